Context: an optimization exercise on an open-source flow, tuned for a short achievable clock period and few clock cycles. The choices shown serve that exercise and are no tape-out recipe.
Function was checked by simulation only, so behaviour that the tests miss may differ from the original.
Order is by start time. A run may have started before the one above it ended, and the first run may already hold edits.
The series may have gaps, and a smaller design here may also do less where the tests do not look.
Power is estimated from default activity; no workload was simulated.

==> design.v <==
module stage_IF (
  input           clk, rst, br_take, hazard,
  input [31:0]    instr_from_mem, pc_res,
  output logic [13:0] instr_addr,
  output logic [31:0] pc_fromIF, pc4_fromIF, instr
);
logic         br_take_reg, hazard_reg;
logic [31:0]  pc, pc4, instr_reg;
assign instr_addr = pc[15:2];
assign pc4 = pc + 4;
always_comb begin
  if(br_take_reg)
    instr = 32'd0;
  else if(hazard_reg)
    instr = instr_reg;
  else
    instr = instr_from_mem;
end
always_ff @(posedge clk) begin
  if (rst)
      pc <= 32'd0;
  else 
    if (br_take)
      pc <= pc_res;
    else if (hazard)
      pc <= pc;
    else
      pc <= pc4;
end
always_ff @(posedge clk) begin
  if (rst || br_take) begin
    pc_fromIF <= 0;
    pc4_fromIF <= 0;
  end
  else if (hazard) begin
    pc_fromIF <= pc_fromIF;
    pc4_fromIF <= pc4_fromIF;    
  end
  else begin
    pc_fromIF <= pc;
    pc4_fromIF <= pc4;
  end
end
always_ff @(posedge clk) begin
  if (rst) begin
    instr_reg <= 32'b0;
    br_take_reg <= 1'b0;
    hazard_reg <= 1'b1;
  end
  else begin
    instr_reg <= instr;
    br_take_reg <= br_take;
    hazard_reg <= hazard;
  end
end
endmodule
module stage_ID (
  input   clk, rst, hazard,
  input   [4:0]   wb_idx,
  input   [31:0]  instr, pc_fromIF, pc4_fromIF, wb_data,  
  output logic        op1_ctrl, op2_ctrl, rd_src_fromID, mem_wr_fromID, mem_rd_fromID,
  output logic [1:0]  br_op,
  output logic [2:0]  funct3_fromID,
  output logic [3:0]  alu_op,
  output logic [4:0]  rs1_idx_fromIF, rs2_idx_fromIF,
  output logic [4:0]  rd_idx_fromID,
  output logic [31:0] imm, rs1_fromID, rs2_fromID, pc_fromID, pc4_fromID
);
logic [31:0]  regfile [31:0];
logic         mem_rd_fromID_comb, mem_wr_fromID_comb;
logic [1:0]   br_op_comb;
logic [3:0]   alu_op_comb;
logic [4:0]   rd_idx_fromIF;
logic [31:0]  imm_comb;
always_comb begin
  case(instr[6:2])
    5'b01100: 
      alu_op_comb = {instr[30], instr[14:12]};
    5'b00100: 
      alu_op_comb = (instr[14:12] == 3'b101) ? {instr[30], instr[14:12]} : {1'b0, instr[14:12]};
    5'b00000, 5'b11001, 5'b01000, 5'b11000, 5'b00101, 5'b01101, 5'b11011:
      alu_op_comb = 4'b0000;
    default:
      alu_op_comb = 4'b1111;
  endcase
end
always_comb begin
  case(instr[6:2])
    5'b00100, 5'b00000, 5'b11001: 
      imm_comb = {{21{instr[31]}}, instr[30:20]};
    5'b01000:
      imm_comb = {{21{instr[31]}}, instr[30:25], instr[11:7]};
    5'b11000:
      imm_comb = {{20{instr[31]}}, instr[7], instr[30:25], instr[11:8], 1'b0};
    5'b00101, 5'b01101:
      imm_comb = {instr[31:12], 12'b0};
    5'b11011:
      imm_comb = {{12{instr[31]}}, instr[19:12], instr[20], instr[30:21], 1'b0};
    default:
      imm_comb = 32'd0;
  endcase
end
always_comb begin
  case(instr[6:2])
    5'b11000: 
      br_op_comb = 2'b01;
    5'b11011, 5'b11001:
      br_op_comb = 2'b10;
    default: 
      br_op_comb = 2'b00;
  endcase
end
always_comb begin
  if (instr[6:2] == 5'b01000 || instr[6:2] == 5'b11000)
    rd_idx_fromIF = 5'd0;
  else
    rd_idx_fromIF = instr[11:7];
end
always_comb begin
  if(instr[6:2] == 5'b01101)
    rs1_idx_fromIF = 5'd0;
  else
    rs1_idx_fromIF = instr[19:15];
end
assign rs2_idx_fromIF = instr[24:20];
always_ff @(posedge clk) begin
  case(instr[6:2])
    5'b11000, 5'b00101, 5'b11011: 
      op1_ctrl <= 1'b1;
    default: 
      op1_ctrl <= 1'b0;
  endcase
  if (instr[6:2] == 5'b01100)
    op2_ctrl <= 1'b0;
  else
    op2_ctrl <= 1'b1;
end
always_ff @(posedge clk) begin
  case(instr[6:2])
    5'b11011, 5'b11001:
      rd_src_fromID <= 1'b1;
    default: 
      rd_src_fromID <= 1'b0;
  endcase
end
always_comb begin
  if (instr[6:2] == 5'b00000) 
    mem_rd_fromID_comb = 1'b1;
  else
    mem_rd_fromID_comb = 1'b0;
  if (instr[6:2] == 5'b01000) 
    mem_wr_fromID_comb = 1'b1;
  else
    mem_wr_fromID_comb = 1'b0;
end
always_ff @(posedge clk) begin
  if (rst)
    regfile[0] <= 32'd0;
  else if (wb_idx > 5'd0)
    regfile[wb_idx] <= wb_data;
end
always_ff @(posedge clk) begin 
  funct3_fromID <= instr[14:12];
end
always_ff @(posedge clk) begin
  if (rst || hazard) begin
    pc_fromID <= 32'd0;
    pc4_fromID <= 32'd0;
    mem_rd_fromID <= 1'b0;
    mem_wr_fromID <= 1'b0;
    rd_idx_fromID <= 5'd0;
    alu_op <= 4'b1111;
    br_op <= 2'b00;
    imm <= 32'd0;
    rs1_fromID <= 32'd0;
    rs2_fromID <= 32'd0;
  end
  else begin
    pc_fromID <= pc_fromIF;
    pc4_fromID <= pc4_fromIF;
    mem_rd_fromID <= mem_rd_fromID_comb;
    mem_wr_fromID <= mem_wr_fromID_comb;
    rd_idx_fromID <= rd_idx_fromIF;
    alu_op <= alu_op_comb;
    br_op <= br_op_comb;
    imm <= imm_comb;
    rs1_fromID <= regfile[rs1_idx_fromIF];
    rs2_fromID <= regfile[rs2_idx_fromIF];
  end
end
endmodule 
module stage_EX(
  input   clk, rst, mem_wr_fromID, mem_rd_fromID, op1_ctrl, op2_ctrl, rd_src_fromID,
  input [1:0]     rs1_ctrl, rs2_ctrl, br_op,
  input [2:0]     funct3_fromID,
  input [3:0]     alu_op,
  input [4:0]     rd_idx_fromID,
  input [31:0]    imm, pc_fromID, pc4_fromID,
  input [31:0]    rs1_fromID, rs1_fw_fromEX, rs1_fw_fromMEM, rs2_fromID, rs2_fw_fromEX, rs2_fw_fromMEM,
  output logic    br_take, mem_rd_fromEX,
  output logic [3:0]    wr_mem_en,
  output logic [2:0]    funct3_fromEX,
  output logic [1:0]    addr_lo_fromEX,
  output logic [4:0]    rd_idx_fromEX,
  output logic [13:0]   mem_addr,
  output logic [31:0]   rd_fromEX, pc_res, rs2_final, wb_mem
  );
logic     br_cond_tmp, br_cond_final;
logic [31:0]  alu_res, op1, op2, rs1_final;
always_comb begin
  case (alu_op)
    4'b0000:
      alu_res = op1 + op2;
    4'b1000:
      alu_res = op1 - op2;
    4'b0001:
      alu_res = op1 << (op2[4:0]);
    4'b0101:
      alu_res = op1 >> (op2[4:0]);
    4'b0010:
      alu_res = $signed(op1) < $signed(op2);
    4'b0011:
      alu_res = $unsigned(op1) < $unsigned(op2);
    4'b0100:
      alu_res = op1 ^ op2;    
    4'b0110:
      alu_res = op1 | op2;
    4'b0111:
      alu_res = op1 & op2;    
    4'b1101:
      alu_res = $signed(op1) >>> (op2[4:0]);
    default:
      alu_res = 32'd0;
  endcase
end
always_ff @(posedge clk) begin
  if(rd_src_fromID == 1'b1)
    rd_fromEX <= pc4_fromID;
  else
    rd_fromEX <= alu_res;
end
assign pc_res = alu_res;
assign mem_addr = alu_res[15:2];
always_comb begin
  case (funct3_fromID[2:1])
    2'b00:
      br_cond_tmp = (rs1_final == rs2_final);
    2'b10:
      br_cond_tmp = ($signed(rs1_final) < $signed(rs2_final));
    2'b11:
      br_cond_tmp = ($unsigned(rs1_final) < $unsigned(rs2_final));
    default:
      br_cond_tmp = 1'b0;
  endcase
end
assign br_cond_final = br_cond_tmp ^ funct3_fromID[0];
always_comb begin
  case(br_op)
    2'b01: 
      br_take = br_cond_final;
    2'b10: 
      br_take = 1'b1;
    default: 
      br_take = 1'b0;
  endcase
end
always_comb begin
  case (rs1_ctrl)
    2'd0:
      rs1_final = rs1_fromID;
    2'd1:
      rs1_final = rs1_fw_fromEX;
    2'd2:
      rs1_final = rs1_fw_fromMEM;
    default:
      rs1_final = rs1_fromID;
  endcase
end
always_comb begin
  if (op1_ctrl == 1'b0)
    op1 = rs1_final;
  else
    op1 = pc_fromID;
end
always_comb begin
  case (rs2_ctrl)
    2'd0:
      rs2_final = rs2_fromID;
    2'd1:
      rs2_final = rs2_fw_fromEX;
    2'd2:
      rs2_final = rs2_fw_fromMEM;
    default:
      rs2_final = rs2_fromID;
  endcase
end
always_comb begin
  if (op2_ctrl == 1'b0)
    op2 = rs2_final;
  else
    op2 = imm;
end
always_comb begin
  if(mem_wr_fromID)
    case(funct3_fromID[1:0])
      2'b00:
        case(alu_res[1:0])
          2'b00: begin
            wr_mem_en = 4'b1110;
            wb_mem = rs2_final;
          end
          2'b01: begin
            wr_mem_en = 4'b1101;
            wb_mem = rs2_final << 8;
          end
          2'b10: begin
            wr_mem_en = 4'b1011;
            wb_mem = rs2_final << 16;
          end
          2'b11: begin
            wr_mem_en = 4'b0111;
            wb_mem = rs2_final << 24;
          end
        endcase
      2'b01: 
        case(alu_res[1:0])
          2'b00: begin
            wr_mem_en = 4'b1100;
            wb_mem = rs2_final;
          end
          2'b01: begin
            wr_mem_en = 4'b1001;
            wb_mem = rs2_final << 8;
          end
          default: begin
            wr_mem_en = 4'b0011;
            wb_mem = rs2_final << 16;
          end
        endcase
      default: begin
        wr_mem_en = 4'b0000;
        wb_mem = rs2_final;
      end
    endcase
  else begin
    wr_mem_en = 4'b1111;
    wb_mem = rs2_final;
  end
end
always_ff @(posedge clk) begin
  if (rst) begin    
    mem_rd_fromEX <= 1'b0;
    rd_idx_fromEX <= 5'd0;
    funct3_fromEX <= 3'd0;
    addr_lo_fromEX <= 2'd0;
  end
  else begin
    mem_rd_fromEX <= mem_rd_fromID;
    rd_idx_fromEX <= rd_idx_fromID;
    funct3_fromEX <= funct3_fromID; 
    addr_lo_fromEX <= alu_res[1:0];
  end
end
endmodule
module stage_MEM_and_WB (
  input   clk, rst, mem_rd_fromEX,
  input [2:0]   funct3_fromEX,
  input [1:0]   addr_lo_fromEX,
  input [4:0]   rd_idx_fromEX,
  input [31:0]  rd_fromEX, mem_read_out,
  output logic [4:0]    wb_idx,
  output logic [31:0]   wb_data, rd_fromMEM
);
logic [31:0] mem_shifted;
assign mem_shifted = mem_read_out >> {addr_lo_fromEX, 3'b000};
always_comb begin
  if(mem_rd_fromEX)
    case(funct3_fromEX)
      3'b000: 
        wb_data = {{24{mem_shifted[7]}}, mem_shifted[7:0]};
      3'b001: 
        wb_data = {{16{mem_shifted[15]}}, mem_shifted[15:0]};
      3'b010: 
        wb_data = mem_read_out[31:0];
      3'b100: 
        wb_data = {24'd0, mem_shifted[7:0]};
      3'b101: 
        wb_data = {16'd0, mem_shifted[15:0]};
      default: 
        wb_data = 32'd0;
    endcase
  else
    wb_data = rd_fromEX;
end
assign wb_idx = rd_idx_fromEX;
always_ff @(posedge clk) begin
  if (rst) begin
    rd_fromMEM <= 32'd0;
  end
  else begin
    if(mem_rd_fromEX)
      rd_fromMEM <= wb_data;
    else
      rd_fromMEM <= rd_fromEX;
  end
end
endmodule
module forward_and_hazard (
  input       clk, rst,
  input       mem_rd_fromID, br_take,
  input [4:0] rs1_idx_fromIF, rs2_idx_fromIF, rd_idx_fromID, rd_idx_fromEX,
  output logic  hazard,
  output logic [1:0]  rs1_ctrl, rs2_ctrl 
);
always_comb begin
  if (((rd_idx_fromID == rs1_idx_fromIF || rd_idx_fromID == rs2_idx_fromIF) 
      && mem_rd_fromID && rd_idx_fromID > 0) || br_take) begin
    hazard = 1'b1;
  end
  else begin
    hazard = 1'b0;
  end
end
always_ff @(posedge clk) begin
  if (rst || hazard)
    rs1_ctrl <= 2'd0;
  else
    if (rd_idx_fromID > 0 && rs1_idx_fromIF == rd_idx_fromID)
      rs1_ctrl <= 2'd1;
    else if (rd_idx_fromEX > 0 && rs1_idx_fromIF == rd_idx_fromEX)
      rs1_ctrl <= 2'd2;
    else
      rs1_ctrl <= 2'd0;
end
always_ff @(posedge clk) begin
  if (rst || hazard)
    rs2_ctrl <= 2'd0;
  else
    if (rd_idx_fromID > 0 && rs2_idx_fromIF == rd_idx_fromID)
      rs2_ctrl <= 2'd1;
    else if (rd_idx_fromEX > 0 && rs2_idx_fromIF == rd_idx_fromEX)
      rs2_ctrl <= 2'd2;
    else
      rs2_ctrl <= 2'd0;
end
endmodule 
module rv32i_core (
    input               clk,
    input               rst,
    output logic [13:0] imem_addr,
    input        [31:0] imem_rdata,
    output logic [13:0] dmem_addr,
    output logic [3:0]  dmem_web,
    output logic [31:0] dmem_wdata,
    input        [31:0] dmem_rdata
);
logic         br_take, hazard, mem_rd_fromEX;
logic         op1_ctrl, op2_ctrl, rd_src_fromID, mem_wr_fromID, mem_rd_fromID;
logic [1:0]   br_op, rs1_ctrl, rs2_ctrl;
logic [1:0]   addr_lo_fromEX;
logic [2:0]   funct3_fromID, funct3_fromEX;
logic [3:0]   alu_op, wr_mem_en;
logic [4:0]   rs1_idx_fromIF, rs2_idx_fromIF, rs1_idx_fromID;
logic [4:0]   rd_idx_fromID, rd_idx_fromEX, wb_idx;
logic [13:0]  instr_addr, data_addr; 
logic [31:0]  instr, instr_from_mem, mem_read_out, pc_fromIF, pc4_fromIF;
logic [31:0]  wb_data, imm, rs1_fromID, rs2_fromID, pc_fromID, pc4_fromID;
logic [31:0]  rd_fromEX, rd_fromMEM, pc_res, rs2_final, wb_mem;
assign imem_addr = instr_addr;
assign instr_from_mem = imem_rdata;
stage_IF IF1(
  .clk(clk),
  .rst(rst),
  .br_take(br_take),
  .hazard(hazard),
  .instr_from_mem(instr_from_mem),
  .pc_res(pc_res),
  .instr_addr(instr_addr), 
  .pc_fromIF(pc_fromIF), 
  .pc4_fromIF(pc4_fromIF),
  .instr(instr)
);
stage_ID ID(
  .clk(clk), 
  .rst(rst), 
  .hazard(hazard),
  .wb_idx(wb_idx),
  .instr(instr), 
  .pc_fromIF(pc_fromIF), 
  .pc4_fromIF(pc4_fromIF), 
  .wb_data(wb_data),  
  .op1_ctrl(op1_ctrl), 
  .op2_ctrl(op2_ctrl), 
  .rd_src_fromID(rd_src_fromID),
  .mem_wr_fromID(mem_wr_fromID), 
  .mem_rd_fromID(mem_rd_fromID),
  .br_op(br_op),
  .funct3_fromID(funct3_fromID),
  .alu_op(alu_op),
  .rs1_idx_fromIF(rs1_idx_fromIF), 
  .rs2_idx_fromIF(rs2_idx_fromIF),
  .rd_idx_fromID(rd_idx_fromID), 
  .imm(imm), 
  .rs1_fromID(rs1_fromID), 
  .rs2_fromID(rs2_fromID), 
  .pc_fromID(pc_fromID), 
  .pc4_fromID(pc4_fromID)
);
stage_EX EX(
  .clk(clk), 
  .rst(rst), 
  .mem_wr_fromID(mem_wr_fromID), 
  .mem_rd_fromID(mem_rd_fromID), 
  .op1_ctrl(op1_ctrl), 
  .op2_ctrl(op2_ctrl), 
  .rd_src_fromID(rd_src_fromID),    
  .rs1_ctrl(rs1_ctrl), 
  .rs2_ctrl(rs2_ctrl),
  .br_op(br_op),
  .funct3_fromID(funct3_fromID),
  .alu_op(alu_op),
  .rd_idx_fromID(rd_idx_fromID),
  .imm(imm), 
  .pc_fromID(pc_fromID), 
  .pc4_fromID(pc4_fromID),
  .rs1_fromID(rs1_fromID), 
  .rs1_fw_fromEX(rd_fromEX), 
  .rs1_fw_fromMEM(rd_fromMEM), 
  .rs2_fromID(rs2_fromID), 
  .rs2_fw_fromEX(rd_fromEX), 
  .rs2_fw_fromMEM(rd_fromMEM),
  .br_take(br_take), 
  .mem_rd_fromEX(mem_rd_fromEX),
  .wr_mem_en(wr_mem_en),
  .funct3_fromEX(funct3_fromEX),
  .addr_lo_fromEX(addr_lo_fromEX),
  .rd_idx_fromEX(rd_idx_fromEX),
  .mem_addr(data_addr),
  .rd_fromEX(rd_fromEX),
  .pc_res(pc_res),
  .rs2_final(rs2_final),
  .wb_mem(wb_mem)
  );
assign dmem_addr = data_addr;
assign dmem_web = wr_mem_en;
assign dmem_wdata = wb_mem;
assign mem_read_out = dmem_rdata;
stage_MEM_and_WB MEMandWB(
  .clk(clk), 
  .rst(rst),
  .mem_rd_fromEX(mem_rd_fromEX), 
  .funct3_fromEX(funct3_fromEX),
  .addr_lo_fromEX(addr_lo_fromEX),
  .rd_idx_fromEX(rd_idx_fromEX),
  .rd_fromEX(rd_fromEX), 
  .mem_read_out(mem_read_out),
  .wb_idx(wb_idx),
  .wb_data(wb_data), 
  .rd_fromMEM(rd_fromMEM)
);
forward_and_hazard FWandHZ(
  .clk(clk), 
  .rst(rst),
  .mem_rd_fromID(mem_rd_fromID),
  .br_take(br_take),
  .rs1_idx_fromIF(rs1_idx_fromIF), 
  .rs2_idx_fromIF(rs2_idx_fromIF), 
  .rd_idx_fromID(rd_idx_fromID), 
  .rd_idx_fromEX(rd_idx_fromEX),
  .hazard(hazard),
  .rs1_ctrl(rs1_ctrl), 
  .rs2_ctrl(rs2_ctrl)  
);
endmodule  
==> run.sh <==
#!/bin/bash
# synth_recipe.tcl (not shown) runs the flow's synth.tcl, then flattens the netlist and writes it again
# the make line also repeats each setting of config.mk as NAME=value (left out here)
make -C /OpenROAD-flow-scripts/flow DESIGN_CONFIG=/design/flow/config.mk WORK_HOME=/design/flow/orfs CLKGATE_MAP_FILE= SYNTH_SCRIPT=/design/flow/synth_recipe.tcl finish
==> config.mk <==
export PLATFORM = sky130hd
export DESIGN_NAME = rv32i_core
export DESIGN_NICKNAME = rv32i_core
export VERILOG_FILES = /design/flow/design.v
export SDC_FILE = /design/flow/constraint.sdc
export NUM_CORES = 4
export LEC_CHECK = 0
export CAP_MARGIN = 20
export CORE_MARGIN = 2
export CORE_UTILIZATION = 40
export PLACE_DENSITY = 0.6
export SLEW_MARGIN = 20
==> constraint.sdc <==
create_clock -name core_clock -period 10.0 [get_ports {clk}]
set_input_delay 2.0000 -clock core_clock [delete_from_list [all_inputs] [get_ports {clk}]]
set_output_delay 2.0000 -clock core_clock [all_outputs]
set_load 0.01 [all_outputs]
==> flow_metrics.env, run 1 <==
export IMPL_status="complete, no violations"
export IMPL_syn_instance_count=7259
export IMPL_critPathKind="reg -> out"
export IMPL_postSynthAreaPerCell_um2=10.53
export IMPL_wl_um=320500
export IMPL_coreArea_mm2=0.1900
export IMPL_cts_inserted_buffers=152
export IMPL_antenna_found_initial=23
export IMPL_grt_usage_pct=32.11
export IMPL_clkTransAtPathRegs_ps=60
export IMPL_cts_hold_buf=0
export IMPL_areaGrowthSynthToFinish_pct=12.38
export IMPL_cts_tree="done"
export IMPL_worstSkewPairLatency_ps=820
export IMPL_drc=0
export IMPL_nets=7359
export IMPL_fin_crit_sh_pct=96.78
export IMPL_vias=62675
export IMPL_crit_chain="inv_1 > ha_1 > buf_4 > a221o_1 > o21ai_1 > o21ai_0 > ha_1 > or4_1 > a21oi_1 > o31ai_1 > a211oi_1 > o41a_1 > o21ai_0 > nand3b_1 > nand2_2 > a211o_1 > o221ai_1 > clkdlybuf4s50_1"
export IMPL_wire_per_inst_um=32.73
export IMPL_gp_congestion=1.023
export IMPL_ys_async_sr_fraction_pct=0
export IMPL_worstMarginPinSlew_ps=1262
export IMPL_internal_power_mw=10.82
export IMPL_min_from="IF1.pc_fromIF[10]$_SDFFE_PP0N_"
export IMPL_grt_pass1_vias=60342
export IMPL_synth_seq_cells=1406
export IMPL_slew_violations=0
export IMPL_power_frac_seq_pct=40.9
export IMPL_dr_pass1_iters=8
export IMPL_top_register="ID.regfile"
export IMPL_die_h_um=441.2
export IMPL_tns_ps=0
export IMPL_power_density_mw_per_mm2=185.3
export IMPL_syn_nets=7463
export IMPL_hold_end="IF1.pc_fromIF[10]$_SDFFE_PP0N_"
export IMPL_postCtsSetupRepairBufs=0
export IMPL_largest_register_ffs=1024
export IMPL_rsz0062_at_grt="no"
export IMPL_synth_flop_cell="edfxtp_1"
export IMPL_p_comb_share_pct=24.0
export IMPL_start_util_pct=40.24
export IMPL_reg2reg_depth=16
export IMPL_fmax_ghz=0.1033
export IMPL_drive_gt1_share_pct=10.95
export IMPL_gr_total_overflow=0
export IMPL_die_area_mm2=0.1946
export IMPL_hold_class="reg -> reg"
export IMPL_synthDistinctLibCells=98
export IMPL_cp_start_kind="register"
export IMPL_critPathRequiredTime_ps=8000
export IMPL_relSlewSlack_pct=15.86
export IMPL_critPathCaptureType="primary output"
export IMPL_skew_ps=48.06
export IMPL_r2r_start="FWandHZ.rs1_ctrl[0]$_SDFF_PP0_"
export IMPL_clkPwrFrac_pct=35.1
export IMPL_ys_seq_area_share_pct=50.23
export IMPL_cts_root_buffer_cell="clkbuf_16"
export IMPL_p_switching_mw=5.101
export IMPL_cts_sinks=1406
export IMPL_io_pins=130
export IMPL_chipWidth_um=441.2
export IMPL_drtAntennaViolNets=0
export IMPL_netSwitchingFraction_pct=32.04
export IMPL_maxCapViolCount=0
export IMPL_p_leak_nw=29.90
export IMPL_row_count=160
export IMPL_synth_cell_area_mm2=0.07644
export IMPL_grt_pass1_wl_um=447900
export IMPL_cpPeakStageDelay_ps=690
export IMPL_r2r_slack_ps=3110
export IMPL_htree_levels=4
export IMPL_hold_depth=2
export IMPL_whs_ps=449.9
export IMPL_period_minus_slack_ps=9678
export IMPL_vias_per_cell=6.399
export IMPL_cts_buffer_depth=3
export IMPL_r2r_end="EX.rd_fromEX[17]$_DFF_P_"
export IMPL_setup_viol=0
export IMPL_grt_max_degree=140
export IMPL_critical_path_arrival_ps=7680
export IMPL_io_buffers=127
export IMPL_cp_slowest_cell="clkdlybuf4s50_1"
export IMPL_drt_iter0_drc=7135
export IMPL_hpwl_um=211300
export IMPL_hold_viol=0
export IMPL_crit_fanout=32
export IMPL_synth_edff_count=1024
export IMPL_ys_warn_count=5
export IMPL_fillCellCount=17525
export IMPL_vdd_ir_drop_max_uv=139.1
synth_stat cells, drive strengths merged (35+ instances only):
cell,n,area (um^2)
mux4,65,1464
xnor2,51,446.7
nand3,57,285.3
a31oi,86,553.0
inv,128,480.5
nor3,129,645.6
edfxtp,1024,30750
nand2b,48,300.3
a311oi,100,893.4
buf,178,908.4
and2,210,1314
a22oi,86,645.6
nor2,521,1958
mux2i,738,7403
mux2,83,938.4
nand2,847,3182
a21oi,410,2056
ha,136,1702
dfxtp,382,7647
a211oi,337,2535
o22ai,38,237.7
clkbuf,462,1735
a32o,35,350.3
a221oi,52,474.2
o21ai,362,1812
a32oi,42,367.9
nor2b,59,369.1
a221o,35,350.3
o221ai,148,1302
critical path: cells and delay by family, from the launching register on:
| family | cells | cell delay, ps |
|---|---|---|
| compound gates | 10 | 3490 |
| simple gates | 3 | 1200 |
| buf+inv | 3 | 990 |
| fa+ha+maj | 2 | 840 |
| flops | 1 | 340 |
metal layers:
| layer | wire length (um) | share of wire (%) | track usage (%) |
|---|---|---|---|
| met1 | 117900 | 37 | 38.44 |
| met2 | 149100 | 47 | 51.92 |
| met3 | 27030 | 8.4 | 6.398 |
| met4 | 26340 | 8.2 | 22.48 |
| met5 | 140 | 0.044 | 0 |
placed cells by master, fill, tap and decap left out, types with 126 or more instances in the layout:
master           count
ha_1               135
and2_1             205
clkdlybuf4s50_1    126
o21ai_0            351
nor2_1             475
clkbuf_16          159
a21oi_1            409
nand2_1            845
dfxtp_1            377
o221ai_1           146
edfxtp_1          1024
mux2i_1            736
buf_4              240
a211oi_1           330
power by group through the flow:
stage	Combinational, mW	Clock, mW	Sequential (mW)
6_report	3.82	5.60	6.51
5_1_grt	3.98	5.88	6.51
4_1_cts	3.72	5.65	6.49
3_5_place_dp	3.70	0	6.62
3_3_place_gp	3.70	0	6.62
2_1_floorplan	2.22	0	6.52
through the flow:
| stage | instance area [um^2] | instances | power, mW | worst slack, ps | utilization (%) |
|---|---|---|---|---|---|
| 2_1_floorplan | 76440 | 7259 | 8.746 | 2461 | - |
| 4_1_cts | 85820 | 9789 | 15.86 | 245.0 | 45.17 |
| 3_5_place_dp | 80930 | 9512 | 10.32 | 1143 | 42.60 |
| 6_report | 85900 | 9795 | 15.92 | 321.6 | 45.22 |
| 3_3_place_gp | 80930 | 9512 | 10.32 | 1093 | 42.60 |
| 5_1_grt | 85900 | 9793 | 16.37 | 93.21 | 45.21 |
cell type report:
cell class	count	area [um^2]	area share (%)
flip-flops and latches	1406	38400	44.70
clock inverters	71	641.9	0.7472
diodes	6	15.01	0.01748
inverters	135	509.2	0.5928
repair buffers	382	3377	3.931
clock buffers	206	4255	4.954
multi-input cells	5078	35560	41.40
well taps	2511	3142	3.657
cells by family after synthesis:
group           synth area share (%)
flops                          50.23
fa+ha+maj                      2.278
simple gates                   11.64
mux                            12.83
compound gates                 17.97
buf+inv                        4.122
xor+xnor                      0.9281
worst max-delay path by stage:
stage | start | end | slack [ps]
after global routing | FWandHZ.rs2_ctrl[0]$_SDFF_PP0_ | dmem_wdata[20] | 90
after detailed placement | FWandHZ.rs2_ctrl[0]$_SDFF_PP0_ | dmem_wdata[24] | 1140
after floorplan | FWandHZ.rs2_ctrl[0]$_SDFF_PP0_ | dmem_wdata[24] | 2460
after CTS | FWandHZ.rs2_ctrl[0]$_SDFF_PP0_ | dmem_wdata[24] | 250
after global placement | FWandHZ.rs2_ctrl[0]$_SDFF_PP0_ | dmem_wdata[24] | 1090
final | FWandHZ.rs2_ctrl[0]$_SDFF_PP0_ | dmem_wdata[20] | 320
timing repair:
action | in CTS | in global routing
hold endpoints to repair | 0 | 0
gates resized for setup | 0 | 1
endpoints found under the setup margin | 0 | 2
Testbench counts, summed over its fixed seeds: cycles 86,707.
==> run 2: changes to the inputs <==
==> design.v (replaced) <==
module rv32i_core (
    input               clk,
    input               rst,
    output logic [13:0] imem_addr,
    input        [31:0] imem_rdata,
    output logic [13:0] dmem_addr,
    output logic [3:0]  dmem_web,
    output logic [31:0] dmem_wdata,
    input        [31:0] dmem_rdata
);
logic [31:0] pc_f;
logic        btb_v   [0:15];
logic [9:0]  btb_tag [0:15];
logic [31:0] btb_tgt [0:15];
logic [1:0]  btb_ctr [0:15];
logic        u_en;
logic [3:0]  u_idx;
logic [9:0]  u_tag;
logic [31:0] u_tgt;
logic [1:0]  u_ctr;
logic        d_valid, d_pt, d_hit;
logic [1:0]  d_ctr;
logic [31:0] d_pc, d_ptgt;
logic        e_valid, e_pt, e_hit;
logic [1:0]  e_ctr;
logic [31:0] e_pc, e_ptgt, e_imm, e_rs1v, e_rs2v;
logic        e_wen, e_ld, e_st, e_br, e_jal, e_jalr, e_ctrl, e_opimm, e_sub, e_sra;
logic [4:0]  e_rd;
logic [2:0]  e_f3;
logic        e_r_add, e_r_sll, e_r_sr, e_r_slt, e_r_sltu, e_r_xor, e_r_or, e_r_and,
             e_r_imm, e_r_tgt, e_r_link;
logic        e_fa_m, e_fa_w, e_fa_x, e_fb_m, e_fb_w, e_fb_x;
logic        m_valid, m_wen, m_ld, m_chk;
logic [4:0]  m_rd;
logic [2:0]  m_f3;
logic [1:0]  m_alo;
logic [31:0] m_res, m_atgt, m_ptgt;
logic        w_wen, w_ld;
logic [4:0]  w_rd;
logic [2:0]  w_f3;
logic [1:0]  w_alo;
logic [31:0] w_res;
logic        x_wen;
logic [4:0]  x_rd;
logic [31:0] x_data;
logic [31:0] rf [1:31];
assign imem_addr = pc_f[15:2];
wire [3:0]  f_idx  = pc_f[5:2];
wire        f_hit  = btb_v[f_idx] && (btb_tag[f_idx] == pc_f[15:6]);
wire [1:0]  f_ctr  = btb_ctr[f_idx];
wire [31:0] f_btgt = btb_tgt[f_idx];
wire        f_pt   = f_hit && f_ctr[1];
wire [31:0] ins = imem_rdata;
wire [4:0]  op  = ins[6:2];
wire [4:0]  rd  = ins[11:7];
wire [2:0]  f3  = ins[14:12];
wire [4:0]  rs1 = ins[19:15];
wire [4:0]  rs2 = ins[24:20];
wire is_lui   = (op == 5'b01101);
wire is_auipc = (op == 5'b00101);
wire is_jal   = (op == 5'b11011);
wire is_jalr  = (op == 5'b11001);
wire is_br    = (op == 5'b11000);
wire is_ld    = (op == 5'b00000);
wire is_st    = (op == 5'b01000);
wire is_opi   = (op == 5'b00100);
wire is_op    = (op == 5'b01100);
wire d_rdw   = (is_lui | is_auipc | is_jal | is_jalr | is_ld | is_opi | is_op) & (rd != 5'd0);
wire use_rs1 = is_jalr | is_br | is_ld | is_st | is_opi | is_op;
wire use_rs2 = is_br | is_st | is_op;
logic [31:0] d_imm;
always_comb begin
  if (is_st)
    d_imm = {{21{ins[31]}}, ins[30:25], ins[11:7]};
  else if (is_br)
    d_imm = {{20{ins[31]}}, ins[7], ins[30:25], ins[11:8], 1'b0};
  else if (is_lui | is_auipc)
    d_imm = {ins[31:12], 12'b0};
  else if (is_jal)
    d_imm = {{12{ins[31]}}, ins[19:12], ins[20], ins[30:21], 1'b0};
  else
    d_imm = {{21{ins[31]}}, ins[30:20]};
end
wire [31:0] rf_a = (rs1 == 5'd0) ? 32'd0 : rf[rs1];
wire [31:0] rf_b = (rs2 == 5'd0) ? 32'd0 : rf[rs2];
wire a_m = e_wen & (e_rd == rs1);
wire a_w = m_wen & (m_rd == rs1);
wire a_x = w_wen & (w_rd == rs1);
wire b_m = e_wen & (e_rd == rs2);
wire b_w = m_wen & (m_rd == rs2);
wire b_x = w_wen & (w_rd == rs2);
wire lu_e = e_ld & e_wen & ((use_rs1 & (e_rd == rs1)) | (use_rs2 & (e_rd == rs2)));
wire lu_m = m_ld & m_wen & ((use_rs1 & (m_rd == rs1)) | (use_rs2 & (m_rd == rs2)));
logic redirect_M, redirect_E, replay_D;
wire [31:0] fa = e_fa_m ? m_res : e_fa_w ? w_res : e_fa_x ? x_data : e_rs1v;
wire [31:0] fb = e_fb_m ? m_res : e_fb_w ? w_res : e_fb_x ? x_data : e_rs2v;
wire [31:0] bop = e_opimm ? e_imm : fb;
wire [31:0] sum  = fa + (e_sub ? ~bop : bop) + {31'd0, e_sub};
wire [4:0]  sh   = bop[4:0];
wire [31:0] sll  = fa << sh;
wire [31:0] srx  = $signed({e_sra & fa[31], fa}) >>> sh;
wire        slt  = $signed(fa) < $signed(bop);
wire        sltu = fa < bop;
wire [31:0] tgt  = e_pc + e_imm;
wire [31:0] link = e_pc + 32'd4;
wire [31:0] jtgt = {sum[31:1], 1'b0};
wire [31:0] e_res =
    ({32{e_r_add}}  & sum)  |
    ({32{e_r_sll}}  & sll)  |
    ({32{e_r_sr}}   & srx)  |
    ({32{e_r_slt}}  & {31'd0, slt})  |
    ({32{e_r_sltu}} & {31'd0, sltu}) |
    ({32{e_r_xor}}  & (fa ^ bop)) |
    ({32{e_r_or}}   & (fa | bop)) |
    ({32{e_r_and}}  & (fa & bop)) |
    ({32{e_r_imm}}  & e_imm) |
    ({32{e_r_tgt}}  & tgt)  |
    ({32{e_r_link}} & link);
wire c_eq  = (fa == fb);
wire c_lt  = $signed(fa) < $signed(fb);
wire c_ltu = fa < fb;
logic c_raw;
always_comb begin
  case (e_f3[2:1])
    2'b00:   c_raw = c_eq;
    2'b10:   c_raw = c_lt;
    2'b11:   c_raw = c_ltu;
    default: c_raw = 1'b0;
  endcase
end
wire cond    = c_raw ^ e_f3[0];
wire e_taken = e_jal | e_jalr | (e_br & cond);
wire e_mis   = e_ctrl ? (e_taken != e_pt) : e_pt;
wire [31:0] e_atgt = e_jalr ? jtgt : tgt;
wire [31:0] e_rtgt = e_pt ? link : e_atgt;
assign redirect_M = m_chk & (m_atgt != m_ptgt);
assign redirect_E = e_valid & e_mis & ~redirect_M;
assign replay_D   = d_valid & (lu_e | lu_m) & ~redirect_E & ~redirect_M;
wire [31:0] ld_sh = dmem_rdata >> {w_alo, 3'b000};
logic [31:0] ld_val;
always_comb begin
  case (w_f3)
    3'b000:  ld_val = {{24{ld_sh[7]}}, ld_sh[7:0]};
    3'b001:  ld_val = {{16{ld_sh[15]}}, ld_sh[15:0]};
    3'b100:  ld_val = {24'd0, ld_sh[7:0]};
    3'b101:  ld_val = {16'd0, ld_sh[15:0]};
    default: ld_val = dmem_rdata;
  endcase
end
wire [31:0] wb_data = w_ld ? ld_val : w_res;
always_ff @(posedge clk) begin
  if (rst)
    pc_f <= 32'd0;
  else if (redirect_M)
    pc_f <= m_atgt;
  else if (redirect_E)
    pc_f <= e_rtgt;
  else if (replay_D)
    pc_f <= d_pc;
  else if (f_pt)
    pc_f <= f_btgt;
  else
    pc_f <= pc_f + 32'd4;
end
always_ff @(posedge clk) begin
  if (rst)
    d_valid <= 1'b0;
  else
    d_valid <= ~(redirect_M | redirect_E | replay_D);
  d_pc   <= pc_f;
  d_pt   <= f_pt;
  d_hit  <= f_hit;
  d_ctr  <= f_ctr;
  d_ptgt <= f_btgt;
end
wire d_go = d_valid & ~redirect_E & ~redirect_M & ~replay_D;
always_ff @(posedge clk) begin
  if (rst) begin
    e_valid <= 1'b0;
    e_wen   <= 1'b0;
    e_ld    <= 1'b0;
    e_st    <= 1'b0;
  end else begin
    e_valid <= d_go;
    e_wen   <= d_go & d_rdw;
    e_ld    <= d_go & is_ld;
    e_st    <= d_go & is_st;
  end
  e_pc    <= d_pc;
  e_pt    <= d_pt;
  e_hit   <= d_hit;
  e_ctr   <= d_ctr;
  e_ptgt  <= d_ptgt;
  e_imm   <= d_imm;
  e_rs1v  <= rf_a;
  e_rs2v  <= rf_b;
  e_rd    <= rd;
  e_f3    <= f3;
  e_br    <= is_br;
  e_jal   <= is_jal;
  e_jalr  <= is_jalr;
  e_ctrl  <= is_br | is_jal | is_jalr;
  e_opimm <= ~is_op & ~is_br;
  e_sub   <= is_op & ins[30] & (f3 == 3'b000);
  e_sra   <= ins[30];
  e_r_add  <= ((is_op | is_opi) & (f3 == 3'b000)) | is_ld | is_st;
  e_r_sll  <= (is_op | is_opi) & (f3 == 3'b001);
  e_r_slt  <= (is_op | is_opi) & (f3 == 3'b010);
  e_r_sltu <= (is_op | is_opi) & (f3 == 3'b011);
  e_r_xor  <= (is_op | is_opi) & (f3 == 3'b100);
  e_r_sr   <= (is_op | is_opi) & (f3 == 3'b101);
  e_r_or   <= (is_op | is_opi) & (f3 == 3'b110);
  e_r_and  <= (is_op | is_opi) & (f3 == 3'b111);
  e_r_imm  <= is_lui;
  e_r_tgt  <= is_auipc;
  e_r_link <= is_jal | is_jalr;
  e_fa_m  <= a_m;
  e_fa_w  <= ~a_m & a_w;
  e_fa_x  <= ~a_m & ~a_w & a_x;
  e_fb_m  <= b_m;
  e_fb_w  <= ~b_m & b_w;
  e_fb_x  <= ~b_m & ~b_w & b_x;
end
wire e_go = e_valid & ~redirect_M;
always_ff @(posedge clk) begin
  if (rst) begin
    m_valid  <= 1'b0;
    m_wen    <= 1'b0;
    m_ld     <= 1'b0;
    m_chk    <= 1'b0;
    dmem_web <= 4'hF;
  end else begin
    m_valid <= e_go;
    m_wen   <= e_wen & ~redirect_M;
    m_ld    <= e_ld & ~redirect_M;
    m_chk   <= e_go & e_pt & e_taken;
    if (e_st & ~redirect_M)
      case (e_f3[1:0])
        2'b00:   dmem_web <= ~(4'b0001 << sum[1:0]);
        2'b01:   dmem_web <= sum[1] ? 4'b0011 : 4'b1100;
        default: dmem_web <= 4'b0000;
      endcase
    else
      dmem_web <= 4'hF;
  end
  m_rd    <= e_rd;
  m_f3    <= e_f3;
  m_alo   <= sum[1:0];
  m_res   <= e_res;
  m_atgt  <= e_atgt;
  m_ptgt  <= e_ptgt;
  dmem_addr <= sum[15:2];
  case (e_f3[1:0])
    2'b00:   dmem_wdata <= {4{fb[7:0]}};
    2'b01:   dmem_wdata <= {2{fb[15:0]}};
    default: dmem_wdata <= fb;
  endcase
end
always_ff @(posedge clk) begin
  if (rst) begin
    w_wen <= 1'b0;
    w_ld  <= 1'b0;
  end else begin
    w_wen <= m_wen;
    w_ld  <= m_ld;
  end
  w_rd  <= m_rd;
  w_f3  <= m_f3;
  w_alo <= m_alo;
  w_res <= m_res;
end
always_ff @(posedge clk) begin
  if (rst)
    x_wen <= 1'b0;
  else
    x_wen <= w_wen;
  x_rd   <= w_rd;
  x_data <= wb_data;
  if (w_wen)
    rf[w_rd] <= wb_data;
end
always_ff @(posedge clk) begin
  if (rst)
    u_en <= 1'b0;
  else
    u_en <= e_go & e_ctrl & (e_taken | e_hit);
  u_idx <= e_pc[5:2];
  u_tag <= e_pc[15:6];
  u_tgt <= e_taken ? e_atgt : e_ptgt;
  if (e_taken)
    u_ctr <= ~e_hit ? 2'b11 : (e_ctr == 2'b11) ? 2'b11 : e_ctr + 2'b01;
  else
    u_ctr <= (e_ctr == 2'b00) ? 2'b00 : e_ctr - 2'b01;
end
always_ff @(posedge clk) begin
  for (int i = 0; i < 16; i++) begin
    if (rst)
      btb_v[i] <= 1'b0;
    else if (u_en && u_idx == i[3:0])
      btb_v[i] <= 1'b1;
    if (u_en && u_idx == i[3:0]) begin
      btb_tag[i] <= u_tag;
      btb_tgt[i] <= u_tgt;
      btb_ctr[i] <= u_ctr;
    end
  end
end
endmodule  
==> run 2 against run 1 <==
Non-clock buffer count shrank 19. Still clean. Largest cell class unchanged. Utilization grew 0.63 points. Count of clock-buffer cells in the layout grew 127. First-iteration DRC count grew 24%. Sequential power grew 69%. Power grew 45%. Worst setup slack gained 2500 ps. Flip-flop and latch count grew 891. Area after synthesis grew 35%. Register-to-register slack lost 240 ps.
==> flow_metrics.env, run 2 <==
export IMPL_status="complete, no violations"
export IMPL_io_buffers=127
export IMPL_cts_resized=0
export IMPL_coreArea_mm2=0.2562
export IMPL_fillCellCount=22355
export IMPL_io_pins=130
export IMPL_chipWidth_um=511.2
export IMPL_synth_edff_count=1696
export IMPL_areaGrowthSynthToFinish_pct=14.18
export IMPL_grt_pass1_wl_um=508900
export IMPL_period_minus_slack_ps=7132
export IMPL_hpwl_um=228800
export IMPL_htree_levels=4
export IMPL_postCtsSetupRepairBufs=0
export IMPL_layout_commonest_cell="edfxtp_1"
export IMPL_postSynthAreaPerCell_um2=14.00
export IMPL_cts_sinks=2297
export IMPL_wl_um=363500
export IMPL_vias=68486
export IMPL_synth_top_area_share_pct=49.50
export IMPL_gr_total_overflow=0
export IMPL_r2r_end="pc_f[6]$_SDFF_PP0_"
export IMPL_critPathLaunch="e_fa_x$_DFF_P_"
export IMPL_critPathRequiredTime_ps=10770
export IMPL_yosys_area_share_simple_pct=6.676
export IMPL_worstMarginPinSlew_ps=1178
export IMPL_cpPeakStageDelay_ps=840
export IMPL_crit_fanout=21
export IMPL_gp_congestion=0.9966
export IMPL_power_density_mw_per_mm2=196.5
export IMPL_p_leak_nw=40.58
export IMPL_synth_seq_cells=2297
export IMPL_ys_async_sr_fraction_pct=0
export IMPL_r2r_start="e_fa_x$_DFF_P_"
export IMPL_worstSkewPairLatency_ps=960
export IMPL_critical_path_arrival_ps=7900
export IMPL_synth_xor_area_share_pct=1.813
export IMPL_row_count=186
export IMPL_cp_start_kind="register"
export IMPL_start_util_pct=40.15
export IMPL_grt_max_degree=100
export IMPL_crit_chain="buf_4 > mux2_2 > mux2i_1 > o21a_1 > inv_1 > ha_1 > nand4_1 > or4_1 > o31ai_1 > a22oi_1 > a41o_1 > nor3_1 > buf_4 > mux2_2 > nand2_1 > buf_4 > nor3_2 > a22oi_1 > a31oi_1"
export IMPL_drc=0
export IMPL_die_h_um=511.2
export IMPL_synth_compound_area_share_pct=9.624
export IMPL_antenna_found_initial=33
export IMPL_drtAntennaViolNets=0
export IMPL_synthDistinctLibCells=88
export IMPL_synthMuxAreaShare_pct=15.67
export IMPL_cp_top_family="simple AND/OR/NAND/NOR gates"
export IMPL_multi_input_area_mm2=0.03811
export IMPL_drive_gt1_share_pct=18.31
export IMPL_grt_pass1_vias=66605
export IMPL_wire_per_inst_um=32.84
export IMPL_yosys_top_cells_count="1696 x edfxtp_1, 629 x nand2_1, 601 x dfxtp_1"
export IMPL_fmax_ghz=0.1402
export IMPL_cts_buffer_depth=3
export IMPL_critPathKind="reg -> reg"
export IMPL_die_area_mm2=0.2613
export IMPL_rsz0062_at_grt="no"
export IMPL_hold_viol=0
export IMPL_top_register="rf"
export IMPL_reg_top3="rf (992), btb_tgt (512), btb_tag (160)"
export IMPL_ys_top_cells_by_area="edfxtp_1 50%, dfxtp_1 12%, mux4_2 11%"
export IMPL_vdd_ir_drop_max_uv=188.1
export IMPL_layout_common_cells="1696 x edfxtp_1, 629 x nand2_1, 588 x dfxtp_1, 499 x mux4_2, 437 x nor2_1"
export IMPL_cts_inserted_buffers=236
export IMPL_maxCapViolCount=0
export IMPL_critPathCapture="pc_f[6]$_SDFF_PP0_"
export IMPL_dp_slack_ps=3143
export IMPL_clkTransAtPathRegs_ps=70
export IMPL_yosysMostFrequentCell="edfxtp_1"
export IMPL_syn_nets=7627
export IMPL_slew_violations=0
export IMPL_cp_buffers_inverters=4
export IMPL_ys_seq_area_share_pct=61.19
export IMPL_setup_viol=0
export IMPL_largest_register_ffs=992
export IMPL_drt_iter0_drc=8813
export IMPL_path_common_cell="buf_4"
export IMPL_r2r_slack_ps=2870
export IMPL_synth_cell_area_mm2=0.1029
export IMPL_crit_cells=19
export IMPL_dr_pass1_iters=6
export IMPL_fin_crit_sh_pct=71.32
export IMPL_fin_ws_ps=2868
export IMPL_yosys_area_top_type="edfxtp_1"
export IMPL_cts_root_buffer_cell="clkbuf_16"
export IMPL_vias_per_cell=6.188
export IMPL_reg2reg_depth=19
export IMPL_synth_flop_cell="edfxtp_1"
export IMPL_cts_tree="done"
export IMPL_skew_ps=126.2
export IMPL_relSlewSlack_pct=20.45
export IMPL_hold_class="reg -> reg"
export IMPL_syn_instance_count=7351
export IMPL_seq_area_mm2=0.06298
export IMPL_critPathCaptureType="register"
export IMPL_cts_hold_buf=0
export IMPL_synth_top_family_by_area="multiplexers"
export IMPL_tns_ps=0
export IMPL_ys_warn_count=5
export IMPL_synth_adder_area_share_pct=2.568
export IMPL_nets=7737
export IMPL_grt_usage_pct=27.16
export IMPL_cp_slowest_cell="nor3_2"
==> run 2: final cells by class <==
| type | instances | area share [%] |
|---|---|---|
| sequential | 2297 | 53.61 |
| tap | 3384 | 3.604 |
| clock buffer | 333 | 5.762 |
| multi-input combinational | 4405 | 32.44 |
| timing repair buffer | 363 | 2.629 |
| inverter | 158 | 0.5049 |
| clock inverter | 116 | 1.426 |
| antenna | 12 | 0.02556 |
==> run 2: layer usage <==
layer / share of wire (%) / GRT usage (%) / wire (um) / vias up
li1: - / - / - / 28850
met1: 40 / 36.16 / 143800 / 35367
met2: 48 / 43.96 / 172900 / 3545
met3: 8.4 / 4.689 / 30540 / 716
met4: 4.5 / 11.29 / 16270 / 8
met5: 0.016 / 0 / 57 / -
==> run 2: cell families after synthesis <==
family,Yosys count
flip-flops,2297
AND/OR/NAND/NOR,1564
XOR/XNOR,213
adder cells (fa/ha/maj),210
buffers and inverters,649
multiplexers,972
AO/OA/AOI/OAI,1446
==> run 2: metrics by stage <==
stage	power [mW]	hold WS [ps]	std cells	cell area [um^2]	util (%)
floorplan	12.58	309.6	7351	102900	-
global placement	13.82	310.2	10605	108900	42.51
detailed placement	13.85	312.1	10607	109000	42.54
CTS	23.13	284.1	11056	117400	45.83
global route	23.72	298.9	11060	117500	45.84
finish	23.08	290.1	11068	117500	45.85
==> run 2: worst min-delay path by stage <==
stage	start	to	slack [ps]	cells after the start
detailed placement	d_ptgt[11]$_DFF_P_	e_ptgt[11]$_DFF_P_	310	0
global route	m_res[11]$_DFF_P_	w_res[11]$_DFF_P_	300	0
global placement	d_ptgt[28]$_DFF_P_	e_ptgt[28]$_DFF_P_	310	0
CTS	d_ptgt[11]$_DFF_P_	e_ptgt[11]$_DFF_P_	280	0
floorplan	d_ctr[0]$_DFF_P_	e_ctr[0]$_DFF_P_	310	0
finish	d_ptgt[11]$_DFF_P_	e_ptgt[11]$_DFF_P_	290	0
==> run 2: power by group <==
part | internal (mW) | total, mW | switching, mW
Combinational | 0.955 | 2.73 | 1.78
Sequential | 10.7 | 11.0 | 0.327
Clock | 5.48 | 9.37 | 3.89
Total | 17.1 | 23.1 | 5.99
Testbench counts for the RTL of run 2, summed over its fixed seeds: cycles 77,266.
==> run 3: changes to the inputs <==
--- a/config.mk
+++ b/config.mk
@@ -9,4 +9,6 @@
 export CORE_MARGIN = 2
 export CORE_UTILIZATION = 40
 export PLACE_DENSITY = 0.6
+export SETUP_SLACK_MARGIN = 5
 export SLEW_MARGIN = 20
+export TNS_END_PERCENT = 100
==> run 3 against run 2 <==
Still clean. Power fell by 1.2%. Sequential share of layout area fell by 0.68 points. Critical path depth fell by 1. Clock power fell by 4.8%. Largest power group unchanged.
==> flow_metrics.env, run 3 <==
export IMPL_status="complete, no violations"
export IMPL_whs_ps=267.1
export IMPL_cts_tree="done"
export IMPL_ys_async_sr_fraction_pct=0
export IMPL_vdd_ir_drop_max_uv=179.9
export IMPL_hpwl_um=227300
export IMPL_drive_gt1_share_pct=20.84
export IMPL_worstSkewPairLatency_ps=940
export IMPL_syn_nets=7627
export IMPL_r2r_end="pc_f[17]$_SDFF_PP0_"
export IMPL_hold_class="reg -> reg"
export IMPL_critPathLaunch="e_fa_x$_DFF_P_"
export IMPL_die_area_mm2=0.2613
export IMPL_fillCellCount=22406
export IMPL_final_core_util_pct=46.45
export IMPL_largest_register_ffs=992
export IMPL_tns_ps=0
export IMPL_chipWidth_um=511.2
export IMPL_cts_root_buffer_cell="clkbuf_16"
export IMPL_cts_sinks=2297
export IMPL_areaGrowthSynthToFinish_pct=15.67
export IMPL_grt_usage_pct=27.29
export IMPL_reg_top3="rf (992), btb_tgt (512), btb_tag (160)"
export IMPL_ys_top_cells_by_area="edfxtp_1 50%, dfxtp_1 12%, mux4_2 11%"
export IMPL_crit_fanout=6
export IMPL_synth_seq_cells=2297
export IMPL_critical_path_arrival_ps=5860
export IMPL_wire_per_inst_um=33.03
export IMPL_power_density_mw_per_mm2=191.5
export IMPL_place_inst=10606
export IMPL_vias=69162
export IMPL_die_h_um=511.2
export IMPL_wl_um=368600
export IMPL_cp_start_kind="register"
export IMPL_r2r_slack_ps=4920
export IMPL_rsz0062_at_grt="yes"
export IMPL_synth_top_area_share_pct=49.50
export IMPL_coreArea_mm2=0.2562
export IMPL_synth_flop_cell="edfxtp_1"
export IMPL_top_register="rf"
export IMPL_min_from="d_ctr[0]$_DFF_P_"
export IMPL_drt_iter0_drc=8799
export IMPL_postSynthAreaPerCell_um2=14.00
export IMPL_io_buffers=127
export IMPL_slew_violations=0
export IMPL_yosys_area_top_type="edfxtp_1"
export IMPL_skew_ps=116.3
export IMPL_layout_commonest_cell="edfxtp_1"
export IMPL_drtAntennaViolNets=0
export IMPL_cts_buffer_depth=3
export IMPL_gp_congestion=0.9853
export IMPL_row_count=186
export IMPL_dr_pass1_iters=8
export IMPL_yosys_top_cells_count="1696 x edfxtp_1, 629 x nand2_1, 601 x dfxtp_1"
export IMPL_period_minus_slack_ps=5080
export IMPL_layout_cells_non_filler=11162
export IMPL_r2r_start="e_fa_x$_DFF_P_"
export IMPL_hold_viol=0
export IMPL_p_leak_nw=41.07
export IMPL_setup_viol=0
export IMPL_synthDistinctLibCells=88
export IMPL_io_pins=130
export IMPL_clkTransAtPathRegs_ps=60
export IMPL_relSlewSlack_pct=25.26
export IMPL_ys_seq_area_share_pct=61.19
export IMPL_cts_inserted_buffers=232
export IMPL_cts_hold_buf=0
export IMPL_syn_instance_count=7351
export IMPL_fmax_ghz=0.1968
export IMPL_yosysMostFrequentCell="edfxtp_1"
export IMPL_gr_total_overflow=0
export IMPL_htree_levels=4
export IMPL_drc=0
export IMPL_ys_warn_count=5
export IMPL_worstMarginPinSlew_ps=1118
export IMPL_critPathKind="reg -> reg"
export IMPL_grt_pass1_vias=66885
export IMPL_maxCapViolCount=0
export IMPL_grt_max_degree=82
export IMPL_synth_edff_count=1696
export IMPL_critPathCaptureType="register"
export IMPL_start_util_pct=40.15
export IMPL_hold_depth=0
export IMPL_vias_per_cell=6.196
export IMPL_layout_common_cells="1696 x edfxtp_1, 627 x nand2_1, 587 x dfxtp_1, 499 x mux4_2, 437 x nor2_1"
export IMPL_hold_end="e_ctr[0]$_DFF_P_"
export IMPL_antenna_found_initial=30
export IMPL_critPathRequiredTime_ps=10780
export IMPL_fin_crit_sh_pct=50.80
export IMPL_reg2reg_depth=18
export IMPL_nets=7839
export IMPL_grt_pass1_wl_um=509400
export IMPL_synth_cell_area_mm2=0.1029
-- run 3: cell counts after synthesis --
Identical to the previous run, type by type.
-- run 3: cell families after synthesis --
family	count (synthesis)	share of synthesized area, %
buffers and inverters	649	2.449
xor gates and xnor gates	213	1.813
DFF	2297	61.19
muxes	972	15.67
adders and majority gates	210	2.568
AOI/OAI and AO/OA	1446	9.624
and+or+nand+nor	1564	6.676
-- run 3: routing by layer --
metal | routed length, um | part of all wire (%) | global-route usage [%] | vias up
li1 | - | - | - | 29071
met1 | 144500 | 39 | 36.17 | 35719
met2 | 174500 | 47 | 44.10 | 3633
met3 | 32620 | 8.8 | 4.931 | 731
met4 | 16910 | 4.6 | 11.57 | 8
met5 | 46 | 0.012 | 0 | -
-- run 3: metrics by stage --
step,worst slack (ps),total power [mW],cell area [um^2]
detailed placement,3557,13.83,109000
global route,4848,23.44,119000
global placement,3247,13.80,108900
CTS,4970,22.74,117900
finish,4920,22.80,119000
floorplan,4982,12.58,102900
-- run 3: timing repair --
action                                  CTS  global route
pin swaps                                10            29
endpoints found under the setup margin  128            77
cloned                                    7             7
gates resized for setup                 132           117
setup buffers                            48            45
-- run 3: how the worst max path moves through the flow --
stage	endpoint	slack (ps)	cells past startpoint
floorplan	pc_f[5]$_SDFF_PP0_	4980	18
CTS	pc_f[3]$_SDFF_PP0_	4970	18
detailed placement	pc_f[30]$_SDFF_PP0_	3560	19
global placement	pc_f[30]$_SDFF_PP0_	3250	19
finish	pc_f[17]$_SDFF_PP0_	4920	18
global route	pc_f[29]$_SDFF_PP0_	4850	19
-- run 3: area by class of cell --
cell class	count	area (um^2)	area share (%)
multi-input combinational	4406	38870	32.66
clock inverter	128	1501	1.262
timing repair buffer	468	4302	3.615
clock buffer	307	6419	5.393
tap	3384	4234	3.558
sequential	2297	62990	52.93
inverter	158	660.6	0.5551
antenna	14	35.03	0.02944
-- run 3: critical path: stages, from the launching register on --
cell	delay (ps)
dfxtp_4	460
buf_12	160
mux2_2	340
mux2i_1	150
o21a_2	310
clkinvlp_4	210
buf_4	160
buf_4	150
ha_1	400
nand2_1	110
or3_1	420
a2111o_1	380
a21oi_4	340
a41oi_1	210
xnor2_1	350
mux2_4	260
mux2i_1	80
mux2_2	300
a211oi_1	210
-- run 3: power breakdown --
part	switching, mW	internal (mW)	leakage, nW
Clock	3.87	5.04	3.84
Combinational	1.85	1.05	16.7
Sequential	0.319	10.7	20.6
Total	6.04	16.8	41.1
==> run 4: changes to the inputs <==
==> flow/run.sh (new file) <==
#!/bin/bash
set -euo pipefail
bash standard.sh SETUP_SLACK_MARGIN=6.5 finish > standard_flow.log 2>&1
==> standard.sh (new file) <==
#!/bin/bash
# synth_recipe.tcl (not shown) runs the flow's synth.tcl, then flattens the netlist and writes it again
# the make line also repeats each setting of config.mk as NAME=value (left out here)
make -C /OpenROAD-flow-scripts/flow DESIGN_CONFIG=/design/flow/config.mk WORK_HOME=/design/flow/orfs CLKGATE_MAP_FILE= SYNTH_SCRIPT=/design/flow/synth_recipe.tcl "${@:-finish}"
--- a/config.mk
+++ b/config.mk
@@ -9,6 +9,5 @@
 export CORE_MARGIN = 2
 export CORE_UTILIZATION = 40
 export PLACE_DENSITY = 0.6
-export SETUP_SLACK_MARGIN = 5
 export SLEW_MARGIN = 20
 export TNS_END_PERCENT = 100
removed: run.sh
==> run 4 against run 3 <==
Clock power rose by 1%. Combinational power rose by about 30%. Final area rose by 6.6%. Critical endpoint is now pc_f[0]$_SDFFE_PP0P_. Flip-flop and latch count did not move. Cell count rose by 3.0%. Utilization rose by 3.1 points. Highest routed layer unchanged. Sequential share of layout area fell by 3.2 points. Global-route usage rose by 2.4 points.
==> flow_metrics.env, run 4 <==
export IMPL_status="complete, no violations"
export IMPL_m1WireLength_um=152800
export IMPL_fin_crit_sh_pct=47.98
export IMPL_r2r_slack_ps=5200
export IMPL_wl_um=399000
export IMPL_synth_seq_cells=2297
export IMPL_synth_adder_area_share_pct=2.568
export IMPL_row_count=186
export IMPL_worstMarginPinSlew_ps=1179
export IMPL_fmax_ghz=0.2084
export IMPL_cts_tree="done"
export IMPL_cp_start_kind="register"
export IMPL_fillCellCount=21499
export IMPL_ys_warn_count=5
export IMPL_cts_inserted_buffers=233
export IMPL_vdd_ir_drop_max_uv=199.1
export IMPL_layout_common_cells="1696 x edfxtp_1, 593 x nand2_1, 575 x dfxtp_1, 499 x mux4_2, 419 x nor2_1"
export IMPL_synth_edff_count=1696
export IMPL_critPathRequiredTime_ps=10780
export IMPL_chipWidth_um=511.2
export IMPL_wire_per_inst_um=34.72
export IMPL_critPathKind="reg -> reg"
export IMPL_start_util_pct=40.15
export IMPL_slew_violations=0
export IMPL_yosys_area_share_simple_pct=6.676
export IMPL_antenna_found_initial=40
export IMPL_whs_ps=305.6
export IMPL_dr_wl_met2_um=179500
export IMPL_synth_top_area_share_pct=49.50
export IMPL_vias_per_cell=6.328
export IMPL_hold_viol=0
export IMPL_synthMuxAreaShare_pct=15.67
export IMPL_synth_flop_cell="edfxtp_1"
export IMPL_synth_top_family_by_area="multiplexers"
export IMPL_nets=8169
export IMPL_drtAntennaViolNets=0
export IMPL_tns_ps=0
export IMPL_final_core_util_pct=49.50
export IMPL_clkTransAtPathRegs_ps=60
export IMPL_cts_hold_buf=0
export IMPL_top_layer="met5"
export IMPL_largest_register_ffs=992
export IMPL_drc=0
export IMPL_worstSkewPairLatency_ps=970
export IMPL_grt_max_degree=67
export IMPL_die_area_mm2=0.2613
export IMPL_maxCapViolCount=0
export IMPL_power_density_mw_per_mm2=187.6
export IMPL_critical_path_arrival_ps=5580
export IMPL_p_leak_nw=44.56
export IMPL_syn_nets=7627
export IMPL_io_pins=130
export IMPL_hold_class="reg -> reg"
export IMPL_rsz0062_at_grt="yes"
export IMPL_coreArea_mm2=0.2562
export IMPL_period_minus_slack_ps=4798
export IMPL_relSlewSlack_pct=21.13
export IMPL_top_register="rf"
export IMPL_met3_length_um=43580
export IMPL_reg_top3="rf (992), btb_tgt (512), btb_tag (160)"
export IMPL_grt_pass1_wl_um=549100
export IMPL_cts_root_buffer_cell="clkbuf_16"
export IMPL_die_h_um=511.2
export IMPL_seq_area_mm2=0.06303
export IMPL_drt_iter0_drc=10456
export IMPL_synth_cell_area_mm2=0.1029
export IMPL_vias=72725
export IMPL_synthDistinctLibCells=88
export IMPL_areaGrowthSynthToFinish_pct=23.28
export IMPL_ys_seq_area_share_pct=61.19
export IMPL_skew_ps=143.3
export IMPL_ys_async_sr_fraction_pct=0
export IMPL_ys_top_cells_by_area="edfxtp_1 50%, dfxtp_1 12%, mux4_2 11%"
export IMPL_critPathCaptureType="register"
export IMPL_gr_total_overflow=0
export IMPL_gp_congestion=0.9528
export IMPL_yosys_top_cells_count="1696 x edfxtp_1, 629 x nand2_1, 601 x dfxtp_1"
export IMPL_multi_input_area_mm2=0.04199
export IMPL_grt_usage_pct=29.70
export IMPL_hpwl_um=221000
export IMPL_syn_instance_count=7351
export IMPL_grt_pass1_vias=70200
export IMPL_htree_levels=4
export IMPL_synth_compound_area_share_pct=9.624
export IMPL_crit_fanout=6
export IMPL_dr_pass1_iters=6
export IMPL_io_buffers=127
export IMPL_drive_gt1_share_pct=27.99
export IMPL_yosys_area_top_type="edfxtp_1"
export IMPL_postSynthAreaPerCell_um2=14.00
export IMPL_cts_sinks=2297
export IMPL_synth_xor_area_share_pct=1.813
export IMPL_yosysMostFrequentCell="edfxtp_1"
export IMPL_layout_commonest_cell="edfxtp_1"
export IMPL_cts_buffer_depth=3
export IMPL_setup_viol=0
[run 4: report_power, final]
part           internal (mW)  leakage [nW]  switching [mW]
clock network           5.14          3.88            3.89
logic                   1.53          20.1            2.25
registers               10.7          20.6           0.323
total                   17.3          44.6            6.46
[run 4: kinds of logic after synthesis]
group / after synthesis
AOI/OAI and AO/OA: 1446
xor gates and xnor gates: 213
adders and majority gates: 210
buffers and inverters: 649
DFF: 2297
muxes: 972
and+or+nand+nor: 1564
[run 4: worst max-delay path: stages, from the launching register on]
cell	delay [ps]
dfxtp_4	390
buf_8	140
buf_4	120
mux2_4	300
mux2i_1	150
o21a_2	320
inv_6	110
ha_4	290
nand3_2	70
or4_4	580
o31ai_4	300
a22oi_2	80
a41o_1	270
nor3_4	220
buf_12	150
mux2_4	350
buf_12	150
nand2_8	60
buf_6	130
mux2i_1	180
mux2i_1	90
a311oi_1	220
[run 4: metal layers]
layer	up-vias	track usage (%)
met5	-	0
met4	8	14.86
met3	982	7.140
met2	4579	45.50
met1	37336	39.45
li1	29820	-
[run 4: metrics by stage]
stage	instances	power (mW)	area, um^2	worst slack, ps
after floorplan	7351	12.74	105300	5742
after global placement	10568	13.92	109700	3390
after detailed placement	10568	13.94	109700	3434
after CTS	11384	23.54	125000	5289
after global routing	11488	24.40	126800	5126
final	11492	23.79	126800	5202
[run 4: final timing paths]
kind                                        start  depth (start not counted)                   end
worst max-delay path               e_fa_x$_DFF_P_                         21  pc_f[0]$_SDFFE_PP0P_
worst min register to register  m_res[21]$_DFF_P_                          0     w_res[21]$_DFF_P_
worst min-delay path            m_res[21]$_DFF_P_                          0     w_res[21]$_DFF_P_
worst max register to register     e_fa_x$_DFF_P_                         21  pc_f[0]$_SDFFE_PP0P_
[run 4: cell type report]
| cell class | count | area share, % |
|---|---|---|
| sequential | 2297 | 49.70 |
| multi-input combinational | 4431 | 33.11 |
| timing repair buffer | 771 | 6.978 |
| clock buffer | 325 | 5.130 |
| tap | 3384 | 3.338 |
| clock inverter | 115 | 1.186 |
| inverter | 158 | 0.5426 |
| antenna | 10 | 0.01973 |
| timing repair inverter | 1 | 0.003946 |
[run 4: timing repair]
action                      CTS  global route
gates cloned                 64             4
setup buffers               312            93
setup endpoints to repair  1021           843
resized for setup           777           190
pin swaps                   181            86
==> run 5: changes to the inputs <==
--- a/design.v
+++ b/design.v
@@ -23,13 +23,14 @@
 logic [31:0] d_pc, d_ptgt;
 logic        e_valid, e_pt, e_hit;
 logic [1:0]  e_ctr;
-logic [31:0] e_pc, e_ptgt, e_imm, e_rs1v, e_rs2v;
-logic        e_wen, e_ld, e_st, e_br, e_jal, e_jalr, e_ctrl, e_opimm, e_sub, e_sra;
+logic [31:0] e_pc, e_ptgt, e_imm, e_rs1v, e_rs2v, e_bop;
+logic        d_hold;
+logic [31:0] d_ins;
+logic        e_wen, e_ld, e_st, e_br, e_jal, e_jalr, e_ctrl, e_sub, e_sra;
 logic [4:0]  e_rd;
 logic [2:0]  e_f3;
 logic        e_r_add, e_r_sll, e_r_sr, e_r_slt, e_r_sltu, e_r_xor, e_r_or, e_r_and,
              e_r_imm, e_r_tgt, e_r_link;
-logic        e_fa_m, e_fa_w, e_fa_x, e_fb_m, e_fb_w, e_fb_x;
 logic        m_valid, m_wen, m_ld, m_chk;
 logic [4:0]  m_rd;
 logic [2:0]  m_f3;
@@ -40,9 +41,6 @@
 logic [2:0]  w_f3;
 logic [1:0]  w_alo;
 logic [31:0] w_res;
-logic        x_wen;
-logic [4:0]  x_rd;
-logic [31:0] x_data;
 logic [31:0] rf [1:31];
 assign imem_addr = pc_f[15:2];
 wire [3:0]  f_idx  = pc_f[5:2];
@@ -50,7 +48,7 @@
 wire [1:0]  f_ctr  = btb_ctr[f_idx];
 wire [31:0] f_btgt = btb_tgt[f_idx];
 wire        f_pt   = f_hit && f_ctr[1];
-wire [31:0] ins = imem_rdata;
+wire [31:0] ins = d_hold ? d_ins : imem_rdata;
 wire [4:0]  op  = ins[6:2];
 wire [4:0]  rd  = ins[11:7];
 wire [2:0]  f3  = ins[14:12];
@@ -83,18 +81,21 @@
 end
 wire [31:0] rf_a = (rs1 == 5'd0) ? 32'd0 : rf[rs1];
 wire [31:0] rf_b = (rs2 == 5'd0) ? 32'd0 : rf[rs2];
-wire a_m = e_wen & (e_rd == rs1);
-wire a_w = m_wen & (m_rd == rs1);
-wire a_x = w_wen & (w_rd == rs1);
-wire b_m = e_wen & (e_rd == rs2);
-wire b_w = m_wen & (m_rd == rs2);
-wire b_x = w_wen & (w_rd == rs2);
+wire a_e = e_wen & (e_rd == rs1);
+wire a_m = ~a_e & m_wen & (m_rd == rs1);
+wire a_w = ~a_e & ~a_m & w_wen & (w_rd == rs1);
+wire a_r = ~a_e & ~a_m & ~a_w;
+wire b_e = e_wen & (e_rd == rs2);
+wire b_m = ~b_e & m_wen & (m_rd == rs2);
+wire b_w = ~b_e & ~b_m & w_wen & (w_rd == rs2);
+wire b_r = ~b_e & ~b_m & ~b_w;
+wire d_opimm = ~is_op & ~is_br;
 wire lu_e = e_ld & e_wen & ((use_rs1 & (e_rd == rs1)) | (use_rs2 & (e_rd == rs2)));
 wire lu_m = m_ld & m_wen & ((use_rs1 & (m_rd == rs1)) | (use_rs2 & (m_rd == rs2)));
-logic redirect_M, redirect_E, replay_D;
-wire [31:0] fa = e_fa_m ? m_res : e_fa_w ? w_res : e_fa_x ? x_data : e_rs1v;
-wire [31:0] fb = e_fb_m ? m_res : e_fb_w ? w_res : e_fb_x ? x_data : e_rs2v;
-wire [31:0] bop = e_opimm ? e_imm : fb;
+logic redirect_M, redirect_E, stall_D;
+wire [31:0] fa  = e_rs1v;
+wire [31:0] fb  = e_rs2v;
+wire [31:0] bop = e_bop;
 wire [31:0] sum  = fa + (e_sub ? ~bop : bop) + {31'd0, e_sub};
 wire [4:0]  sh   = bop[4:0];
 wire [31:0] sll  = fa << sh;
@@ -135,7 +136,7 @@
 wire [31:0] e_rtgt = e_pt ? link : e_atgt;
 assign redirect_M = m_chk & (m_atgt != m_ptgt);
 assign redirect_E = e_valid & e_mis & ~redirect_M;
-assign replay_D   = d_valid & (lu_e | lu_m) & ~redirect_E & ~redirect_M;
+assign stall_D    = d_valid & (lu_e | lu_m) & ~redirect_E & ~redirect_M;
 wire [31:0] ld_sh = dmem_rdata >> {w_alo, 3'b000};
 logic [31:0] ld_val;
 always_comb begin
@@ -148,6 +149,8 @@
   endcase
 end
 wire [31:0] wb_data = w_ld ? ld_val : w_res;
+wire [31:0] fwd_a = ({32{a_e}} & e_res) | ({32{a_m}} & m_res) | ({32{a_w}} & wb_data) | ({32{a_r}} & rf_a);
+wire [31:0] fwd_b = ({32{b_e}} & e_res) | ({32{b_m}} & m_res) | ({32{b_w}} & wb_data) | ({32{b_r}} & rf_b);
 always_ff @(posedge clk) begin
   if (rst)
     pc_f <= 32'd0;
@@ -155,25 +158,31 @@
     pc_f <= m_atgt;
   else if (redirect_E)
     pc_f <= e_rtgt;
-  else if (replay_D)
-    pc_f <= d_pc;
+  else if (stall_D)
+    pc_f <= pc_f;
   else if (f_pt)
     pc_f <= f_btgt;
   else
     pc_f <= pc_f + 32'd4;
 end
 always_ff @(posedge clk) begin
-  if (rst)
+  if (rst) begin
     d_valid <= 1'b0;
-  else
-    d_valid <= ~(redirect_M | redirect_E | replay_D);
-  d_pc   <= pc_f;
-  d_pt   <= f_pt;
-  d_hit  <= f_hit;
-  d_ctr  <= f_ctr;
-  d_ptgt <= f_btgt;
+    d_hold  <= 1'b0;
+  end else begin
+    d_valid <= ~(redirect_M | redirect_E);
+    d_hold  <= stall_D;
+  end
+  d_ins <= ins;
+  if (!stall_D) begin
+    d_pc   <= pc_f;
+    d_pt   <= f_pt;
+    d_hit  <= f_hit;
+    d_ctr  <= f_ctr;
+    d_ptgt <= f_btgt;
+  end
 end
-wire d_go = d_valid & ~redirect_E & ~redirect_M & ~replay_D;
+wire d_go = d_valid & ~redirect_E & ~redirect_M & ~stall_D;
 always_ff @(posedge clk) begin
   if (rst) begin
     e_valid <= 1'b0;
@@ -192,15 +201,15 @@
   e_ctr   <= d_ctr;
   e_ptgt  <= d_ptgt;
   e_imm   <= d_imm;
-  e_rs1v  <= rf_a;
-  e_rs2v  <= rf_b;
+  e_rs1v  <= fwd_a;
+  e_rs2v  <= fwd_b;
+  e_bop   <= d_opimm ? d_imm : fwd_b;
   e_rd    <= rd;
   e_f3    <= f3;
   e_br    <= is_br;
   e_jal   <= is_jal;
   e_jalr  <= is_jalr;
   e_ctrl  <= is_br | is_jal | is_jalr;
-  e_opimm <= ~is_op & ~is_br;
   e_sub   <= is_op & ins[30] & (f3 == 3'b000);
   e_sra   <= ins[30];
   e_r_add  <= ((is_op | is_opi) & (f3 == 3'b000)) | is_ld | is_st;
@@ -214,12 +223,6 @@
   e_r_imm  <= is_lui;
   e_r_tgt  <= is_auipc;
   e_r_link <= is_jal | is_jalr;
-  e_fa_m  <= a_m;
-  e_fa_w  <= ~a_m & a_w;
-  e_fa_x  <= ~a_m & ~a_w & a_x;
-  e_fb_m  <= b_m;
-  e_fb_w  <= ~b_m & b_w;
-  e_fb_x  <= ~b_m & ~b_w & b_x;
 end
 wire e_go = e_valid & ~redirect_M;
 always_ff @(posedge clk) begin
@@ -270,12 +273,6 @@
   w_res <= m_res;
 end
 always_ff @(posedge clk) begin
-  if (rst)
-    x_wen <= 1'b0;
-  else
-    x_wen <= w_wen;
-  x_rd   <= w_rd;
-  x_data <= wb_data;
   if (w_wen)
     rf[w_rd] <= wb_data;
 end
==> run 5 against run 4 <==
Maximum frequency increased by 18%. Clock skew fell by 14 ps. Sequential power increased by 8%. Largest power group unchanged.
==> flow_metrics.env, run 5 <==
export IMPL_status="complete, no violations"
export IMPL_power_density_mw_per_mm2=189.1
export IMPL_reg2reg_depth=13
export IMPL_postSynthAreaPerCell_um2=10.91
export IMPL_fin_area_mm2=0.1427
export IMPL_r2r_end="pc_f[13]$_SDFFE_PP0P_"
export IMPL_hold_depth=0
export IMPL_critPathRequiredTime_ps=10760
export IMPL_dr_pass1_iters=12
export IMPL_relSlewSlack_pct=13.78
export IMPL_grt_use_met3_pct=12.55
export IMPL_htree_levels=4
export IMPL_crit_fanout=16
export IMPL_grt_max_degree=65
export IMPL_hold_class="reg -> reg"
export IMPL_fin_crit_sh_pct=40.64
export IMPL_yosys_top_cells_count="2253 x nand2_1, 1764 x edfxtp_1, 899 x nand3_1"
export IMPL_r2r_start="m_atgt[4]$_DFF_P_"
export IMPL_slew_violations=0
export IMPL_grt_pass1_wl_um=690400
export IMPL_r2r_slack_ps=6030
export IMPL_critPathKind="in -> reg"
export IMPL_ys_top_cells_by_area="edfxtp_1 50%, dfxtp_1 10%, nand2_1 8.0%"
export IMPL_nets=10807
export IMPL_wl_um=519100
export IMPL_die_area_mm2=0.2700
export IMPL_critical_path_arrival_ps=4820
export IMPL_hold_viol=0
export IMPL_ys_async_sr_fraction_pct=0
export IMPL_grt_usage_pct=35.95
export IMPL_cts_buffer_depth=4
export IMPL_reg_top3="rf (992), btb_tgt (512), btb_tag (160)"
export IMPL_cts_sinks=2311
export IMPL_row_count=189
export IMPL_grt_use_met1_pct=44.00
export IMPL_coreArea_mm2=0.2649
export IMPL_hpwl_um=247600
export IMPL_synthDistinctLibCells=96
export IMPL_cts_tree="done"
export IMPL_vias=95815
export IMPL_yosys_area_top_type="edfxtp_1"
export IMPL_rsz0062_at_grt="yes"
export IMPL_grt_pass1_vias=88469
export IMPL_dp_slack_ps=2261
export IMPL_top_register="rf"
export IMPL_layout_common_cells="2030 x nand2_1, 1764 x edfxtp_1, 788 x nand3_1, 492 x dfxtp_1, 477 x buf_4"
export IMPL_chipWidth_um=519.7
export IMPL_synth_flop_cell="edfxtp_1"
export IMPL_drive_gt1_share_pct=27.97
export IMPL_min_from="d_ptgt[15]$_DFFE_PN_"
export IMPL_fmax_ghz=0.2461
export IMPL_syn_nets=10013
export IMPL_syn_instance_count=9750
export IMPL_skew_ps=129.3
export IMPL_ys_warn_count=5
export IMPL_io_pins=130
export IMPL_critPathCaptureType="register"
export IMPL_synth_edff_count=1764
export IMPL_synth_cell_area_mm2=0.1064
export IMPL_maxCapViolCount=0
export IMPL_start_util_pct=40.16
export IMPL_fin_ws_ps=5936
export IMPL_synth_seq_cells=2311
export IMPL_layout_cells_non_filler=14299
export IMPL_placedInstanceArea_mm2=0.1130
export IMPL_ys_seq_area_share_pct=60.10
export IMPL_die_h_um=519.7
export IMPL_cts_inserted_buffers=247
export IMPL_gp_congestion=0.9756
export IMPL_clkTransAtPathRegs_ps=70
export IMPL_vdd_ir_drop_max_uv=192.6
export IMPL_antenna_found_initial=27
export IMPL_cts_root_buffer_cell="clkbuf_16"
export IMPL_yosysMostFrequentCell="nand2_1"
export IMPL_setup_viol=0
export IMPL_largest_register_ffs=992
export IMPL_areaGrowthSynthToFinish_pct=34.18
export IMPL_vias_per_cell=6.701
export IMPL_place_inst=12912
export IMPL_drt_iter0_drc=16271
export IMPL_p_leak_nw=52.72
export IMPL_top_usage_layer="met2"
export IMPL_drtAntennaViolNets=0
export IMPL_hold_end="e_ptgt[15]$_DFF_P_"
export IMPL_synth_top_area_share_pct=49.80
export IMPL_worstMarginPinSlew_ps=1290
export IMPL_worstSkewPairLatency_ps=980
export IMPL_gr_total_overflow=0
export IMPL_cp_start_kind="primary input"
export IMPL_finalPower_mw=26.98
export IMPL_tns_ps=0
export IMPL_layout_commonest_cell="nand2_1"
export IMPL_io_buffers=127
export IMPL_use_met2_pct=52.71
export IMPL_drc=0
export IMPL_period_minus_slack_ps=4064
export IMPL_wire_per_inst_um=36.31
## run 5: area by class of cell
type	instances	area (um^2)
clock inverter	133	1446
timing repair buffer	1213	17480
fill	21387	122100
inverter	215	1089
timing repair inverter	30	426.7
antenna	17	42.54
multi-input combinational	6526	46930
sequential	2311	64060
tap	3533	4420
clock buffer	321	6828
## run 5: how the worst max path moves through the flow
stage / cells past startpoint / to / slack [ps] / start
final: 15 / e_bop[18]$_DFF_P_ / 5940 / imem_rdata[20]
after CTS: 12 / e_bop[19]$_DFF_P_ / 6070 / e_sub$_DFF_P_
after floorplan: 3 / btb_ctr[2][0]$_DFFE_PP_ / 5660 / u_idx[3]$_DFF_P_
after detailed placement: 13 / pc_f[12]$_SDFFE_PP0P_ / 2260 / imem_rdata[19]
after global routing: 17 / pc_f[22]$_SDFFE_PP0P_ / 5950 / pc_f[3]$_SDFFE_PP0P_
after global placement: 13 / pc_f[12]$_SDFFE_PP0P_ / 2320 / imem_rdata[19]
## run 5: critical path, cell delays in order
cell,delay (ps)
buf_6,70
mux2i_4,60
buf_12,170
buf_6,110
buf_16,150
buf_16,190
buf_16,190
nand2_1,120
nand3_2,120
a311oi_4,410
a311oi_4,70
a21oi_4,430
o221ai_2,190
a21o_1,210
mux2_2,260
## run 5: what timing repair did
action	4_1_cts	5_1_grt
setup buffers	472	202
pin swaps	420	315
resized for setup	1687	543
gates cloned	213	28
setup endpoints to repair	1218	529
hold buffers	0	0
## run 5: metrics by stage
stage,hold WS [ps],util [%]
2_1_floorplan,309.6,-
3_3_place_gp,313.7,42.64
3_5_place_dp,312.0,42.67
4_1_cts,255.9,51.90
5_1_grt,267.6,53.87
6_report,258.5,53.89
## run 5: cell families (layout without fill, tap and decap cells)
logic type | after synthesis | after routing | synth area share (%)
and+or+nand+nor | 4026 | 4039 | 16.38
DFF | 2311 | 2311 | 60.10
AOI/OAI and AO/OA | 1804 | 1804 | 12.53
buffers and inverters | 926 | 1912 | 3.422
muxes | 276 | 276 | 3.514
xor gates and xnor gates | 210 | 210 | 1.729
adders and majority gates | 197 | 197 | 2.332
other | 0 | 17 | 0
## run 5: layer usage
layer / up-vias / routed length, um
met5: - / 571
met4: 36 / 50270
met3: 2592 / 78000
met2: 8675 / 215500
met1: 46559 / 174800
li1: 37953 / -
## run 5: power breakdown
| part | total, mW | internal [mW] | switching (mW) |
|---|---|---|---|
| clock network | 9.52 | 5.49 | 4.03 |
| logic | 5.59 | 2.13 | 3.46 |
| registers | 11.9 | 11.2 | 0.631 |
| total | 27.0 | 18.9 | 8.13 |
Testbench counts for the RTL of run 5, summed over its fixed seeds: cycles 76,390.
==> run 6: changes to the inputs <==
--- a/design.v
+++ b/design.v
@@ -8,6 +8,7 @@
     output logic [31:0] dmem_wdata,
     input        [31:0] dmem_rdata
 );
+localparam bit STATIC_PRED = 1'b1;
 logic [31:0] pc_f;
 logic        btb_v   [0:15];
 logic [9:0]  btb_tag [0:15];
@@ -18,20 +19,21 @@
 logic [9:0]  u_tag;
 logic [31:0] u_tgt;
 logic [1:0]  u_ctr;
-logic        d_valid, d_pt, d_hit;
+logic        d_valid, d_hold, d_pt, d_hit;
 logic [1:0]  d_ctr;
-logic [31:0] d_pc, d_ptgt;
+logic [31:0] d_pc, d_ptgt, d_ins;
 logic        e_valid, e_pt, e_hit;
 logic [1:0]  e_ctr;
-logic [31:0] e_pc, e_ptgt, e_imm, e_rs1v, e_rs2v, e_bop;
-logic        d_hold;
-logic [31:0] d_ins;
-logic        e_wen, e_ld, e_st, e_br, e_jal, e_jalr, e_ctrl, e_sub, e_sra;
+logic [31:0] e_ptgt, e_imm, e_rs1v, e_rs2v, e_bop, e_tgt, e_link;
+logic        e_wen, e_ld, e_st, e_br, e_jal, e_jalr, e_ctrl, e_sub, e_sra, e_misnb;
+logic        e_beq, e_bne, e_blt, e_bge, e_bltu, e_bgeu;
 logic [4:0]  e_rd;
+logic [3:0]  e_tag_lo;
+logic [9:0]  e_tag_hi;
 logic [2:0]  e_f3;
 logic        e_r_add, e_r_sll, e_r_sr, e_r_slt, e_r_sltu, e_r_xor, e_r_or, e_r_and,
              e_r_imm, e_r_tgt, e_r_link;
-logic        m_valid, m_wen, m_ld, m_chk;
+logic        m_wen, m_ld, m_chk, m_force;
 logic [4:0]  m_rd;
 logic [2:0]  m_f3;
 logic [1:0]  m_alo;
@@ -42,6 +44,7 @@
 logic [1:0]  w_alo;
 logic [31:0] w_res;
 logic [31:0] rf [1:31];
+logic redirect_M, redirect_E, stall_D, redirect_D;
 assign imem_addr = pc_f[15:2];
 wire [3:0]  f_idx  = pc_f[5:2];
 wire        f_hit  = btb_v[f_idx] && (btb_tag[f_idx] == pc_f[15:6]);
@@ -63,9 +66,11 @@
 wire is_st    = (op == 5'b01000);
 wire is_opi   = (op == 5'b00100);
 wire is_op    = (op == 5'b01100);
+wire is_alu   = is_op | is_opi;
 wire d_rdw   = (is_lui | is_auipc | is_jal | is_jalr | is_ld | is_opi | is_op) & (rd != 5'd0);
 wire use_rs1 = is_jalr | is_br | is_ld | is_st | is_opi | is_op;
 wire use_rs2 = is_br | is_st | is_op;
+wire d_opimm = ~is_op & ~is_br;
 logic [31:0] d_imm;
 always_comb begin
   if (is_st)
@@ -79,6 +84,7 @@
   else
     d_imm = {{21{ins[31]}}, ins[30:20]};
 end
+wire [31:0] d_tgt = d_pc + d_imm;
 wire [31:0] rf_a = (rs1 == 5'd0) ? 32'd0 : rf[rs1];
 wire [31:0] rf_b = (rs2 == 5'd0) ? 32'd0 : rf[rs2];
 wire a_e = e_wen & (e_rd == rs1);
@@ -89,22 +95,19 @@
 wire b_m = ~b_e & m_wen & (m_rd == rs2);
 wire b_w = ~b_e & ~b_m & w_wen & (w_rd == rs2);
 wire b_r = ~b_e & ~b_m & ~b_w;
-wire d_opimm = ~is_op & ~is_br;
 wire lu_e = e_ld & e_wen & ((use_rs1 & (e_rd == rs1)) | (use_rs2 & (e_rd == rs2)));
 wire lu_m = m_ld & m_wen & ((use_rs1 & (m_rd == rs1)) | (use_rs2 & (m_rd == rs2)));
-logic redirect_M, redirect_E, stall_D;
 wire [31:0] fa  = e_rs1v;
 wire [31:0] fb  = e_rs2v;
 wire [31:0] bop = e_bop;
-wire [31:0] sum  = fa + (e_sub ? ~bop : bop) + {31'd0, e_sub};
-wire [4:0]  sh   = bop[4:0];
-wire [31:0] sll  = fa << sh;
-wire [31:0] srx  = $signed({e_sra & fa[31], fa}) >>> sh;
-wire        slt  = $signed(fa) < $signed(bop);
-wire        sltu = fa < bop;
-wire [31:0] tgt  = e_pc + e_imm;
-wire [31:0] link = e_pc + 32'd4;
-wire [31:0] jtgt = {sum[31:1], 1'b0};
+wire [32:0] sum33 = {1'b0, fa} + {1'b0, bop ^ {32{e_sub}}} + {32'd0, e_sub};
+wire [31:0] sum   = sum33[31:0];
+wire        sltu  = ~sum33[32];
+wire        slt   = (fa[31] ^ bop[31]) ? fa[31] : sltu;
+wire [4:0]  sh    = bop[4:0];
+wire [31:0] sll   = fa << sh;
+wire [31:0] srx   = $signed({e_sra & fa[31], fa}) >>> sh;
+wire [31:0] jtgt  = {sum[31:1], 1'b0};
 wire [31:0] e_res =
     ({32{e_r_add}}  & sum)  |
     ({32{e_r_sll}}  & sll)  |
@@ -115,28 +118,24 @@
     ({32{e_r_or}}   & (fa | bop)) |
     ({32{e_r_and}}  & (fa & bop)) |
     ({32{e_r_imm}}  & e_imm) |
-    ({32{e_r_tgt}}  & tgt)  |
-    ({32{e_r_link}} & link);
+    ({32{e_r_tgt}}  & e_tgt) |
+    ({32{e_r_link}} & e_link);
+wire [32:0] cmp33 = {1'b0, fa} + {1'b0, ~fb} + 33'd1;
 wire c_eq  = (fa == fb);
-wire c_lt  = $signed(fa) < $signed(fb);
-wire c_ltu = fa < fb;
-logic c_raw;
-always_comb begin
-  case (e_f3[2:1])
-    2'b00:   c_raw = c_eq;
-    2'b10:   c_raw = c_lt;
-    2'b11:   c_raw = c_ltu;
-    default: c_raw = 1'b0;
-  endcase
-end
-wire cond    = c_raw ^ e_f3[0];
-wire e_taken = e_jal | e_jalr | (e_br & cond);
-wire e_mis   = e_ctrl ? (e_taken != e_pt) : e_pt;
-wire [31:0] e_atgt = e_jalr ? jtgt : tgt;
-wire [31:0] e_rtgt = e_pt ? link : e_atgt;
-assign redirect_M = m_chk & (m_atgt != m_ptgt);
+wire c_ltu = ~cmp33[32];
+wire c_lt  = (fa[31] ^ fb[31]) ? fa[31] : c_ltu;
+wire cond  = (e_beq & c_eq) | (e_bne & ~c_eq) | (e_blt & c_lt) | (e_bge & ~c_lt) |
+             (e_bltu & c_ltu) | (e_bgeu & ~c_ltu);
+wire e_taken = e_jal | e_jalr | cond;
+wire e_mis   = e_br ? (cond ^ e_pt) : e_misnb;
+wire [31:0] e_rtgt = e_pt ? e_link : e_tgt;
+wire [31:0] e_atgt = e_jalr ? jtgt : e_tgt;
+assign redirect_M = m_force | (m_chk & (m_atgt != m_ptgt));
 assign redirect_E = e_valid & e_mis & ~redirect_M;
 assign stall_D    = d_valid & (lu_e | lu_m) & ~redirect_E & ~redirect_M;
+assign redirect_D = STATIC_PRED & d_valid & ~d_pt & (is_jal | (is_br & ins[31])) &
+                    ~(lu_e | lu_m) & ~redirect_E & ~redirect_M;
+wire   d_ptk      = d_pt | redirect_D;
 wire [31:0] ld_sh = dmem_rdata >> {w_alo, 3'b000};
 logic [31:0] ld_val;
 always_comb begin
@@ -160,6 +159,8 @@
     pc_f <= e_rtgt;
   else if (stall_D)
     pc_f <= pc_f;
+  else if (redirect_D)
+    pc_f <= d_tgt;
   else if (f_pt)
     pc_f <= f_btgt;
   else
@@ -170,7 +171,7 @@
     d_valid <= 1'b0;
     d_hold  <= 1'b0;
   end else begin
-    d_valid <= ~(redirect_M | redirect_E);
+    d_valid <= ~(redirect_M | redirect_E | redirect_D);
     d_hold  <= stall_D;
   end
   d_ins <= ins;
@@ -195,12 +196,15 @@
     e_ld    <= d_go & is_ld;
     e_st    <= d_go & is_st;
   end
-  e_pc    <= d_pc;
-  e_pt    <= d_pt;
+  e_tag_lo <= d_pc[5:2];
+  e_tag_hi <= d_pc[15:6];
+  e_pt    <= d_ptk;
   e_hit   <= d_hit;
   e_ctr   <= d_ctr;
-  e_ptgt  <= d_ptgt;
+  e_ptgt  <= redirect_D ? d_tgt : d_ptgt;
   e_imm   <= d_imm;
+  e_tgt   <= d_tgt;
+  e_link  <= d_pc + 32'd4;
   e_rs1v  <= fwd_a;
   e_rs2v  <= fwd_b;
   e_bop   <= d_opimm ? d_imm : fwd_b;
@@ -210,16 +214,23 @@
   e_jal   <= is_jal;
   e_jalr  <= is_jalr;
   e_ctrl  <= is_br | is_jal | is_jalr;
-  e_sub   <= is_op & ins[30] & (f3 == 3'b000);
+  e_misnb <= is_jal ? ~d_ptk : (~is_br & ~is_jalr & d_ptk);
+  e_beq   <= is_br & (f3 == 3'b000);
+  e_bne   <= is_br & (f3 == 3'b001);
+  e_blt   <= is_br & (f3 == 3'b100);
+  e_bge   <= is_br & (f3 == 3'b101);
+  e_bltu  <= is_br & (f3 == 3'b110);
+  e_bgeu  <= is_br & (f3 == 3'b111);
+  e_sub   <= (is_op & ins[30] & (f3 == 3'b000)) | (is_alu & (f3[2:1] == 2'b01));
   e_sra   <= ins[30];
-  e_r_add  <= ((is_op | is_opi) & (f3 == 3'b000)) | is_ld | is_st;
-  e_r_sll  <= (is_op | is_opi) & (f3 == 3'b001);
-  e_r_slt  <= (is_op | is_opi) & (f3 == 3'b010);
-  e_r_sltu <= (is_op | is_opi) & (f3 == 3'b011);
-  e_r_xor  <= (is_op | is_opi) & (f3 == 3'b100);
-  e_r_sr   <= (is_op | is_opi) & (f3 == 3'b101);
-  e_r_or   <= (is_op | is_opi) & (f3 == 3'b110);
-  e_r_and  <= (is_op | is_opi) & (f3 == 3'b111);
+  e_r_add  <= (is_alu & (f3 == 3'b000)) | is_ld | is_st;
+  e_r_sll  <= is_alu & (f3 == 3'b001);
+  e_r_slt  <= is_alu & (f3 == 3'b010);
+  e_r_sltu <= is_alu & (f3 == 3'b011);
+  e_r_xor  <= is_alu & (f3 == 3'b100);
+  e_r_sr   <= is_alu & (f3 == 3'b101);
+  e_r_or   <= is_alu & (f3 == 3'b110);
+  e_r_and  <= is_alu & (f3 == 3'b111);
   e_r_imm  <= is_lui;
   e_r_tgt  <= is_auipc;
   e_r_link <= is_jal | is_jalr;
@@ -227,16 +238,16 @@
 wire e_go = e_valid & ~redirect_M;
 always_ff @(posedge clk) begin
   if (rst) begin
-    m_valid  <= 1'b0;
     m_wen    <= 1'b0;
     m_ld     <= 1'b0;
     m_chk    <= 1'b0;
+    m_force  <= 1'b0;
     dmem_web <= 4'hF;
   end else begin
-    m_valid <= e_go;
     m_wen   <= e_wen & ~redirect_M;
     m_ld    <= e_ld & ~redirect_M;
     m_chk   <= e_go & e_pt & e_taken;
+    m_force <= e_go & e_jalr & ~e_pt;
     if (e_st & ~redirect_M)
       case (e_f3[1:0])
         2'b00:   dmem_web <= ~(4'b0001 << sum[1:0]);
@@ -281,8 +292,8 @@
     u_en <= 1'b0;
   else
     u_en <= e_go & e_ctrl & (e_taken | e_hit);
-  u_idx <= e_pc[5:2];
-  u_tag <= e_pc[15:6];
+  u_idx <= e_tag_lo;
+  u_tag <= e_tag_hi;
   u_tgt <= e_taken ? e_atgt : e_ptgt;
   if (e_taken)
     u_ctr <= ~e_hit ? 2'b11 : (e_ctr == 2'b11) ? 2'b11 : e_ctr + 2'b01;
==> run 6 against run 5 <==
Still clean. Clock power shrank 6.0%. Wire length fell by 4.8%. Maximum frequency fell by 22%. Largest cell class unchanged.
==> flow_metrics.env, run 6 <==
export IMPL_ys_top_cells_by_area="edfxtp_1 49%, dfxtp_1 11%, nand2_1 8.1%"
export IMPL_critical_path_arrival_ps=6000
export IMPL_cp_top_family="compound AO/OA/AOI/OAI gates"
export IMPL_reg_top3="rf (992), btb_tgt (512), btb_tag (160)"
export IMPL_dr_pass1_iters=13
export IMPL_internal_power_mw=17.99
export IMPL_cts_hold_buf=0
export IMPL_whs_ps=323.4
export IMPL_cts_sinks=2365
export IMPL_maxCapViolCount=0
export IMPL_hpwl_um=251600
export IMPL_syn_nets=10178
export IMPL_p_switching_mw=7.458
export IMPL_layout_commonest_cell="nand2_1"
export IMPL_cp_start_kind="primary input"
export IMPL_grt_usage_pct=34.15
export IMPL_p_comb_share_pct=18.6
export IMPL_clkTransAtPathRegs_ps=60
export IMPL_coreArea_mm2=0.2682
export IMPL_die_h_um=523.4
export IMPL_setup_viol=0
export IMPL_nets=10809
export IMPL_yosys_area_top_type="edfxtp_1"
export IMPL_layout_common_cells="2249 x nand2_1, 1764 x edfxtp_1, 928 x nand3_1, 540 x dfxtp_1, 451 x buf_4"
export IMPL_areaGrowthSynthToFinish_pct=28.08
export IMPL_synth_flop_cell="edfxtp_1"
export IMPL_cp_slowest_cell="fa_2"
export IMPL_drtAntennaViolNets=0
export IMPL_start_util_pct=40.25
export IMPL_crit_fanout=4
export IMPL_wire_per_inst_um=34.50
export IMPL_worstMarginPinSlew_ps=1277
export IMPL_yosysMostFrequentCell="nand2_1"
export IMPL_synth_cell_area_mm2=0.1079
export IMPL_drc=0
export IMPL_io_pins=130
export IMPL_synthDistinctLibCells=97
export IMPL_io_buffers=127
export IMPL_synth_seq_cells=2365
export IMPL_critPathKind="in -> reg"
export IMPL_critPathCaptureType="register"
export IMPL_clkPwrFrac_pct=35.2
export IMPL_grt_pass1_vias=86714
export IMPL_p_leak_nw=50.90
export IMPL_synth_edff_count=1764
export IMPL_top_register="rf"
export IMPL_tns_ps=0
export IMPL_fmax_ghz=0.1931
export IMPL_period_minus_slack_ps=5177
export IMPL_power_density_mw_per_mm2=184.1
export IMPL_vdd_ir_drop_max_uv=154.3
export IMPL_syn_instance_count=9946
export IMPL_cts_inserted_buffers=244
export IMPL_gr_total_overflow=0
export IMPL_power_frac_seq_pct=46.2
export IMPL_fin_crit_sh_pct=51.77
export IMPL_worstSkewPairLatency_ps=960
export IMPL_slew_violations=0
export IMPL_rsz0062_at_grt="yes"
export IMPL_grt_pass1_wl_um=666200
export IMPL_drt_iter0_drc=16603
export IMPL_vias_per_cell=6.601
export IMPL_vias=94606
export IMPL_cp_buffers_inverters=6
export IMPL_relSlewSlack_pct=14.70
export IMPL_cts_tree="done"
export IMPL_gp_congestion=0.9937
export IMPL_wl_um=494500
export IMPL_cpPeakStageDelay_ps=360
export IMPL_drive_gt1_share_pct=22.99
export IMPL_r2r_slack_ps=5220
export IMPL_die_area_mm2=0.2740
export IMPL_ys_async_sr_fraction_pct=0
export IMPL_postSynthAreaPerCell_um2=10.85
export IMPL_largest_register_ffs=992
export IMPL_antenna_found_initial=23
export IMPL_cts_root_buffer_cell="clkbuf_16"
export IMPL_skew_ps=84.83
export IMPL_htree_levels=4
export IMPL_cts_buffer_depth=4
export IMPL_synth_top_area_share_pct=49.08
export IMPL_hold_class="reg -> reg"
export IMPL_crit_chain="buf_12 > mux2_4 > nand2b_4 > nor3_4 > buf_12 > or2_4 > o32ai_4 > ha_4 > inv_2 > fa_2 > nor2b_4 > o31ai_4 > a21oi_2 > o311ai_4 > buf_6 > a21oi_4 > o21ai_4 > a311oi_2 > buf_4 > buf_12 > a41oi_4 > a21oi_2 > o221a_1"
export IMPL_ys_seq_area_share_pct=60.23
export IMPL_ys_warn_count=5
export IMPL_status="complete, no violations"
export IMPL_hold_viol=0
export IMPL_netSwitchingFraction_pct=29.31
export IMPL_grt_max_degree=81
export IMPL_row_count=190
export IMPL_path_common_cell="buf_12"
export IMPL_critPathRequiredTime_ps=10820
export IMPL_yosys_top_cells_count="2326 x nand2_1, 1764 x edfxtp_1, 952 x nand3_1"
export IMPL_chipWidth_um=523.4
[run 6: changes by cell type after synthesis, moves of 25 or more]
cell      change
buf_1        +36
xnor2_1      +40
dfxtp_1      +54
o211ai_1     +43
nand2_1      +73
o221ai_1     -25
nand3_1      +53
a31oi_1      -31
ha_1         -31
xor2_1       -39
[run 6: cell type report]
cell class / count / area (um^2)
well taps: 3552 / 4444
diodes: 8 / 20.02
multi-input cells: 6663 / 45420
flip-flops and latches: 2365 / 65160
repair buffers: 1079 / 14220
repair inverters: 27 / 389.1
inverters: 197 / 967.2
clock buffers: 337 / 6794
clock inverters: 104 / 818.3
fillers: 22370 / 129900
[run 6: final timing paths]
path,to,startpoint,depth (start not counted)
setup / recovery,pc_f[30]$_SDFFE_PP0P_,imem_rdata[4],23
hold / removal,m_ptgt[27]$_DFF_P_,e_ptgt[27]$_DFF_P_,0
setup reg to reg,pc_f[30]$_SDFFE_PP0P_,d_hold$_SDFF_PP0_,23
hold reg to reg,m_ptgt[27]$_DFF_P_,e_ptgt[27]$_DFF_P_,0
[run 6: through the flow]
step | area (um^2) | cells | power, mW | worst slack [ps] | utilization, %
after floorplan | 109500 | 9946 | 13.68 | 4498 | -
after global placement | 113800 | 13113 | 15.21 | 2238 | 42.42
after detailed placement | 113800 | 13114 | 15.25 | 2164 | 42.43
after CTS | 134500 | 14131 | 24.92 | 5018 | 50.15
after global routing | 138200 | 14327 | 25.95 | 4749 | 51.55
final | 138200 | 14332 | 25.45 | 4823 | 51.55
[run 6: per-layer routing]
layer  GRT usage, %  share of wire, %
met3          12.22                16
met2          48.35                41
met4          18.84               6.8
met1          45.33                36
met5              0             0.035
[run 6: repair_timing]
item	CTS	global route
pin swaps	307	261
setup buffers	442	168
gates cloned	134	24
setup endpoints to repair	1269	863
endpoints found under the hold margin	0	0
gates resized for setup	1619	414
[run 6: kinds of logic (layout without fill, tap and decap cells)]
group           after synthesis  count (layout)  synth area share, %
simple gates               4174            4190                16.81
mux                         299             299                3.600
other cells                   0               8                    0
flops                      2365            2365                60.23
xor+xnor                    211             211                1.712
fa+ha+maj                   166             166                1.938
compound gates             1797            1797                12.30
buf+inv                     934            1744                3.415
[run 6: power by group through the flow]
stage / Combinational [mW] / Sequential [mW] / Clock [mW]
floorplan: 1.93 / 11.7 / 0
global placement: 3.31 / 11.9 / 0
detailed placement: 3.32 / 11.9 / 0
CTS: 4.26 / 11.7 / 8.95
global route: 4.84 / 11.8 / 9.32
finish: 4.74 / 11.7 / 8.95
[run 6: worst register-to-register path, stage by stage, from the launching register on]
cell and delay, ps:
dfxtp_4 400, buf_8 350, mux2_4 380, nand2b_4 90, nor3_4 60, buf_12 120
or2_4 300, o32ai_4 290, ha_4 240, inv_2 40, fa_2 360, nor2b_4 160
o31ai_4 90, a21oi_2 230, o311ai_4 110, buf_6 150, a21oi_4 210, o21ai_4 90
a311oi_2 200, buf_4 190, buf_12 120, a41oi_4 120, a21oi_2 220, o221a_1 200
Testbench counts for the RTL of run 6, summed over its fixed seeds: cycles 75,716.
==> run 7: changes to the inputs <==
--- a/design.v
+++ b/design.v
@@ -8,7 +8,6 @@
     output logic [31:0] dmem_wdata,
     input        [31:0] dmem_rdata
 );
-localparam bit STATIC_PRED = 1'b1;
 logic [31:0] pc_f;
 logic        btb_v   [0:15];
 logic [9:0]  btb_tag [0:15];
@@ -24,12 +23,10 @@
 logic [31:0] d_pc, d_ptgt, d_ins;
 logic        e_valid, e_pt, e_hit;
 logic [1:0]  e_ctr;
-logic [31:0] e_ptgt, e_imm, e_rs1v, e_rs2v, e_bop, e_tgt, e_link;
+logic [31:0] e_pc, e_ptgt, e_imm, e_rs1v, e_rs2v, e_bop, e_link;
 logic        e_wen, e_ld, e_st, e_br, e_jal, e_jalr, e_ctrl, e_sub, e_sra, e_misnb;
 logic        e_beq, e_bne, e_blt, e_bge, e_bltu, e_bgeu;
 logic [4:0]  e_rd;
-logic [3:0]  e_tag_lo;
-logic [9:0]  e_tag_hi;
 logic [2:0]  e_f3;
 logic        e_r_add, e_r_sll, e_r_sr, e_r_slt, e_r_sltu, e_r_xor, e_r_or, e_r_and,
              e_r_imm, e_r_tgt, e_r_link;
@@ -44,13 +41,25 @@
 logic [1:0]  w_alo;
 logic [31:0] w_res;
 logic [31:0] rf [1:31];
-logic redirect_M, redirect_E, stall_D, redirect_D;
+logic redirect_M, redirect_E, stall_D;
 assign imem_addr = pc_f[15:2];
-wire [3:0]  f_idx  = pc_f[5:2];
-wire        f_hit  = btb_v[f_idx] && (btb_tag[f_idx] == pc_f[15:6]);
-wire [1:0]  f_ctr  = btb_ctr[f_idx];
-wire [31:0] f_btgt = btb_tgt[f_idx];
-wire        f_pt   = f_hit && f_ctr[1];
+logic [15:0] f_sel;
+logic        f_hit, f_pt;
+logic [1:0]  f_ctr;
+logic [31:0] f_btgt;
+always_comb begin
+  f_hit  = 1'b0;
+  f_pt   = 1'b0;
+  f_ctr  = 2'b00;
+  f_btgt = 32'd0;
+  for (int i = 0; i < 16; i++) begin
+    f_sel[i] = btb_v[i] && (pc_f[5:2] == i[3:0]) && (btb_tag[i] == pc_f[15:6]);
+    f_hit  = f_hit | f_sel[i];
+    f_pt   = f_pt | (f_sel[i] & btb_ctr[i][1]);
+    f_ctr  = f_ctr | ({2{f_sel[i]}} & btb_ctr[i]);
+    f_btgt = f_btgt | ({32{f_sel[i]}} & btb_tgt[i]);
+  end
+end
 wire [31:0] ins = d_hold ? d_ins : imem_rdata;
 wire [4:0]  op  = ins[6:2];
 wire [4:0]  rd  = ins[11:7];
@@ -84,9 +93,15 @@
   else
     d_imm = {{21{ins[31]}}, ins[30:20]};
 end
-wire [31:0] d_tgt = d_pc + d_imm;
-wire [31:0] rf_a = (rs1 == 5'd0) ? 32'd0 : rf[rs1];
-wire [31:0] rf_b = (rs2 == 5'd0) ? 32'd0 : rf[rs2];
+logic [31:0] rf_a, rf_b;
+always_comb begin
+  rf_a = 32'd0;
+  rf_b = 32'd0;
+  for (int i = 1; i < 32; i++) begin
+    rf_a = rf_a | ({32{rs1 == i[4:0]}} & rf[i]);
+    rf_b = rf_b | ({32{rs2 == i[4:0]}} & rf[i]);
+  end
+end
 wire a_e = e_wen & (e_rd == rs1);
 wire a_m = ~a_e & m_wen & (m_rd == rs1);
 wire a_w = ~a_e & ~a_m & w_wen & (w_rd == rs1);
@@ -108,6 +123,7 @@
 wire [31:0] sll   = fa << sh;
 wire [31:0] srx   = $signed({e_sra & fa[31], fa}) >>> sh;
 wire [31:0] jtgt  = {sum[31:1], 1'b0};
+wire [31:0] e_tgt = e_pc + e_imm;      
 wire [31:0] e_res =
     ({32{e_r_add}}  & sum)  |
     ({32{e_r_sll}}  & sll)  |
@@ -131,11 +147,8 @@
 wire [31:0] e_rtgt = e_pt ? e_link : e_tgt;
 wire [31:0] e_atgt = e_jalr ? jtgt : e_tgt;
 assign redirect_M = m_force | (m_chk & (m_atgt != m_ptgt));
-assign redirect_E = e_valid & e_mis & ~redirect_M;
-assign stall_D    = d_valid & (lu_e | lu_m) & ~redirect_E & ~redirect_M;
-assign redirect_D = STATIC_PRED & d_valid & ~d_pt & (is_jal | (is_br & ins[31])) &
-                    ~(lu_e | lu_m) & ~redirect_E & ~redirect_M;
-wire   d_ptk      = d_pt | redirect_D;
+assign redirect_E = e_valid & e_mis;
+assign stall_D    = d_valid & (lu_e | lu_m);
 wire [31:0] ld_sh = dmem_rdata >> {w_alo, 3'b000};
 logic [31:0] ld_val;
 always_comb begin
@@ -159,8 +172,6 @@
     pc_f <= e_rtgt;
   else if (stall_D)
     pc_f <= pc_f;
-  else if (redirect_D)
-    pc_f <= d_tgt;
   else if (f_pt)
     pc_f <= f_btgt;
   else
@@ -171,8 +182,8 @@
     d_valid <= 1'b0;
     d_hold  <= 1'b0;
   end else begin
-    d_valid <= ~(redirect_M | redirect_E | redirect_D);
-    d_hold  <= stall_D;
+    d_valid <= ~(redirect_M | redirect_E);
+    d_hold  <= stall_D & ~redirect_E & ~redirect_M;
   end
   d_ins <= ins;
   if (!stall_D) begin
@@ -196,14 +207,12 @@
     e_ld    <= d_go & is_ld;
     e_st    <= d_go & is_st;
   end
-  e_tag_lo <= d_pc[5:2];
-  e_tag_hi <= d_pc[15:6];
-  e_pt    <= d_ptk;
+  e_pc    <= d_pc;
+  e_pt    <= d_pt;
   e_hit   <= d_hit;
   e_ctr   <= d_ctr;
-  e_ptgt  <= redirect_D ? d_tgt : d_ptgt;
+  e_ptgt  <= d_ptgt;
   e_imm   <= d_imm;
-  e_tgt   <= d_tgt;
   e_link  <= d_pc + 32'd4;
   e_rs1v  <= fwd_a;
   e_rs2v  <= fwd_b;
@@ -214,7 +223,7 @@
   e_jal   <= is_jal;
   e_jalr  <= is_jalr;
   e_ctrl  <= is_br | is_jal | is_jalr;
-  e_misnb <= is_jal ? ~d_ptk : (~is_br & ~is_jalr & d_ptk);
+  e_misnb <= is_jal ? ~d_pt : (~is_br & ~is_jalr & d_pt);
   e_beq   <= is_br & (f3 == 3'b000);
   e_bne   <= is_br & (f3 == 3'b001);
   e_blt   <= is_br & (f3 == 3'b100);
@@ -292,8 +301,8 @@
     u_en <= 1'b0;
   else
     u_en <= e_go & e_ctrl & (e_taken | e_hit);
-  u_idx <= e_tag_lo;
-  u_tag <= e_tag_hi;
+  u_idx <= e_pc[5:2];
+  u_tag <= e_pc[15:6];
   u_tgt <= e_taken ? e_atgt : e_ptgt;
   if (e_taken)
     u_ctr <= ~e_hit ? 2'b11 : (e_ctr == 2'b11) ? 2'b11 : e_ctr + 2'b01;
--- a/config.mk
+++ b/config.mk
@@ -7,7 +7,7 @@
 export LEC_CHECK = 0
 export CAP_MARGIN = 20
 export CORE_MARGIN = 2
-export CORE_UTILIZATION = 40
-export PLACE_DENSITY = 0.6
+export CORE_UTILIZATION = 55
+export PLACE_DENSITY = 0.7
 export SLEW_MARGIN = 20
 export TNS_END_PERCENT = 100
==> run 7 against run 6 <==
The flow now stops in global routing. Synthesized cell count is 24% lower. Area after synthesis down 6.2%.
==> flow_metrics.env, run 7 <==
export IMPL_row_count=157
export IMPL_chipWidth_um=433.1
export IMPL_htree_levels=4
export IMPL_synth_top_area_share_pct=52.27
export IMPL_cts_root_buffer_cell="clkbuf_16"
export IMPL_io_pins=130
export IMPL_ys_warn_count=5
export IMPL_synth_seq_cells=2347
export IMPL_hpwl_um=260000
export IMPL_synth_edff_count=1763
export IMPL_ys_seq_area_share_pct=63.81
export IMPL_syn_instance_count=7572
export IMPL_cts_inserted_buffers=228
export IMPL_die_h_um=433.1
export IMPL_gr_total_overflow=1
export IMPL_yosys_area_top_type="edfxtp_1"
export IMPL_ys_async_sr_fraction_pct=0
export IMPL_io_buffers=127
export IMPL_grt_max_degree=55
export IMPL_grt_usage_pct=54.78
export IMPL_cts_sinks=2347
export IMPL_synth_flop_cell="edfxtp_1"
export IMPL_postSynthAreaPerCell_um2=13.38
export IMPL_ys_top_cells_by_area="edfxtp_1 52%, dfxtp_1 12%, a22oi_1 4.2%"
export IMPL_stop_stage="global routing"
export IMPL_cts_buffer_depth=3
export IMPL_yosys_top_cells_count="1763 x edfxtp_1, 584 x dfxtp_1, 569 x a22oi_1"
export IMPL_yosysMostFrequentCell="edfxtp_1"
export IMPL_synth_cell_area_mm2=0.1013
export IMPL_place_inst=9934
export IMPL_syn_nets=7804
export IMPL_start_util_pct=55.32
export IMPL_status="aborted with a tool error"
export IMPL_gp_congestion=1.056
export IMPL_synthDistinctLibCells=116
export IMPL_cts_hold_buf=0
export IMPL_tool_error="[ERROR GRT-0232] Routing congestion too high. Check the congestion heatmap in the GUI."
==> run 7: stage by stage <==
stage	utilization, %	setup WS [ps]	area (um^2)
after floorplan	-	5625	103500
after global placement	58.63	2968	107300
after detailed placement	58.65	2869	107400
after CTS	69.20	5823	126700
==> run 7: worst max path at each step <==
stage               cells after the start      startpoint            endpoint
CTS                                    16  imem_rdata[24]   e_bop[31]$_DFF_P_
global placement                       12  imem_rdata[21]    e_bop[6]$_DFF_P_
floorplan                              10  dmem_rdata[23]  e_rs1v[23]$_DFF_P_
detailed placement                     12  imem_rdata[24]   e_bop[17]$_DFF_P_
==> run 7: what timing repair did <==
| item | in CTS |
|---|---|
| setup endpoints to repair | 1122 |
| gates cloned | 71 |
| buffers inserted | 504 |
| pin swaps | 313 |
| gates resized for setup | 1411 |
==> run 7: power groups by stage <==
stage                     registers (mW)  logic, mW  clock network (mW)
after CTS                           10.9       2.86                8.77
after detailed placement            11.1       2.35                   0
after global placement              11.1       2.33                   0
after floorplan                     11.0       1.30                   0
==> run 7: logic make-up after synthesis <==
| group | after synthesis | share of synthesized area (%) |
|---|---|---|
| adder cells (fa/ha/maj) | 166 | 2.065 |
| AND/OR/NAND/NOR | 1550 | 7.591 |
| multiplexers | 264 | 3.613 |
| buffers and inverters | 707 | 3.123 |
| flip-flops | 2347 | 63.81 |
| XOR/XNOR | 351 | 3.035 |
| AO/OA/AOI/OAI | 2187 | 16.76 |
==> run 7: metal layers <==
layer	overflow	global-route usage, %
met5	0	20.63
met4	0	42.19
met3	0	35.34
met2	1	69.09
met1	0	63.49
Testbench counts for the RTL of run 7, summed over its fixed seeds: cycles 76,868.
==> run 8: changes to the inputs <==
--- a/design.v
+++ b/design.v
@@ -18,9 +18,9 @@
 logic [9:0]  u_tag;
 logic [31:0] u_tgt;
 logic [1:0]  u_ctr;
-logic        d_valid, d_hold, d_pt, d_hit;
+logic        d_valid, d_pt, d_hit;
 logic [1:0]  d_ctr;
-logic [31:0] d_pc, d_ptgt, d_ins;
+logic [31:0] d_pc, d_ptgt;
 logic        e_valid, e_pt, e_hit;
 logic [1:0]  e_ctr;
 logic [31:0] e_pc, e_ptgt, e_imm, e_rs1v, e_rs2v, e_bop, e_link;
@@ -43,24 +43,12 @@
 logic [31:0] rf [1:31];
 logic redirect_M, redirect_E, stall_D;
 assign imem_addr = pc_f[15:2];
-logic [15:0] f_sel;
-logic        f_hit, f_pt;
-logic [1:0]  f_ctr;
-logic [31:0] f_btgt;
-always_comb begin
-  f_hit  = 1'b0;
-  f_pt   = 1'b0;
-  f_ctr  = 2'b00;
-  f_btgt = 32'd0;
-  for (int i = 0; i < 16; i++) begin
-    f_sel[i] = btb_v[i] && (pc_f[5:2] == i[3:0]) && (btb_tag[i] == pc_f[15:6]);
-    f_hit  = f_hit | f_sel[i];
-    f_pt   = f_pt | (f_sel[i] & btb_ctr[i][1]);
-    f_ctr  = f_ctr | ({2{f_sel[i]}} & btb_ctr[i]);
-    f_btgt = f_btgt | ({32{f_sel[i]}} & btb_tgt[i]);
-  end
-end
-wire [31:0] ins = d_hold ? d_ins : imem_rdata;
+wire [3:0]  f_idx  = pc_f[5:2];
+wire        f_hit  = btb_v[f_idx] && (btb_tag[f_idx] == pc_f[15:6]);
+wire [1:0]  f_ctr  = btb_ctr[f_idx];
+wire [31:0] f_btgt = btb_tgt[f_idx];
+wire        f_pt   = f_hit && f_ctr[1];
+wire [31:0] ins = imem_rdata;
 wire [4:0]  op  = ins[6:2];
 wire [4:0]  rd  = ins[11:7];
 wire [2:0]  f3  = ins[14:12];
@@ -93,15 +81,8 @@
   else
     d_imm = {{21{ins[31]}}, ins[30:20]};
 end
-logic [31:0] rf_a, rf_b;
-always_comb begin
-  rf_a = 32'd0;
-  rf_b = 32'd0;
-  for (int i = 1; i < 32; i++) begin
-    rf_a = rf_a | ({32{rs1 == i[4:0]}} & rf[i]);
-    rf_b = rf_b | ({32{rs2 == i[4:0]}} & rf[i]);
-  end
-end
+wire [31:0] rf_a = (rs1 == 5'd0) ? 32'd0 : rf[rs1];
+wire [31:0] rf_b = (rs2 == 5'd0) ? 32'd0 : rf[rs2];
 wire a_e = e_wen & (e_rd == rs1);
 wire a_m = ~a_e & m_wen & (m_rd == rs1);
 wire a_w = ~a_e & ~a_m & w_wen & (w_rd == rs1);
@@ -110,6 +91,11 @@
 wire b_m = ~b_e & m_wen & (m_rd == rs2);
 wire b_w = ~b_e & ~b_m & w_wen & (w_rd == rs2);
 wire b_r = ~b_e & ~b_m & ~b_w;
+wire o_i = d_opimm;
+wire o_e = ~d_opimm & b_e;
+wire o_m = ~d_opimm & b_m;
+wire o_w = ~d_opimm & b_w;
+wire o_r = ~d_opimm & b_r;
 wire lu_e = e_ld & e_wen & ((use_rs1 & (e_rd == rs1)) | (use_rs2 & (e_rd == rs2)));
 wire lu_m = m_ld & m_wen & ((use_rs1 & (m_rd == rs1)) | (use_rs2 & (m_rd == rs2)));
 wire [31:0] fa  = e_rs1v;
@@ -163,6 +149,8 @@
 wire [31:0] wb_data = w_ld ? ld_val : w_res;
 wire [31:0] fwd_a = ({32{a_e}} & e_res) | ({32{a_m}} & m_res) | ({32{a_w}} & wb_data) | ({32{a_r}} & rf_a);
 wire [31:0] fwd_b = ({32{b_e}} & e_res) | ({32{b_m}} & m_res) | ({32{b_w}} & wb_data) | ({32{b_r}} & rf_b);
+wire [31:0] fwd_o = ({32{o_e}} & e_res) | ({32{o_m}} & m_res) | ({32{o_w}} & wb_data) | ({32{o_r}} & rf_b) |
+                    ({32{o_i}} & d_imm);
 always_ff @(posedge clk) begin
   if (rst)
     pc_f <= 32'd0;
@@ -171,28 +159,22 @@
   else if (redirect_E)
     pc_f <= e_rtgt;
   else if (stall_D)
-    pc_f <= pc_f;
+    pc_f <= d_pc;      
   else if (f_pt)
     pc_f <= f_btgt;
   else
     pc_f <= pc_f + 32'd4;
 end
 always_ff @(posedge clk) begin
-  if (rst) begin
+  if (rst)
     d_valid <= 1'b0;
-    d_hold  <= 1'b0;
-  end else begin
-    d_valid <= ~(redirect_M | redirect_E);
-    d_hold  <= stall_D & ~redirect_E & ~redirect_M;
-  end
-  d_ins <= ins;
-  if (!stall_D) begin
-    d_pc   <= pc_f;
-    d_pt   <= f_pt;
-    d_hit  <= f_hit;
-    d_ctr  <= f_ctr;
-    d_ptgt <= f_btgt;
-  end
+  else
+    d_valid <= ~(redirect_M | redirect_E | stall_D);
+  d_pc   <= pc_f;
+  d_pt   <= f_pt;
+  d_hit  <= f_hit;
+  d_ctr  <= f_ctr;
+  d_ptgt <= f_btgt;
 end
 wire d_go = d_valid & ~redirect_E & ~redirect_M & ~stall_D;
 always_ff @(posedge clk) begin
@@ -216,7 +198,7 @@
   e_link  <= d_pc + 32'd4;
   e_rs1v  <= fwd_a;
   e_rs2v  <= fwd_b;
-  e_bop   <= d_opimm ? d_imm : fwd_b;
+  e_bop   <= fwd_o;
   e_rd    <= rd;
   e_f3    <= f3;
   e_br    <= is_br;
--- a/config.mk
+++ b/config.mk
@@ -7,7 +7,7 @@
 export LEC_CHECK = 0
 export CAP_MARGIN = 20
 export CORE_MARGIN = 2
-export CORE_UTILIZATION = 55
-export PLACE_DENSITY = 0.7
+export CORE_UTILIZATION = 40
+export PLACE_DENSITY = 0.6
 export SLEW_MARGIN = 20
 export TNS_END_PERCENT = 100
==> run 8 against run 7 <==
The run now finishes clean. Area after synthesis grew 1.6%. Synthesized cell count shrank 8.5%.
==> flow_metrics.env, run 8 <==
export IMPL_critPathLaunch="pc_f[4]$_SDFF_PP0_"
export IMPL_power_density_mw_per_mm2=189.8
export IMPL_dr_pass1_iters=9
export IMPL_cts_inserted_buffers=228
export IMPL_period_minus_slack_ps=3836
export IMPL_fillCellCount=20675
export IMPL_cts_buffer_depth=3
export IMPL_setup_viol=0
export IMPL_cp_slowest_cell="nor4_4"
export IMPL_chipWidth_um=511.2
export IMPL_maxCapViolCount=0
export IMPL_internal_power_mw=17.94
export IMPL_cp_top_family="buffers and inverters"
export IMPL_wire_per_inst_um=36.18
export IMPL_vias=72036
export IMPL_yosysMostFrequentCell="edfxtp_1"
export IMPL_syn_instance_count=6925
export IMPL_hold_class="reg -> reg"
export IMPL_power_frac_seq_pct=45.9
export IMPL_slew_violations=0
export IMPL_cpPeakStageDelay_ps=420
export IMPL_drtAntennaViolNets=0
export IMPL_yosys_top_cells_count="1696 x edfxtp_1, 634 x mux4_2, 632 x dfxtp_1"
export IMPL_gr_total_overflow=0
export IMPL_fmax_ghz=0.2607
export IMPL_crit_fanout=14
export IMPL_hpwl_um=221000
export IMPL_grt_pass1_wl_um=548000
export IMPL_r2r_start="pc_f[4]$_SDFF_PP0_"
export IMPL_ys_seq_area_share_pct=61.79
export IMPL_layout_common_cells="1696 x edfxtp_1, 634 x mux4_2, 565 x dfxtp_1, 416 x nand2_1, 385 x buf_4"
export IMPL_cts_hold_buf=0
export IMPL_crit_chain="buf_4 > buf_4 > and3b_4 > buf_4 > buf_12 > a22oi_1 > and4_1 > a41oi_2 > nand3_1 > nor4_4 > buf_12 > buf_12 > buf_16 > nand2_4 > o221ai_2 > o221ai_1"
export IMPL_status="complete, no violations"
export IMPL_skew_ps=122.9
export IMPL_yosys_area_top_type="edfxtp_1"
export IMPL_placedInstanceArea_mm2=0.1088
export IMPL_postSynthAreaPerCell_um2=14.86
export IMPL_cts_root_buffer_cell="clkbuf_16"
export IMPL_min_from="d_ptgt[12]$_DFF_P_"
export IMPL_top_register="rf"
export IMPL_multi_input_area_mm2=0.04095
export IMPL_coreArea_mm2=0.2562
export IMPL_syn_nets=7157
export IMPL_synth_edff_count=1696
export IMPL_cts_tree="done"
export IMPL_clkPwrFrac_pct=37.7
export IMPL_synth_seq_cells=2328
export IMPL_p_leak_nw=45.78
export IMPL_worstMarginPinSlew_ps=1104
export IMPL_io_buffers=127
export IMPL_relSlewSlack_pct=26.25
export IMPL_reg_top3="rf (992), btb_tgt (512), btb_tag (160)"
export IMPL_critical_path_arrival_ps=4550
export IMPL_die_h_um=511.2
export IMPL_io_pins=130
export IMPL_netSwitchingFraction_pct=27.32
export IMPL_drc=0
export IMPL_ys_warn_count=5
export IMPL_vdd_ir_drop_max_uv=179.3
export IMPL_critPathKind="reg -> reg"
export IMPL_hold_viol=0
export IMPL_start_util_pct=40.16
export IMPL_htree_levels=4
export IMPL_layout_commonest_cell="edfxtp_1"
export IMPL_finalPower_mw=24.68
export IMPL_vias_per_cell=6.437
export IMPL_fin_area_mm2=0.1300
export IMPL_areaGrowthSynthToFinish_pct=26.35
export IMPL_synth_cell_area_mm2=0.1029
export IMPL_rsz0062_at_grt="yes"
export IMPL_critPathCaptureType="register"
export IMPL_cp_buffers_inverters=7
export IMPL_wl_um=404900
export IMPL_nets=7820
export IMPL_grt_usage_pct=29.75
export IMPL_tns_ps=0
export IMPL_largest_register_ffs=992
export IMPL_cts_sinks=2328
export IMPL_p_comb_share_pct=16.4
export IMPL_p_switching_mw=6.744
export IMPL_grt_max_degree=64
export IMPL_drt_iter0_drc=10836
export IMPL_ys_async_sr_fraction_pct=0
export IMPL_grt_pass1_vias=69255
export IMPL_worstSkewPairLatency_ps=960
export IMPL_die_area_mm2=0.2613
export IMPL_row_count=186
export IMPL_drive_gt1_share_pct=32.81
export IMPL_synthDistinctLibCells=101
export IMPL_critPathRequiredTime_ps=10710
export IMPL_seq_area_mm2=0.06373
export IMPL_synth_top_area_share_pct=49.49
export IMPL_fin_crit_sh_pct=38.36
export IMPL_gp_congestion=0.9880
export IMPL_cp_start_kind="register"
export IMPL_antenna_found_initial=18
export IMPL_synth_flop_cell="edfxtp_1"
export IMPL_ys_top_cells_by_area="edfxtp_1 49%, mux4_2 14%, dfxtp_1 12%"
export IMPL_clkTransAtPathRegs_ps=60
-- run 8: metal layers --
metal / vias to the layer above / part of all wire (%) / global-route usage (%)
met1: 36941 / 36 / 38.42
met4: 10 / 6.5 / 16.57
met3: 1051 / 12 / 7.333
met2: 5158 / 46 / 45.99
li1: 28876 / - / -
met5: - / 0.048 / 0
-- run 8: repair_timing --
action / 4_1_cts / 5_1_grt
setup buffers: 291 / 121
cloned: 122 / 25
gates resized for setup: 1069 / 334
endpoints found under the setup margin: 566 / 245
pin swaps: 127 / 175
-- run 8: final timing paths --
kind	endpoint	cells past startpoint	slack [ps]
setup / recovery	pc_f[20]$_SDFF_PP0_	16	6160
hold / removal	e_ptgt[12]$_DFF_P_	0	290
setup reg to reg	pc_f[20]$_SDFF_PP0_	16	6160
hold reg to reg	e_ptgt[12]$_DFF_P_	0	290
-- run 8: cell families after synthesis --
group	after synthesis	share of synthesized area, %
flip-flops	2328	61.79
AND/OR/NAND/NOR	1353	5.982
AO/OA/AOI/OAI	1324	9.025
multiplexers	910	16.76
buffers and inverters	637	2.651
XOR/XNOR	207	1.762
adder cells (fa/ha/maj)	166	2.033
-- run 8: layout make-up --
type	count	area share, %
clock buffer	312	4.951
timing repair inverter	2	0.01059
timing repair buffer	879	9.339
multi-input combinational	3980	31.49
tap	3384	3.257
antenna	14	0.02695
sequential	2328	49.02
inverter	169	0.4985
clock inverter	123	1.404
-- run 8: power by group through the flow --
stage / clock network, mW / registers (mW) / logic [mW]
after floorplan: 0 / 11.4 / 1.74
after global placement: 0 / 11.5 / 2.95
after detailed placement: 0 / 11.5 / 2.97
after CTS: 9.35 / 11.3 / 3.70
after global routing: 9.75 / 11.4 / 4.16
final: 9.30 / 11.3 / 4.05
-- run 8: worst register-to-register path: cells and delay by family, from the launching register on --
family	cells	cell delay, ps
flip-flops	1	370
AND/OR/NAND/NOR	5	1270
AO/OA/AOI/OAI	4	680
buffers and inverters	7	1350
-- run 8: through the flow --
stage / setup slack (ps) / hold WS [ps] / util (%) / cells
floorplan: 5715 / 309.6 / - / 6925
global placement: 3612 / 310.4 / 42.45 / 10183
detailed placement: 3593 / 312.1 / 42.46 / 10183
CTS: 6249 / 300.9 / 49.52 / 11031
global route: 6092 / 306.0 / 50.74 / 11187
finish: 6164 / 291.1 / 50.74 / 11191
Testbench counts for the RTL of run 8, summed over its fixed seeds: cycles 77,744.

[afterwards: timing with drivers on the ports]
No port has a modelled driver above. Below, the same layouts with a new extraction and two added sets of constraints.
Step 1 (the two cells are an assumption about what drives the block):
set clk [get_ports {clk}]
set_driving_cell -lib_cell sky130_fd_sc_hd__clkbuf_16 $clk
set_driving_cell -lib_cell sky130_fd_sc_hd__buf_2 [delete_from_list [all_inputs] $clk]
Step 2 adds t to the input delays and takes it off the output delays; t is the mean of the earliest and latest rising clock arrival at the registers after step 1. Input paths then give back, and output paths get back, about the clock's delay inside the block.
a / b / c = ideal ports / drivers / drivers and shift; a / b = the first two.
| run | t, ns | slack for setup (ns) | worst hold slack (ns) | worst setup path after step 2 | worst slew at a driven data input, ns |
|---|---|---|---|---|---|
| run 1 | 0.880 | 0.322 / 0.239 / 1.119 | 0.450 / 0.450 / 0.450 | register to output | 0.08 |
| run 2 | 0.984 | 2.868 / 2.868 / 2.868 | 0.290 / 0.290 / 0.290 | register to register | 0.24 |
| run 3 | 0.976 | 4.920 / 4.920 / 4.053 | 0.267 / 0.267 / 0.267 | input to register | 0.25 |
| run 4 | 0.978 | 5.202 / 5.202 / 4.400 | 0.306 / 0.306 / 0.306 | input to register | 0.26 |
| run 5 | 1.008 | 5.936 / 5.982 / 4.975 | 0.259 / 0.259 / 0.259 | input to register | 0.17 |
| run 6 | 1.010 | 4.823 / 4.860 / 3.850 | 0.323 / 0.323 / 0.323 | input to register | 0.08 |
| run 8 | 0.986 | 6.164 / 5.918 / 4.932 | 0.291 / 0.291 / 0.291 | input to register | 0.50 |
After both steps setup and hold are still met in every run listed. For run 8, which loses most, drivers alone change the setup slack by -0.246 ns; drivers and shift together by -1.232 ns.
